This is an optimization exercise on Yosys and OpenROAD, whose aim is a short achievable clock period and few clock cycles, not a production implementation. In this exercise RTL edits were held to simulation tests only and were not proved equivalent to the original. Runs are listed by start time; runs that overlapped did not see each other's results, and the first one shown may already differ from the original design. The series may have gaps, and a smaller design here may also do less where the tests do not look. No activity file was given, so power comes from the tool's default toggle rates.

### flow/design.v
`timescale 1ns / 1ps
module alu ( input      [4:0]  alu_ctl, 
             input      [31:0] a_in, b_in, 
             output reg [31:0] result, 
             output            zero_flag );
     assign zero_flag = (result == 0);
     always @(alu_ctl, a_in, b_in) begin          
          case (alu_ctl)
               0:  result = a_in & b_in;          
               1:  result = a_in | b_in;          
               2:  result = a_in + b_in;          
               6:  result = a_in - b_in;          
               7:  result = a_in < b_in ? 1 : 0;  
               8:  result = ~(a_in | b_in);       
               9:  result = a_in ^ b_in;          
               default: result = 0;
          endcase
     end
endmodule
`timescale 1ns / 1ps
module alu_ctrl( input      [1:0] alu_op,
                 input      [5:0] func_code,
		       output reg [4:0] alu_ctl );
     always @* begin
          if(alu_op == 0)       
               alu_ctl = 2;              
          else if(alu_op == 1)  
               alu_ctl = 6;      
          else case( func_code )
               32: alu_ctl = 2;	      
               34: alu_ctl = 6;	      
               36: alu_ctl = 0;	      
               37: alu_ctl = 1;	      
               38: alu_ctl = 9;	      
               39: alu_ctl = 8;	      
               42: alu_ctl = 7;	      
               default: alu_ctl = 15;    
          endcase
     end
endmodule
`timescale 1ns / 1ps
module control( input [5:0]      opcode,
                input            branch_eq,        
                output reg [1:0] if_pc_source,
                output           id_rt_is_source,  
                output           ex_imm_command,
                output reg       ex_alu_src_b,
                output reg       ex_dst_reg_sel,
                output reg [1:0] ex_alu_op,
                output reg       mem_read,
                output reg       mem_write,
                output reg       wb_mem_to_reg,
                output reg       wb_reg_write );
     localparam     LW    = 6'b100011, 
                    SW    = 6'b101011, 
                    BEQ   = 6'b000100, 
                    RTYPE = 6'b0, 
                    J     = 6'd2,
                    JAL   = 6'd3,			
                    ADDI  = 6'b001000, 
                    ANDI  = 6'b001100, 
                    ORI   = 6'b001101, 
                    XORI  = 6'b001110, 
                    SLTI  = 6'b001010;  
     reg memory_op;
     reg r_type_op;
     reg immediate_op;
     reg branch_op;
     reg jump_op;
     assign ex_imm_command = immediate_op;
     assign id_rt_is_source = (r_type_op | branch_op | opcode == SW);
     always @* begin
          if_pc_source   = 0;
          ex_alu_src_b   = 0;
          ex_dst_reg_sel = 0;
          ex_alu_op      = 0;
          mem_read       = 0;
          mem_write      = 0;
          wb_mem_to_reg  = 0;
          wb_reg_write   = 0;
          memory_op    = ( (opcode == LW) | (opcode == SW) );
          r_type_op    = ( opcode == RTYPE );
          branch_op    = ( opcode == BEQ );
          immediate_op = ( (opcode == ADDI) | (opcode == ANDI) | (opcode == ORI) | (opcode == XORI) | (opcode == SLTI) );
          jump_op      = ( opcode == J);
          if (memory_op) begin
               ex_alu_src_b   = 1'b1;   
               ex_dst_reg_sel = 1'b0;   
               ex_alu_op      = 2'b00;  
               wb_mem_to_reg  = 1'b1;   
               if ( opcode == LW ) begin
                    mem_read = 1'b1;
                    wb_reg_write = 1'b1;              
               end
               else 
                    mem_write = 1'b1;        
          end
          else if (r_type_op) begin
               ex_alu_src_b = 1'b0;     
               ex_dst_reg_sel = 1'b1;   
               ex_alu_op = 2'b10;       
               wb_mem_to_reg = 1'b0;    
               wb_reg_write  = 1'b1;    
          end
          else if (immediate_op) begin
               ex_alu_src_b = 1'b1;     
               ex_dst_reg_sel = 1'b0;   
               ex_alu_op = 2'b10;       
               wb_mem_to_reg = 1'b0;    
               wb_reg_write = 1'b1;           
          end
          else if (branch_op) begin
               if (branch_eq) 
                    if_pc_source = 2'b01;  
               else 
                    if_pc_source = 2'b00;
          end
          else if (jump_op)
               if_pc_source = 2'b10;   
          else begin
          end
     end
endmodule
`timescale 1ns / 1ps
module regfile(
               input wire         clk,                    
               input wire         rst,                    
               input wire [4:0]   raddr1, raddr2, waddr,  
               input wire [31:0]  wdata,                  
               input wire         w_en,                   
               output wire [31:0] rdata1, rdata2          
               );    
   reg [31:0]                        rf [31:0];           
   assign rdata1 = rf [raddr1];
   assign rdata2 = rf [raddr2];
   always @(posedge clk)
     begin
        if (rst)
          rf[0] <= 0;
        else
          if(w_en && waddr != 0)
            rf [waddr] <= wdata;
     end
endmodule
`timescale 1ns / 1ps
module forwarding_unit (
     input        ex_mem_reg_write, 
     input        mem_wb_reg_write,
     input [4:0]  ex_mem_dst_reg, 
     input [4:0]  mem_wb_dst_reg,
     input [4:0]  id_ex_rs, 
     input [4:0]  id_ex_rt,
     input [4:0]  if_id_rs, 
     input [4:0]  if_id_rt,
     output [1:0] if_rs_forward_control, 
     output [1:0] id_rt_forward_control,
     output [1:0] ex_rs_forward_control, 
     output [1:0] ex_rt_forward_control );
     wire [3:0]   id_fwd_ctrl, ex_fwd_ctrl;
     assign if_rs_forward_control = id_fwd_ctrl[0] ? 2'b01 : id_fwd_ctrl[2] ? 2'b10 : 2'b00;
     assign id_rt_forward_control = id_fwd_ctrl[1] ? 2'b01 : id_fwd_ctrl[3] ? 2'b10 : 2'b00;
     assign ex_rs_forward_control = ex_fwd_ctrl[0] ? 2'b01 : ex_fwd_ctrl[2] ? 2'b10 : 2'b00;
     assign ex_rt_forward_control = ex_fwd_ctrl[1] ? 2'b01 : ex_fwd_ctrl[3] ? 2'b10 : 2'b00;
     base_forwarding_unit ex_forwarding_inst(
          .ex_mem_reg_write(ex_mem_reg_write),
          .mem_wb_reg_write(mem_wb_reg_write),
          .ex_mem_dst_reg(ex_mem_dst_reg), 
          .mem_wb_dst_reg(mem_wb_dst_reg), 
          .rs(id_ex_rs), 
          .rt(id_ex_rt),			     
          .forward_control(ex_fwd_ctrl));
     base_forwarding_unit id_forwarding_inst(
          .ex_mem_reg_write(ex_mem_reg_write),
          .mem_wb_reg_write(mem_wb_reg_write),
          .ex_mem_dst_reg(ex_mem_dst_reg), 
          .mem_wb_dst_reg(mem_wb_dst_reg), 
          .rs(if_id_rs),
          .rt(if_id_rt),			     
          .forward_control(id_fwd_ctrl));
endmodule
module base_forwarding_unit ( input            ex_mem_reg_write, 
                              input            mem_wb_reg_write,
                              input      [4:0] ex_mem_dst_reg, 
                              input      [4:0] mem_wb_dst_reg, 
                              input      [4:0] rs, 
                              input      [4:0] rt,
                              output reg [3:0] forward_control);
     reg ex_mem_dst_reg_is_not_zero;
     reg mem_wb_dst_reg_is_not_zero;
     always @* begin
          ex_mem_dst_reg_is_not_zero = |ex_mem_dst_reg;
          mem_wb_dst_reg_is_not_zero = |mem_wb_dst_reg;
          forward_control = 4'h0;        
          if (ex_mem_reg_write & ex_mem_dst_reg_is_not_zero) begin
               if (ex_mem_dst_reg == rs) 
                    forward_control[0] = 1'b1;
               else 
                    forward_control[0] = 1'b0;
               if (ex_mem_dst_reg == rt) 
                    forward_control[1] = 1'b1;
               else 
                    forward_control[1] = 1'b0;
          end
          else 
               forward_control[1:0] = 2'b00;
          if (mem_wb_reg_write & mem_wb_dst_reg_is_not_zero) begin
               if (mem_wb_dst_reg == rs) 
                    forward_control[2] = 1'b1;
               else 
                    forward_control[2] = 1'b0;
               if (mem_wb_dst_reg == rt)
                    forward_control[3] = 1'b1;
               else 
                    forward_control[3] = 1'b0;
          end
          else
               forward_control[3:2] = 2'b00;
     end
endmodule
`timescale 1ns / 1ps
module hazard_unit( input       clk,        
                    input       rst,        
                    input [4:0] ex_dst_reg,
                    input [4:0] mem_dst_reg,
                    input [4:0] id_rs,
                    input [4:0] id_rt,	
                    input wb_done_i,
                    output pstop_o,
                    input [5:0] mem_opcode, 
                    input [5:0] ex_opcode, 
                    input [5:0] id_opcode,
                    input       id_rt_is_source,
                    input       ex_reg_write,
                    input       mem_reg_write,
                    output      pc_write,
                    output      if_id_write_en,
                    output      hazard_detected_o );
     localparam     LW  = 6'b100011, 
                    SW  = 6'b101011,
                    BEQ = 6'b000100;
     assign pc_write       = ~hazard_detected_o;
     assign if_id_write_en = ~hazard_detected_o;
     reg mem_wait_r;
     reg hazard_detected;
     assign hazard_detected_o = hazard_detected;
     assign pstop_o = mem_wait_r;
     always@(posedge clk) begin
        if(rst)  
            mem_wait_r <= 0;
        else if (wb_done_i)
            mem_wait_r <= 0;
        else if (id_opcode == LW || id_opcode == SW)
            mem_wait_r <= (id_opcode == LW || id_opcode == SW);
     end
     reg [1:0] coincidence;
     always @* begin
          coincidence = 0;
          if (ex_reg_write && ( (id_rs == ex_dst_reg) | ( (id_rt == ex_dst_reg) && id_rt_is_source)))
               coincidence[0] = 1'b1;
          else if (mem_reg_write && ( (id_rs == mem_dst_reg) | ( (id_rt == mem_dst_reg) && id_rt_is_source)))
               coincidence[1] = 1'b1;        
     end
     always @* begin
          hazard_detected = 0;
          if (coincidence [0]) begin
               if ( id_opcode == BEQ && ex_opcode == LW )
                    hazard_detected = 1;
               else if ( id_opcode == BEQ && ex_opcode != LW)
                    hazard_detected = 1;
               else if ( id_opcode != BEQ && ex_opcode == LW)
                    hazard_detected = 1;             
          end
          else if (coincidence [1]) begin
               if (id_opcode == BEQ && mem_opcode == LW)
                    hazard_detected = 1;             
          end
     end
endmodule
`timescale 1ns / 1ps
module if_stage( input             clk, rst,
                 input             if_id_write_en,
                 input             pc_write,
                 input      [1:0]  pc_source,
                 input pstop_i,
                 output            i_read_en,
                 output     [31:0] i_addr,
                 input      [31:0] i_instr_in, 
                 input      [31:0] jump_addr, branch_addr,
                 output reg [31:0] IF_ID_next_i_addr,
                 output reg [31:0] IF_ID_instruction );
     reg  [31:0] pc_reg, pc_next;  
     wire [31:0] next_i_addr;
     localparam     LW  = 6'b100011, 
                    SW  = 6'b101011;
     wire mem_op = (IF_ID_instruction[31:26] == LW) || (IF_ID_instruction[31:26] == SW);
     assign next_i_addr = pc_reg + 4;
     assign i_read_en   = 1;
     assign i_addr      = pc_reg >> 2;
     always @* begin
          pc_next = pc_reg;
          case (pc_source)
               2'b00: pc_next = next_i_addr;
               2'b01: pc_next = branch_addr;
               2'b10: pc_next = jump_addr;                   
          endcase
     end
     always @(posedge clk) begin
          if (rst)
               pc_reg <= 0;        
          else begin
               if (pc_write && !(pstop_i || mem_op))
                    pc_reg <= pc_next;             
          end        
     end
     always @(posedge clk) begin
          if (rst) begin
               IF_ID_next_i_addr <= 0;
               IF_ID_instruction <= 0;           
          end
          else begin
               if ( if_id_write_en) begin
                    IF_ID_next_i_addr <= next_i_addr;
                    IF_ID_instruction <= !(pstop_i || mem_op)? i_instr_in: 0;
               end
          end
     end
endmodule
`timescale 1ns / 1ps
module id_stage( input             clk, rst,
                 input             reg_write,
                 input [4:0]       wreg_addr,                 
                 input [31:0]      wreg_data,                 
                 input [31:0]      instruction, next_i_addr,  
                 input [1:0]       rs_fwd_sel, rt_fwd_sel,    
                 input [31:0]      mem_fwd_val, wb_fwd_val,   
                 input             hazard,
                 input pstop_i,
                 output [4:0] id_rs,
                 output [4:0] id_rt,
                 output [5:0] id_opcode,
                 output reg [31:0] ID_EX_A,
                 output reg [31:0] ID_EX_B,
                 output reg [4:0]  ID_EX_rt,
                 output reg [4:0]  ID_EX_rs,
                 output reg [4:0]  ID_EX_rd,
                 output reg [5:0]  ID_EX_opcode,
                 output reg [31:0] ID_EX_sign_extend_offset,
                 output reg        ID_EX_wb_reg_write,
                 output reg        ID_EX_wb_mem_to_reg,
                 output reg        ID_EX_mem_read,
                 output reg        ID_EX_mem_write,
                 output reg        ID_EX_ex_imm_command,
                 output reg        ID_EX_ex_alu_src_b,
                 output reg        ID_EX_ex_dst_reg_sel,
                 output reg [1:0]  ID_EX_ex_alu_op,
                 output [31:0]     branch_addr, jump_addr,     
                 output            id_rt_is_source,
                 output [1:0]      if_pc_source );
     reg  [31:0] A, B;
     wire [31:0] a_out;
     wire [31:0] b_out;
     wire [31:0] sign_extend_offset;
     wire        ex_imm_command;   
     wire        ex_alu_src_b;   
     wire        ex_dst_reg_sel;   
     wire [1:0]  ex_alu_op;   
     wire        mem_read;   
     wire        mem_write;   
     wire        wb_mem_to_reg;   
     wire        wb_reg_write;
     wire        is_nop;
     wire        branch_eq;
     regfile regfile_inst (
          .clk( clk ),
          .rst( rst ),
          .raddr1( instruction[25:21] ),
          .raddr2( instruction[20:16] ),
          .waddr( wreg_addr ),
          .wdata( wreg_data ),
          .w_en( reg_write ),
          .rdata1( a_out ),
          .rdata2( b_out ));
     always @* begin
          A = 0;     
          case (rs_fwd_sel)
               0: A = a_out;
               1: A = mem_fwd_val;
               2: A = wb_fwd_val;
          endcase
     end
     always @* begin
          B = 0;
          case (rt_fwd_sel)
               0: B = b_out;
               1: B = mem_fwd_val;
               2: B = wb_fwd_val;       
          endcase
     end
     assign sign_extend_offset = { { 16{instruction[15]} }, instruction [15:0]};
     assign branch_addr = next_i_addr + ( sign_extend_offset << 2 );
     assign jump_addr = {next_i_addr[31:28], instruction[25:0], 2'b00 };
     assign branch_eq = ( A == B);
     assign id_rs = instruction[25:21];
     assign id_rt =  instruction[20:16];   
     assign id_opcode = instruction[31:26];
     assign is_nop = ~|instruction;
     control cunit_instance (
          .opcode( instruction [31:26] ),
          .branch_eq( branch_eq ),
          .id_rt_is_source(id_rt_is_source),
          .if_pc_source(if_pc_source),
          .ex_imm_command(ex_imm_command),
          .ex_alu_src_b(ex_alu_src_b),
          .ex_dst_reg_sel(ex_dst_reg_sel),
          .ex_alu_op(ex_alu_op),
          .mem_read(mem_read),
          .mem_write(mem_write),
          .wb_mem_to_reg(wb_mem_to_reg),
          .wb_reg_write(wb_reg_write));
     always @(posedge clk) begin
          if (rst) begin
               ID_EX_A <= 0;
               ID_EX_B <= 0;
               ID_EX_rt <= 0;
               ID_EX_rs <= 0;
               ID_EX_rd <= 0;
               ID_EX_opcode <= 0;
               ID_EX_sign_extend_offset <= 0;
               ID_EX_wb_reg_write <= 0;
               ID_EX_wb_mem_to_reg <= 0;
               ID_EX_mem_read <= 0;
               ID_EX_mem_write <= 0;
               ID_EX_ex_imm_command <= 0;
               ID_EX_ex_alu_src_b <= 0;
               ID_EX_ex_dst_reg_sel <= 0;
               ID_EX_ex_alu_op <= 0;
          end
          else begin
               if(!pstop_i) begin
                   ID_EX_A <= A;
                   ID_EX_B <= B;
                   ID_EX_rt <= id_rt;
                   ID_EX_rs <= id_rs;
                   ID_EX_rd <= instruction[15:11];
                   ID_EX_opcode <= id_opcode;
                   ID_EX_sign_extend_offset <= sign_extend_offset;
               end                
               if(!pstop_i) begin
                   if (is_nop || hazard) begin
                        ID_EX_wb_reg_write   <= 0;
                        ID_EX_wb_mem_to_reg  <= 0;
                        ID_EX_mem_read       <= 0;
                        ID_EX_mem_write      <= 0;
                        ID_EX_ex_imm_command <= 0;
                        ID_EX_ex_alu_src_b   <= 0;
                        ID_EX_ex_dst_reg_sel <= 0;
                        ID_EX_ex_alu_op      <= 0;                        
                    end
                    else begin
                        ID_EX_wb_reg_write <= wb_reg_write;
                        ID_EX_wb_mem_to_reg <= wb_mem_to_reg;
                        ID_EX_mem_read <= mem_read;
                        ID_EX_mem_write <= mem_write;
                        ID_EX_ex_imm_command <= ex_imm_command;
                        ID_EX_ex_alu_src_b <= ex_alu_src_b;
                        ID_EX_ex_dst_reg_sel <= ex_dst_reg_sel;
                        ID_EX_ex_alu_op <= ex_alu_op;   
                    end
                end
          end
     end
endmodule
module ex_stage( input             clk,
                 input             rst,
                 input             wb_reg_write,
                 input             wb_mem_to_reg,               
                 input             mem_read, 
                 input             mem_write,
                 input             ex_imm_command,
                 input             ex_alu_src_b,
                 input             ex_dst_reg_sel,
                 input [1:0]       ex_alu_op,
                 input pstop_i,
                 input [31:0]      A,
                 input [31:0]      B,
                 input [31:0]      sign_extend_offset,
                 input [4:0]       rt,                  
                 input [4:0]       rd,                  
                 input [5:0]       opcode, 
                 input [1:0]       rs_fwd_sel,          
                 input [1:0]       rt_fwd_sel,          
                 input [31:0]      mem_fwd_val,         
                 input [31:0]      wb_fwd_val,          
                 output [4:0]      ex_dst_reg,
                 output [5:0]      ex_opcode,
                 output reg [31:0] EX_MEM_alu_result,
                 output reg [31:0] EX_MEM_B_value,
                 output reg [4:0]  EX_MEM_dst_reg,
                 output reg [5:0]  EX_MEM_opcode,                 
                 output reg        EX_MEM_mem_read,
                 output reg        EX_MEM_mem_write,
                 output reg        EX_MEM_wb_reg_write,
                 output reg        EX_MEM_wb_mem_to_reg );
     wire [5:0]  func_field;      
     wire [5:0]  func_code;       
     wire [4:0]  alu_ctl;         
     reg  [31:0] alu_a_in;
     wire [31:0] alu_b_in;
     reg  [31:0] b_value;
     wire [31:0] alu_result;                    
     wire        zero;
     always @* begin
          case(rs_fwd_sel)
               0: alu_a_in = A;
               1: alu_a_in = mem_fwd_val;
               2: alu_a_in = wb_fwd_val;
               default: alu_a_in = 0;   
          endcase
     end
     always @* begin
          case(rt_fwd_sel)
               0: b_value = B;
               1: b_value = mem_fwd_val;
               2: b_value = wb_fwd_val;
               default: b_value = 0;    
          endcase
     end
     assign alu_b_in   = ex_alu_src_b ? sign_extend_offset : b_value;
     assign func_field = sign_extend_offset [5:0];  
     assign func_code  = ex_imm_command ? {{2'b10},{~opcode[2] & opcode[1] & ~opcode[0]},opcode[2:0]} : func_field;
     assign ex_opcode  = opcode;
     assign ex_dst_reg = ex_dst_reg_sel ? rd : rt;
     alu_ctrl aluctl_inst(
          .alu_op    (ex_alu_op),
          .func_code (func_code),
          .alu_ctl   (alu_ctl));
     alu alu_inst(
          .alu_ctl   (alu_ctl), 
          .a_in      (alu_a_in), 
          .b_in      (alu_b_in), 
          .result    (alu_result), 
          .zero_flag (zero));
     always @(posedge clk) begin
          if (rst) begin
                EX_MEM_alu_result <= 0;
                EX_MEM_B_value <= 0;
                EX_MEM_dst_reg <= 0;
                EX_MEM_mem_read <= 0;
                EX_MEM_mem_write <= 0;
                EX_MEM_wb_reg_write <= 0;
                EX_MEM_wb_mem_to_reg <= 0;
          end
          else begin
                EX_MEM_alu_result <= alu_result;
                EX_MEM_B_value <= b_value;
                EX_MEM_dst_reg <= ex_dst_reg;
                EX_MEM_opcode <= opcode;           
                EX_MEM_mem_read <= mem_read;
                EX_MEM_mem_write <= mem_write;
                EX_MEM_wb_reg_write <= wb_reg_write;
                EX_MEM_wb_mem_to_reg <= wb_mem_to_reg;
          end
     end
endmodule
`timescale 1ns / 1ps
module mem_stage  (
                   input             clk, 
                   input             rst,
                   input             mem_read, 
                   input             mem_write,
                   input [31:0]      alu_result, 
                   input [31:0]      B,
                   input [4:0]       dst_reg,
                   input             wb_reg_write,
                   input             wb_mem_to_reg,
                   input pstop_i,
                   output reg [4:0]  MEM_WB_dst_reg,
                   output reg        MEM_WB_reg_write,
                   output reg        MEM_WB_mem_to_reg,
                   output reg [31:0] MEM_WB_mem_out,
                   output reg [31:0] MEM_WB_alu_out,
                   output            d_read_en,
                   output            d_write_en,
                   output [31:0]     d_addr,
                   output [31:0]     d_write_data,
                   input [31:0]      d_data_in                   
   );
   assign d_read_en    = mem_read;
   assign d_write_en   = mem_write;
   assign d_addr       = alu_result;
   assign d_write_data = B;
   always @(posedge clk) begin
      if (rst)
        begin
           MEM_WB_dst_reg <= 0;
           MEM_WB_reg_write <= 0;
           MEM_WB_mem_to_reg <= 0;
           MEM_WB_mem_out <= 0;
           MEM_WB_alu_out <= 0;
        end
      else
        begin
           MEM_WB_dst_reg <= dst_reg;
           MEM_WB_reg_write <= wb_reg_write;
           MEM_WB_mem_to_reg <= wb_mem_to_reg;
           MEM_WB_mem_out <= d_data_in;
           MEM_WB_alu_out <= alu_result;
        end
   end
endmodule
`timescale 1ns / 1ps
module wb_stage( input         mem_to_reg,
                 input  [31:0] mem_out, alu_out,
                 output [31:0] write_data );
     assign write_data = mem_to_reg ? mem_out : alu_out;
endmodule
`timescale 1ns / 1ps
module pipeline ( input wire         clk,
                  input wire         rst,
                  output             i_read_en,
                  output [31:0]      i_addr,
                  input [31:0]       i_instr_in,
                  input wb_done_i,
                  output wire        d_read_en,
                  output wire        d_write_en,
                  output wire [31:0] d_addr,
                  output wire [31:0] d_write_data,
                  input  wire [31:0] d_data_in );
     wire [1:0]  pc_source;
     wire        pc_write;
     wire [31:0] jump_addr;
     wire [31:0] branch_addr;
     wire [31:0] next_i_addr;
     wire [31:0] i_fetched;              
     wire        if_id_write_en;         
     wire [31:0] wreg_data;              
     wire [4:0]  ex_dst_reg;
     wire [5:0]  ex_opcode;
     wire [4:0]  id_rs;
     wire [4:0]  id_rt;
     wire [5:0]  id_opcode;
     wire        ID_EX_wb_reg_write;
     wire        ID_EX_wb_mem_to_reg;
     wire        ID_EX_mem_read;
     wire        ID_EX_mem_write;
     wire        ID_EX_ex_imm_command;
     wire        ID_EX_ex_alu_src_b;
     wire        ID_EX_ex_dst_reg_sel;
     wire [1:0]  ID_EX_ex_alu_op;
     wire [31:0] ID_EX_A;
     wire [31:0] ID_EX_B;
     wire [31:0] ID_EX_sign_extend_offset;
     wire [4:0]  ID_EX_rt;               
     wire [4:0]  ID_EX_rd;               
     wire [4:0]  ID_EX_rs;               
     wire [5:0]  ID_EX_opcode;
     wire [31:0] EX_MEM_alu_result;
     wire [31:0] EX_MEM_B_value;
     wire [4:0]  EX_MEM_dst_reg;
     wire [5:0]  EX_MEM_opcode;
     wire        EX_MEM_mem_read;
     wire        EX_MEM_mem_write;
     wire        EX_MEM_wb_reg_write;
     wire        EX_MEM_wb_mem_to_reg;
     wire [4:0]  MEM_WB_dst_reg;
     wire        MEM_WB_reg_write;
     wire        MEM_WB_mem_to_reg;
     wire [31:0] MEM_WB_mem_out;
     wire [31:0] MEM_WB_alu_out;
     wire        id_rt_is_source;
     wire        hazard_detected;
     wire        pstop;                  
     wire [1:0]  if_rs_forward_control;
     wire [1:0]  id_rt_forward_control;
     wire [1:0]  ex_rs_forward_control;
     wire [1:0]  ex_rt_forward_control;
     if_stage ifetch_inst(
          .clk               ( clk ),
          .rst               ( rst ),
          .pstop_i(pstop),
          .if_id_write_en    ( if_id_write_en ),
          .pc_write          ( pc_write ),
          .pc_source         ( pc_source ),
          .i_read_en         ( i_read_en ),
          .i_addr            ( i_addr ),
          .i_instr_in        ( i_instr_in),
          .jump_addr         ( jump_addr ),
          .branch_addr       ( branch_addr ),
          .IF_ID_instruction ( i_fetched ),
          .IF_ID_next_i_addr ( next_i_addr ));
     hazard_unit hazard_inst(
          .clk ( clk ),                
          .rst ( rst ),                
          .ex_dst_reg ( ex_dst_reg ),
          .pstop_o(pstop),
          .mem_dst_reg ( EX_MEM_dst_reg ),
          .id_rs ( id_rs ),
          .id_rt ( id_rt ),
          .mem_opcode ( EX_MEM_opcode ),
          .ex_opcode ( ex_opcode ),
          .id_opcode ( id_opcode ),
          .id_rt_is_source ( id_rt_is_source ),
          .ex_reg_write ( ID_EX_wb_reg_write ),
          .mem_reg_write ( EX_MEM_wb_reg_write ),
          .pc_write ( pc_write ),
          .if_id_write_en ( if_id_write_en ),
          .wb_done_i(wb_done_i),
          .hazard_detected_o ( hazard_detected ));
     forwarding_unit forwarding_inst(
          .ex_mem_reg_write (EX_MEM_wb_reg_write),
          .mem_wb_reg_write (MEM_WB_reg_write),
          .ex_mem_dst_reg (EX_MEM_dst_reg),
          .mem_wb_dst_reg (MEM_WB_dst_reg),
          .id_ex_rs (ID_EX_rs),
          .id_ex_rt (ID_EX_rt),
          .if_id_rs (id_rs),
          .if_id_rt (id_rt),
          .if_rs_forward_control ( if_rs_forward_control ),
          .id_rt_forward_control ( id_rt_forward_control ),
          .ex_rs_forward_control ( ex_rs_forward_control ),
          .ex_rt_forward_control ( ex_rt_forward_control ));
     id_stage idecode_inst(      
          .clk ( clk ),
          .rst ( rst ),      
          .reg_write ( MEM_WB_reg_write ),
          .wreg_addr ( MEM_WB_dst_reg ),                
          .wreg_data ( wreg_data ),                     
          .instruction ( i_fetched ),
          .next_i_addr ( next_i_addr ),                 
          .pstop_i(pstop),
          .rs_fwd_sel ( if_rs_forward_control ),        
          .rt_fwd_sel ( id_rt_forward_control ),        
          .mem_fwd_val ( EX_MEM_alu_result ),           
          .wb_fwd_val ( wreg_data ),                    
          .hazard ( hazard_detected ),
          .id_rs( id_rs ),
          .id_rt( id_rt ),
          .id_opcode( id_opcode ),
          .ID_EX_A ( ID_EX_A ),
          .ID_EX_B ( ID_EX_B ),
          .ID_EX_rt ( ID_EX_rt ),
          .ID_EX_rs ( ID_EX_rs ),
          .ID_EX_rd ( ID_EX_rd ),
          .ID_EX_opcode ( ID_EX_opcode ),
          .ID_EX_sign_extend_offset ( ID_EX_sign_extend_offset ),
          .ID_EX_wb_reg_write ( ID_EX_wb_reg_write ),
          .ID_EX_wb_mem_to_reg ( ID_EX_wb_mem_to_reg ),
          .ID_EX_mem_read ( ID_EX_mem_read ),
          .ID_EX_mem_write ( ID_EX_mem_write ),
          .ID_EX_ex_imm_command ( ID_EX_ex_imm_command ),
          .ID_EX_ex_alu_src_b ( ID_EX_ex_alu_src_b ),
          .ID_EX_ex_dst_reg_sel ( ID_EX_ex_dst_reg_sel ),
          .ID_EX_ex_alu_op ( ID_EX_ex_alu_op ),
          .branch_addr ( branch_addr ),
          .jump_addr ( jump_addr ),
          .id_rt_is_source ( id_rt_is_source ),
          .if_pc_source ( pc_source ));
     ex_stage execute_inst(
          .clk ( clk ),
          .rst ( rst ),
          .wb_reg_write ( ID_EX_wb_reg_write ),
          .wb_mem_to_reg ( ID_EX_wb_mem_to_reg ),
          .mem_read ( ID_EX_mem_read ),
          .pstop_i(pstop),
          .mem_write ( ID_EX_mem_write ),
          .ex_imm_command ( ID_EX_ex_imm_command ),
          .ex_alu_src_b ( ID_EX_ex_alu_src_b ),
          .ex_dst_reg_sel ( ID_EX_ex_dst_reg_sel ),
          .ex_alu_op ( ID_EX_ex_alu_op ),
          .A ( ID_EX_A ),
          .B ( ID_EX_B ),
          .sign_extend_offset ( ID_EX_sign_extend_offset ),
          .rt ( ID_EX_rt ),                                  
          .rd ( ID_EX_rd ),                                  
          .opcode ( ID_EX_opcode ),
          .rs_fwd_sel ( ex_rs_forward_control ),             
          .rt_fwd_sel ( ex_rt_forward_control ),             
          .mem_fwd_val ( EX_MEM_alu_result ),                
          .wb_fwd_val ( wreg_data ),                         
          .ex_dst_reg ( ex_dst_reg ),
          .ex_opcode ( ex_opcode ),
          .EX_MEM_alu_result ( EX_MEM_alu_result ),
          .EX_MEM_B_value ( EX_MEM_B_value ),
          .EX_MEM_dst_reg ( EX_MEM_dst_reg ),
          .EX_MEM_opcode ( EX_MEM_opcode ),
          .EX_MEM_mem_read ( EX_MEM_mem_read ),
          .EX_MEM_mem_write ( EX_MEM_mem_write ),
          .EX_MEM_wb_reg_write ( EX_MEM_wb_reg_write ),
          .EX_MEM_wb_mem_to_reg ( EX_MEM_wb_mem_to_reg ));
     mem_stage memstage_inst(
          .clk ( clk ),
          .rst ( rst ),
          .mem_read ( EX_MEM_mem_read ),
          .mem_write ( EX_MEM_mem_write ),
          .alu_result ( EX_MEM_alu_result ),
          .B ( EX_MEM_B_value ),
          .pstop_i(pstop),
          .dst_reg ( EX_MEM_dst_reg ),
          .wb_reg_write ( EX_MEM_wb_reg_write ),
          .wb_mem_to_reg ( EX_MEM_wb_mem_to_reg ),
          .MEM_WB_dst_reg ( MEM_WB_dst_reg ),
          .MEM_WB_reg_write ( MEM_WB_reg_write ),
          .MEM_WB_mem_to_reg ( MEM_WB_mem_to_reg ),
          .MEM_WB_mem_out ( MEM_WB_mem_out ),
          .MEM_WB_alu_out ( MEM_WB_alu_out ),
          .d_read_en ( d_read_en ),
          .d_write_en ( d_write_en ),
          .d_addr ( d_addr ),
          .d_write_data ( d_write_data ),
          .d_data_in ( d_data_in ));
     wb_stage wb_inst(
          .mem_to_reg ( MEM_WB_mem_to_reg ),
          .mem_out ( MEM_WB_mem_out ),
          .alu_out ( MEM_WB_alu_out ),
          .write_data ( wreg_data ));
endmodule
`timescale 1ns / 1ps
module master_wb(
    input clk,
    input rst,
    output reg done_o,
    input  wire         d_read_en,
    input  wire         d_write_en,
    input  wire [31:0]  d_addr,
    input  wire [31:0]  d_write_data,
    output reg  [31:0]  d_data_out,
    input             wbm_done_pls_i,
    input      [31:0] wbm_dat_i,
    input             wbm_ack_i,
    output reg [31:0] wbm_dat_o,
    output reg        wbm_we_o,
    output     [3:0]  wbm_sel_o,
    output reg [31:0] wbm_adr_o,
    output reg        wbm_cyc_o,
    output reg        wbm_stb_o
);
    reg [1:0] state_r;
    assign wbm_sel_o = 4'b1111;
    localparam IDLE      = 0;
    localparam WRITE_ACK = 1;
    localparam READ_ACK  = 2;
    localparam DONE_PLS  = 3;
    reg rd_r, wr_r;
    always@(posedge clk) 
        if(rst) begin
             state_r    <= IDLE;
             done_o     <= 1'b0;
             wbm_adr_o <= 0;
             wbm_dat_o  <= 0;
             wbm_we_o   <= 1'b0;
             wbm_stb_o  <= 1'b0;
             wbm_cyc_o  <= 1'b0;
             d_data_out <= 0;
             rd_r <= 0;
             wr_r <= 0;
        end else begin
            rd_r <= d_read_en;
            wr_r <= d_write_en;
            done_o <= 1'b0;
            case(state_r) 
                IDLE: 
                    if(d_write_en && !wr_r) begin
                         wbm_adr_o <= d_addr;
                         wbm_dat_o  <= d_write_data;
                         wbm_we_o   <= 1'b1;
                         wbm_stb_o  <= 1'b1;
                         wbm_cyc_o  <= 1'b1;
                         state_r    <= WRITE_ACK;
                    end else if (d_read_en && !rd_r) begin
                         wbm_adr_o <= d_addr;
                         wbm_stb_o  <= 1'b1;
                         wbm_cyc_o  <= 1'b1;
                         state_r <= READ_ACK;
                    end else if (wbm_done_pls_i) begin
                         done_o  <= 1'b1;
                         state_r <= DONE_PLS;
                    end
                WRITE_ACK: 
                    if(wbm_ack_i) begin
                        wbm_we_o   <= 1'b0;
                        wbm_stb_o  <= 1'b0;
                        wbm_cyc_o  <= 1'b0;
                        done_o     <= 1'b1;
                        state_r    <= IDLE;
                    end
                READ_ACK:
                    if(wbm_ack_i) begin
                         wbm_stb_o  <= 1'b0;
                         wbm_cyc_o  <= 1'b0;
                         d_data_out <= wbm_dat_i;
                         done_o     <= 1'b1;
                         state_r    <= IDLE;
                    end
                DONE_PLS: 
                    if(!wbm_done_pls_i)
                         state_r <= IDLE;
            endcase
        end
endmodule
`timescale 1ns / 1ps
module mips_core (
     input  wire        clk,
     input  wire        rst,
     output wire [31:0] i_addr,
     input  wire [31:0] i_instr_in,
     input  wire [31:0] wbm_dat_i,
     input  wire        wbm_ack_i,
     output wire [31:0] wbm_dat_o,
     output wire        wbm_we_o,
     output wire [3:0]  wbm_sel_o,
     output wire [31:0] wbm_adr_o,
     output wire        wbm_cyc_o,
     output wire        wbm_stb_o
);
     wire        i_read_en;
     wire        d_read_en;
     wire        d_write_en;
     wire [31:0] d_addr;
     wire [31:0] d_write_data;
     wire [31:0] d_read_data;
     wire        wb_done;
     pipeline pipeline_inst (
          .clk(clk),
          .rst(rst),
          .wb_done_i(wb_done),
          .i_read_en(i_read_en),
          .i_addr(i_addr),
          .i_instr_in(i_instr_in),
          .d_read_en(d_read_en),
          .d_write_en(d_write_en),
          .d_addr(d_addr),
          .d_write_data(d_write_data),
          .d_data_in(d_read_data));
     master_wb mwb_inst (
          .clk(clk),
          .rst(rst),
          .done_o(wb_done),
          .d_read_en(d_read_en),
          .d_write_en(d_write_en),
          .d_addr(d_addr),
          .d_write_data(d_write_data),
          .d_data_out(d_read_data),
          .wbm_done_pls_i(1'b0),
          .wbm_dat_i(wbm_dat_i),
          .wbm_ack_i(wbm_ack_i),
          .wbm_dat_o(wbm_dat_o),
          .wbm_we_o(wbm_we_o),
          .wbm_sel_o(wbm_sel_o),
          .wbm_adr_o(wbm_adr_o),
          .wbm_cyc_o(wbm_cyc_o),
          .wbm_stb_o(wbm_stb_o));
endmodule
### flow/run.sh
#!/bin/bash
# synth_recipe.tcl (not shown) runs the flow's synth.tcl, then flattens the netlist and writes it again
# the make line also repeats each setting of config.mk as NAME=value (left out here)
make -C /OpenROAD-flow-scripts/flow DESIGN_CONFIG=/design/flow/config.mk WORK_HOME=/design/flow/orfs CLKGATE_MAP_FILE= SYNTH_SCRIPT=/design/flow/synth_recipe.tcl finish
### flow/config.mk
export PLATFORM = sky130hd
export DESIGN_NAME = mips_core
export DESIGN_NICKNAME = mips_core
export VERILOG_FILES = /design/flow/design.v
export SDC_FILE = /design/flow/constraint.sdc
export NUM_CORES = 4
export LEC_CHECK = 0
export CAP_MARGIN = 20
export CORE_MARGIN = 2
export CORE_UTILIZATION = 40
export SLEW_MARGIN = 20
### flow/constraint.sdc
create_clock -name core_clock -period 10.0 [get_ports {clk}]
set_input_delay 2.0000 -clock core_clock [delete_from_list [all_inputs] [get_ports {clk}]]
set_output_delay 2.0000 -clock core_clock [all_outputs]
set_load 0.01 [all_outputs]
==> flow_summary_export.csv, run 1 <==
group,metric,value,unit
floorplan,die_area,189000,µm²
global_routing,grt_pass1_vias,50600,
placed_design,numPortBuffers,163,
setup_path,critPathSlowestCell,"dfxtp_4",
synthesis,ys_seq_elements,1484,
clock_tree,cts_sinks,1484,
synthesis,synth_area_per_cell,13.0,µm²
run_status,status,"complete, no violations",
timing,setup_tns,0,ps
setup_path,path_max_fanout,40,
clock_tree,cts_hold_buf,0,
synthesis,yosysSeqAreaShare,53.8,%
route,routed_wl,252000,µm
power_and_ir_drop,pwr_density_cell,176,nW/µm²
route,drt_drc_violations_left,0,
route,ant_nets,0,
clock_tree,path_clk_slew,60,ps
clock_tree,cts_tree,"done",
timing,setup_violations,0,
global_routing,antenna_found_initial,4,
timing,worst_pin_slew,1190,ps
floorplan,io_pins,170,
clock_tree,htreeDepth,4,
final_layout,nets,5992,
clock_tree,post_cts_resize_count,0,
final_layout,top_register,"pipeline_inst.idecode_inst.regfile_inst.rf",
route,drt_first_pass_iters,8,
floorplan,num_rows,158,
global_routing,grt_usage,26.0,%
power_and_ir_drop,p_leak,28.2,nW
timing,setup_ws,2230,ps
timing,max-slew-margin-rel,18.3,%
timing,skew,57.0,ps
setup_path,crit_arrival,8460,ps
setup_path,crit_top_cell,"mux4_2",
synthesis,ys_warn_count,11,
timing,final_min_period_over_clock_period,77.7,%
timing,fmax,129,MHz
floorplan,die_w,435,µm
clock_tree,cts_root_buf,"clkbuf_16",
timing,fin_crit,7770,ps
synthesis,syn_inst,5721,
global_routing,grt_pass1_wl,361000,µm
setup_path,end_kind,"register",
timing,rsz0062_at_grt,"false",
setup_path,critPathRequiredTime,10690,ps
floorplan,start_util,40.2,%
synthesis,synth_edf_count,1030,
flow_run,drv_cap,0,
clock_tree,cts_setup_buffers,0,
final_layout,drive_gt1_share,18.6,%
power_and_ir_drop,peakVddDrop,0.142,mV
placed_design,hpwl,158000,µm
clock_tree,cts.path.max_buffers,3,
final_layout,fin_cells,8408,
route,initialDrtViolationCount,6234,
placed_design,dpl_worst_slack,2400,ps
final_layout,syn2layout_area_growth,13.7,%
global_routing,gr-total-overflow,0,
synthesis,ys.flop_type,"edfxtp_1",
synthesis,syn_area,74300,µm²
timing,drv_slew,0,
setup_path,worst-setup-path-type,"reg -> reg",
clock_tree,cts_inserted_buffers,158,
route,wl_per_cell,29.9,µm
global_routing,grt_max_degree,168,
clock_tree,insertion_delay,840,ps
route,vias,52100,
power_and_ir_drop,p_total,14.8,mW
hold_path,hold_class,"reg -> reg",
route,vias_per_cell,6.20,
placed_design,dp_cells,8108,
setup_path,critPathMaxStageDelay,930,ps
floorplan,die_y,435,µm
final_layout,largest_reg_flops,1024,
setup_path,rrSetupSlack,2230,ps
timing,final_hold_viol_count,0,
setup_path,cp-start-kind,"register",
floorplan,core,185000,µm²
synthesis,synth_cell_type_count,90,
setup_path,worstPathCellList,"buf_12 > buf_4 > mux4_2 > mux4_2 > a2111o_1 > xor2_1 > nand4_1 > nor4_1 > nand3_1 > nor4_2 > ha_1 > clkinv_1 > nand2_1 > a21oi_1 > a2111oi_0",
synthesis,async_flop_share,0,%
placed_design,globalplace.congestion,0.943,
## routing by layer
layer | GRT usage, % | routed length [µm] | vias to the layer above
met5 | 0 | 0 | -
met4 | 11.6 | 12200 | 0
met3 | 5.04 | 23400 | 543
met2 | 41.2 | 117000 | 2858
met1 | 34.6 | 99000 | 26500
li1 | - | - | 22200
## power breakdown
part	internal [mW]	switching, mW	total [mW]
combinational	0.721	1.08	1.80
sequential	6.60	0.197	6.80
clock	3.64	2.59	6.23
## per-stage QoR
stage	cell area, µm²	utilization [%]	hold slack [ps]
2_1_floorplan	74300	-	373
3_3_place_gp	78900	42.7	385
3_5_place_dp	79000	42.7	393
4_1_cts	84500	45.7	407
5_1_grt	84500	45.7	420
6_report	84500	45.7	400
## Yosys cell counts (102+ instances only)
| master | instances | area (µm²) |
|---|---|---|
| nor2_1 | 390 | 1460 |
| ha_1 | 134 | 1680 |
| a21oi_1 | 357 | 1790 |
| nand3_1 | 102 | 510 |
| mux4_2 | 532 | 12000 |
| inv_1 | 115 | 432 |
| clkbuf_1 | 255 | 957 |
| edfxtp_1 | 1030 | 30900 |
| nor2b_1 | 108 | 676 |
| nand2_1 | 542 | 2030 |
| dfxtp_1 | 454 | 9090 |
| mux2i_1 | 266 | 2660 |
| o21ai_0 | 225 | 1130 |
## placed cells by master, fill, tap and decap left out, types with 16 or more instances in the layout
| master | count |
|---|---|
| edfxtp_1 | 1030 |
| nand2_1 | 540 |
| mux4_2 | 532 |
| dfxtp_1 | 443 |
| a21oi_1 | 357 |
| nor2_1 | 351 |
| mux2i_1 | 263 |
| o21ai_0 | 225 |
| buf_4 | 166 |
| clkbuf_16 | 165 |
| clkdlybuf4s50_1 | 162 |
| ha_1 | 134 |
| inv_1 | 115 |
| nor2b_1 | 107 |
| nand3_1 | 101 |
| xnor2_1 | 87 |
| a22oi_1 | 73 |
| a211oi_1 | 69 |
| xor2_1 | 58 |
| nand4_1 | 49 |
| o21a_1 | 47 |
| and2_1 | 47 |
| nor3_1 | 47 |
| a221oi_1 | 43 |
| a21o_1 | 42 |
| nor4_1 | 36 |
| nor2_4 | 35 |
| a31oi_1 | 30 |
| clkinv_2 | 30 |
| mux2_2 | 28 |
| o22ai_1 | 28 |
| nand2b_1 | 27 |
| o211ai_1 | 27 |
| clkbuf_1 | 26 |
| o21bai_1 | 23 |
| bufinv_16 | 20 |
| or3_1 | 17 |
| clkinv_1 | 16 |
## path summary, 6_finish.rpt
check	start	to	depth (start not counted)
min reg2reg	mwb_inst.done_o$_SDFF_PP0_	pipeline_inst.hazard_inst.mem_wait_r$_SDFFE_PP0P_	1
max	register	pipeline_inst.ifetch_inst.pc_reg[24]$_SDFFE_PP0P_	15
max reg2reg	register	pipeline_inst.ifetch_inst.pc_reg[24]$_SDFFE_PP0P_	15
min	mwb_inst.done_o$_SDFF_PP0_	pipeline_inst.hazard_inst.mem_wait_r$_SDFFE_PP0P_	1
## critical path, delay by kind of cell (launching register included)
| family | cells | cell delay, ps |
|---|---|---|
| simple gates | 5 | 2130 |
| flops | 1 | 930 |
| xor+xnor | 1 | 170 |
| buf+inv | 3 | 1580 |
| fa+ha+maj | 1 | 620 |
| compound gates | 3 | 930 |
| mux | 2 | 1120 |
## cells by family (layout without fill, tap and decap cells)
family,Yosys count,count (layout),share of synthesized area (%)
flops,1484,1484,53.8
simple gates,1440,1440,8.85
compound gates,1129,1129,9.80
mux,826,826,20.1
buf+inv,558,757,3.33
xor+xnor,145,145,1.71
fa+ha+maj,137,137,2.34
other cells,2,10,0.0101
## final cells by class
type | instances | area, µm²
diodes | 4 | 10.0
clock buffers | 202 | 4380
clock inverters | 94 | 1130
fillers | 16500 | 101000
inverters | 119 | 447
multi-input cells | 3683 | 32200
flip-flops and latches | 1484 | 40100
well taps | 2480 | 3100
repair buffers | 342 | 3140
Testbench counts, summed over its fixed seeds: cycles 37,053.
==> inputs of run 2 (changes only) <==
==> flow/design.v (replaced) <==
`timescale 1ns / 1ps
module ks_add #(parameter W = 32) (
     input  wire [W-1:0] a,
     input  wire [W-1:0] b,
     input  wire         cin,
     output reg  [W-1:0] sum,
     output reg          cout
);
     reg [W-1:0] p, g, gg, pp, ng, np;
     integer d, i;
     always @* begin
          p = a ^ b;
          g = a & b;
          g[0] = g[0] | (p[0] & cin);
          gg = g;
          pp = p;
          for (d = 1; d < W; d = d * 2) begin
               ng = gg;
               np = pp;
               for (i = d; i < W; i = i + 1) begin
                    ng[i] = gg[i] | (pp[i] & gg[i-d]);
                    np[i] = pp[i] & pp[i-d];
               end
               gg = ng;
               pp = np;
          end
          sum  = p ^ {gg[W-2:0], cin};
          cout = gg[W-1];
     end
endmodule
`timescale 1ns / 1ps
module mips_core (
     input  wire        clk,
     input  wire        rst,
     output wire [31:0] i_addr,
     input  wire [31:0] i_instr_in,
     input  wire [31:0] wbm_dat_i,
     input  wire        wbm_ack_i,
     output wire [31:0] wbm_dat_o,
     output wire        wbm_we_o,
     output wire [3:0]  wbm_sel_o,
     output wire [31:0] wbm_adr_o,
     output wire        wbm_cyc_o,
     output wire        wbm_stb_o
);
     localparam OP_R    = 6'd0,
                OP_J    = 6'd2,
                OP_BEQ  = 6'd4,
                OP_ADDI = 6'd8,
                OP_SLTI = 6'd10,
                OP_ANDI = 6'd12,
                OP_ORI  = 6'd13,
                OP_XORI = 6'd14,
                OP_LW   = 6'd35,
                OP_SW   = 6'd43;
     integer i;
     reg  [29:0] pc;                  
     reg  [31:0] fd_ins;
     reg  [29:0] fd_npc;              
     reg  [31:0] fd_rs_oh, fd_rt_oh, fd_rd_oh;  
     reg         fd_r, fd_imm, fd_lw, fd_sw, fd_beq, fd_j;
     reg  [31:0] e_a, e_op2, e_sd;    
     reg  [31:0] e_op2n;              
     reg         e_fa, e_fb, e_fs;    
     reg  [4:0]  e_dest;
     reg         e_wr;                
     reg         e_mem, e_ld, e_ldbusy, e_beq;
     reg  [29:0] e_target;            
     reg         e_and, e_or, e_xor, e_nor;
     reg         s_add_ab, s_add_mb, s_add_am, s_add_mm;
     reg         s_sub_ab, s_sub_mb, s_sub_am;
     reg         s_slt_ab, s_slt_mb, s_slt_am;
     reg  [31:0] m_res, m_resn;       
     reg  [31:0] m_wd;                
     reg  [4:0]  m_dest;
     reg         m_wr;
     reg         o_valid, o_we, o_ld;
     reg  [31:0] o_adr, o_dat;
     reg  [4:0]  o_dest;
     reg  [31:0] o_ldoh;              
     localparam QN = 4, QB = 2;
     reg  [QN-1:0] q_we;
     reg  [31:0]   q_adr  [0:QN-1];
     reg  [31:0]   q_dat  [0:QN-1];
     reg  [4:0]    q_dest [0:QN-1];
     reg  [31:0]   q_ldoh [0:QN-1];
     reg  [QN-1:0] q_th;              
     reg  [QB-1:0] q_rd, q_wr;
     reg  [31:0]   busy;
     reg         w_valid;
     reg  [31:0] w_data;
     reg  [4:0]  w_dest;
     reg  [31:0] rf [1:31];
     assign i_addr = {2'b00, pc};
     wire [5:0] f_op = i_instr_in[31:26];
     wire [4:0]  d_rs  = fd_ins[25:21];
     wire [4:0]  d_rt  = fd_ins[20:16];
     wire [4:0]  d_rd  = fd_ins[15:11];
     wire [5:0]  d_fn  = fd_ins[5:0];
     wire [31:0] d_se  = {{16{fd_ins[15]}}, fd_ins[15:0]};
     reg  [31:0] a_rf, b_rf;
     always @* begin
          a_rf = 32'd0;
          b_rf = 32'd0;
          for (i = 1; i < 32; i = i + 1) begin
               a_rf = a_rf | ({32{fd_rs_oh[i]}} & rf[i]);
               b_rf = b_rf | ({32{fd_rt_oh[i]}} & rf[i]);
          end
     end
     wire        byp_a  = m_wr && (m_dest == d_rs);
     wire        byp_b  = m_wr && (m_dest == d_rt);
     wire        wbyp_a = w_valid && (w_dest == d_rs);
     wire        wbyp_b = w_valid && (w_dest == d_rt);
     wire [31:0] d_a    = byp_a ? m_wd : wbyp_a ? w_data : a_rf;
     wire [31:0] d_b    = byp_b ? m_wd : wbyp_b ? w_data : b_rf;
     wire [4:0]  d_dest    = fd_r ? d_rd : d_rt;
     wire        d_writes  = fd_r | fd_imm | fd_lw;
     wire        d_wr      = (fd_r | fd_imm) && (d_dest != 5'd0);
     wire        d_use_rs  = fd_r | fd_imm | fd_lw | fd_sw | fd_beq;
     wire        d_use_rt  = fd_r | fd_sw | fd_beq;
     wire        d_op2_imm = fd_imm | fd_lw | fd_sw;
     wire r_add = fd_r && (d_fn == 6'd32);
     wire r_sub = fd_r && (d_fn == 6'd34);
     wire r_and = fd_r && (d_fn == 6'd36);
     wire r_or  = fd_r && (d_fn == 6'd37);
     wire r_xor = fd_r && (d_fn == 6'd38);
     wire r_nor = fd_r && (d_fn == 6'd39);
     wire r_slt = fd_r && (d_fn == 6'd42);
     wire [5:0] d_op = fd_ins[31:26];
     wire d_add = r_add | (d_op == OP_ADDI) | fd_lw | fd_sw;
     wire d_and = r_and | (d_op == OP_ANDI);
     wire d_or  = r_or  | (d_op == OP_ORI);
     wire d_xor = r_xor | (d_op == OP_XORI);
     wire d_slt = r_slt | (d_op == OP_SLTI);
     wire [31:0] d_dest_oh = fd_r ? fd_rd_oh : fd_rt_oh;
     wire haz_ld  = (d_use_rs && |(fd_rs_oh & busy)) || (d_use_rt && |(fd_rt_oh & busy)) ||
                    (d_writes && |(d_dest_oh & busy));
     wire q_empty = !q_th[0];
     wire q_full  = q_th[QN-1];
     wire stall_e = e_mem && q_full;
     wire haz_d   = haz_ld;
     wire stall_d = stall_e | haz_d;
     wire [31:0] x_a   = e_fa ? m_res : e_a;
     wire [31:0] x_b   = e_fb ? m_res : e_op2;
     wire [31:0] x_sd  = e_fs ? m_res : e_sd;
     wire [31:0] sum_ab, sum_mb, sum_am, diff_ab, diff_mb, diff_am;
     wire        c_ab, c_mb, c_am, nlt_ab, nlt_mb, nlt_am;
     wire [31:0] sum_mm  = {m_res[30:0], 1'b0};
     ks_add add_ab (.a(e_a),   .b(e_op2),  .cin(1'b0), .sum(sum_ab),  .cout(c_ab));
     ks_add add_mb (.a(m_res), .b(e_op2),  .cin(1'b0), .sum(sum_mb),  .cout(c_mb));
     ks_add add_am (.a(e_a),   .b(m_res),  .cin(1'b0), .sum(sum_am),  .cout(c_am));
     ks_add sub_ab (.a(e_a),   .b(e_op2n), .cin(1'b1), .sum(diff_ab), .cout(nlt_ab));
     ks_add sub_mb (.a(m_res), .b(e_op2n), .cin(1'b1), .sum(diff_mb), .cout(nlt_mb));
     ks_add sub_am (.a(e_a),   .b(m_resn), .cin(1'b1), .sum(diff_am), .cout(nlt_am));
     wire        lt_ab   = !nlt_ab;
     wire        lt_mb   = !nlt_mb;
     wire        lt_am   = !nlt_am;
     wire [31:0] x_addr = e_fa ? sum_mb : sum_ab;
     wire [31:0] x_res = ({32{s_add_ab}} & sum_ab) |
                         ({32{s_add_mb}} & sum_mb) |
                         ({32{s_add_am}} & sum_am) |
                         ({32{s_add_mm}} & sum_mm) |
                         ({32{s_sub_ab}} & diff_ab) |
                         ({32{s_sub_mb}} & diff_mb) |
                         ({32{s_sub_am}} & diff_am) |
                         ({32{e_and}} & (x_a & x_b)) |
                         ({32{e_or }} & (x_a | x_b)) |
                         ({32{e_xor}} & (x_a ^ x_b)) |
                         ({32{e_nor}} & ~(x_a | x_b)) |
                         {31'd0, (s_slt_ab & lt_ab) | (s_slt_mb & lt_mb) | (s_slt_am & lt_am)};
     wire eq_rr  = (e_a == e_op2);
     wire eq_mr  = (m_res == e_op2);
     wire eq_rm  = (e_a == m_res);
     wire x_eq   = e_fa ? (e_fb ? 1'b1 : eq_mr) : (e_fb ? eq_rm : eq_rr);
     wire taken  = e_beq && x_eq;
     wire e_send = e_mem && !q_full;
     wire n_fa = e_wr && (e_dest == d_rs);
     wire n_fb = e_wr && (e_dest == d_rt) && !d_op2_imm;
     wire o_free = !o_valid || wbm_ack_i;
     assign wbm_cyc_o = o_valid;
     assign wbm_stb_o = o_valid;
     assign wbm_we_o  = o_we;
     assign wbm_adr_o = o_adr;
     assign wbm_dat_o = o_dat;
     assign wbm_sel_o = 4'b1111;
     always @(posedge clk) begin
          if (rst)
               pc <= 30'd0;
          else if (taken)
               pc <= e_target;
          else if (!stall_d) begin
               if (fd_j)
                    pc <= {pc[29:26], fd_ins[25:0]};
               else
                    pc <= pc + 30'd1;
          end
     end
     always @(posedge clk) begin
          if (rst) begin
               fd_r     <= 1'b0;
               fd_imm   <= 1'b0;
               fd_lw    <= 1'b0;
               fd_sw    <= 1'b0;
               fd_beq   <= 1'b0;
               fd_j     <= 1'b0;
          end else if (!stall_d) begin
               fd_r     <= !taken && (f_op == OP_R);
               fd_imm   <= !taken && ((f_op == OP_ADDI) | (f_op == OP_SLTI) | (f_op == OP_ANDI) |
                                      (f_op == OP_ORI) | (f_op == OP_XORI));
               fd_lw    <= !taken && (f_op == OP_LW);
               fd_sw    <= !taken && (f_op == OP_SW);
               fd_beq   <= !taken && (f_op == OP_BEQ);
               fd_j     <= !taken && (f_op == OP_J);
          end
     end
     always @(posedge clk) begin
          if (!stall_d) begin
               fd_ins   <= i_instr_in;
               fd_npc   <= pc + 30'd1;
               fd_rs_oh <= 32'd1 << i_instr_in[25:21];
               fd_rt_oh <= 32'd1 << i_instr_in[20:16];
               fd_rd_oh <= 32'd1 << i_instr_in[15:11];
          end
     end
     always @(posedge clk) begin
          if (rst) begin
               e_wr     <= 1'b0;
               e_mem    <= 1'b0;
               e_ldbusy <= 1'b0;
               e_beq    <= 1'b0;
               e_fa     <= 1'b0;
               e_fb     <= 1'b0;
               e_fs     <= 1'b0;
          end else if (stall_e) begin
               e_fa     <= 1'b0;
               e_fb     <= 1'b0;
               e_fs     <= 1'b0;
          end else begin
               e_fa     <= n_fa;
               e_fb     <= n_fb;
               e_fs     <= e_wr && (e_dest == d_rt);
               e_wr     <= !haz_d && d_wr;
               e_mem    <= !haz_d && (fd_lw | fd_sw);
               e_ldbusy <= !haz_d && fd_lw && (d_rt != 5'd0);
               e_beq    <= !haz_d && fd_beq;
          end
     end
     always @(posedge clk) begin
          if (stall_e) begin
               e_a      <= x_a;
               e_op2    <= x_b;
               e_op2n   <= ~x_b;
               e_sd     <= x_sd;
          end else begin
               e_a      <= d_a;
               e_op2    <= d_op2_imm ? d_se : d_b;
               e_op2n   <= ~(d_op2_imm ? d_se : d_b);
               e_sd     <= d_b;
               e_dest   <= d_dest;
               e_ld     <= fd_lw;
               e_target <= fd_npc + d_se[29:0];
               s_add_ab <= d_add & !n_fa & !n_fb;
               s_add_mb <= d_add &  n_fa & !n_fb;
               s_add_am <= d_add & !n_fa &  n_fb;
               s_add_mm <= d_add &  n_fa &  n_fb;
               s_sub_ab <= r_sub & !n_fa & !n_fb;
               s_sub_mb <= r_sub &  n_fa & !n_fb;
               s_sub_am <= r_sub & !n_fa &  n_fb;
               s_slt_ab <= d_slt & !n_fa & !n_fb;
               s_slt_mb <= d_slt &  n_fa & !n_fb;
               s_slt_am <= d_slt & !n_fa &  n_fb;
               e_and    <= d_and;
               e_or     <= d_or;
               e_xor    <= d_xor;
               e_nor    <= r_nor;
          end
     end
     always @(posedge clk) begin
          if (rst)
               m_wr <= 1'b0;
          else
               m_wr <= e_wr;
          m_res  <= x_res;
          m_resn <= ~x_res;
          if (e_wr)
               m_wd <= x_res;
          m_dest <= e_dest;
     end
     wire q_pop  = o_free && !q_empty;
     wire q_push = e_send && !(o_free && q_empty);
     wire [31:0] e_ldoh = e_ldbusy ? (32'd1 << e_dest) : 32'd0;
     always @(posedge clk) begin
          if (rst) begin
               o_valid <= 1'b0;
               q_th    <= 0;
               q_rd    <= 0;
               q_wr    <= 0;
          end else begin
               if (o_free)
                    o_valid <= !q_empty | e_send;
               if (q_pop)
                    q_rd <= q_rd + 1'b1;
               if (q_push)
                    q_wr <= q_wr + 1'b1;
               if (q_push && !q_pop)
                    q_th <= {q_th[QN-2:0], 1'b1};
               else if (q_pop && !q_push)
                    q_th <= {1'b0, q_th[QN-1:1]};
          end
     end
     wire d_go = !stall_e && !haz_d;
     always @(posedge clk) begin
          if (rst)
               busy <= 32'd0;
          else
               busy <= (busy & ~({32{o_valid && wbm_ack_i}} & o_ldoh)) |
                       ((d_go && fd_lw) ? (fd_rt_oh & 32'hFFFF_FFFE) : 32'd0);
     end
     always @(posedge clk) begin
          if (o_free) begin
               if (!q_empty) begin
                    o_we    <= q_we[q_rd];
                    o_ld    <= |q_ldoh[q_rd];
                    o_ldoh  <= q_ldoh[q_rd];
                    o_adr   <= q_adr[q_rd];
                    o_dat   <= q_dat[q_rd];
                    o_dest  <= q_dest[q_rd];
               end else begin
                    o_we    <= !e_ld;
                    o_ld    <= e_ldbusy;
                    o_ldoh  <= e_ldoh;
                    o_adr   <= x_addr;
                    o_dat   <= x_sd;
                    o_dest  <= e_dest;
               end
          end
          if (e_send) begin
               q_we[q_wr]   <= !e_ld;
               q_ldoh[q_wr] <= e_ldoh;
               q_adr[q_wr]  <= x_addr;
               q_dat[q_wr]  <= x_sd;
               q_dest[q_wr] <= e_dest;
          end
     end
     always @(posedge clk) begin
          if (rst)
               w_valid <= 1'b0;
          else
               w_valid <= o_valid && o_ld && wbm_ack_i;
          w_data <= wbm_dat_i;
          w_dest <= o_dest;
     end
     always @(posedge clk) begin
          for (i = 1; i < 32; i = i + 1) begin
               if (w_valid && w_dest == i)
                    rf[i] <= w_data;
               else if (m_wr && m_dest == i)
                    rf[i] <= m_wd;
          end
     end
endmodule
==> flow/flow/run.sh (new file) <==
#!/bin/bash
# The standard ORFS layout (standard.sh) of the standard synthesis,
# with timing repair aiming further below the unchanged clock period.
# Each tool's output goes to a log file of its own in the work folder.
set -euo pipefail
bash standard.sh synth > synth_tool.log 2>&1
bash standard.sh finish SETUP_SLACK_MARGIN=6.8 > layout_tool.log 2>&1
==> flow/standard.sh (new file) <==
#!/bin/bash
# synth_recipe.tcl (not shown) runs the flow's synth.tcl, then flattens the netlist and writes it again
# the make line also repeats each setting of config.mk as NAME=value (left out here)
make -C /OpenROAD-flow-scripts/flow DESIGN_CONFIG=/design/flow/config.mk WORK_HOME=/design/flow/orfs CLKGATE_MAP_FILE= SYNTH_SCRIPT=/design/flow/synth_recipe.tcl "${@:-finish}"
--- a/flow/config.mk
+++ b/flow/config.mk
@@ -8,4 +8,7 @@
 export CAP_MARGIN = 20
+export CELL_PAD_IN_SITES_DETAIL_PLACEMENT = 1
 export CORE_MARGIN = 2
-export CORE_UTILIZATION = 40
+export CORE_UTILIZATION = 30
+export PLACE_DENSITY = 0.45
 export SLEW_MARGIN = 20
+export TNS_END_PERCENT = 100
removed: flow/run.sh
==> run 2 against run 1 <==
Non-clock buffer count rose by 495. Final cell count rose by 67%. Critical path depth fell by 3. Maximum frequency rose by 110%. Clock skew fell by 0.94 ps. Power rose by 60%. Hold slack got worse by 4.2 ps. Global-route usage rose by 4.6 points. Die area rose by 94%. Synthesized cell count rose by 52%. Critical path type unchanged. Largest cell class unchanged. Highest routed layer is now met5.
==> flow_summary_export.csv, run 2 <==
group,metric,value,unit
run_status,status,"complete, no violations",
clock_tree,cts_sinks,2065,
synthesis,synth_largest_area_cell,"edfxtp_1",
timing,skew,56.1,ps
floorplan,die_area,368000,µm²
synthesis,syn_area,109000,µm²
hold_path,worstHoldStart,"o_dest[1]$_DFFE_PN_",
global_routing,grt_usage,30.6,%
timing,fin_crit,3670,ps
placed_design,hpwl,342000,µm
synthesis,synth_top_cell_area_share,48.1,%
final_layout,syn2layout_area_growth,22.0,%
timing,fmax,273,MHz
global_routing,antenna_found_initial,44,
power_and_ir_drop,peakVddDrop,0.159,mV
synthesis,synthAdderAreaFrac,3.47,%
clock_tree,cts.path.max_buffers,4,
route,wl_per_cell,41.7,µm
synthesis,yosysSeqAreaShare,54.0,%
final_layout,nets,9376,
synthesis,yosys.area_share.simple,6.98,%
setup_path,rrSetupSlack,6330,ps
timing,hold_ws,396,ps
synthesis,synth_edf_count,1743,
clock_tree,cts_tree,"done",
timing,worst_pin_slew,1300,ps
setup_path,critPathMaxStageDelay,520,ps
setup_path,crit_family,"compound AO/OA/AOI/OAI gates",
setup_path,reg2reg_depth,12,
synthesis,synth_compound_area_share,14.9,%
floorplan,num_rows,221,
synthesis,synth_top_family_by_area,"multiplexers",
timing,setup_violations,0,
power_and_ir_drop,pwr_density_cell,179,nW/µm²
clock_tree,htreeDepth,4,
synthesis,synthMuxAreaShare,15.1,%
setup_path,crit_arrival,4350,ps
placed_design,placed_area,117000,µm²
route,drt_first_pass_iters,11,
synthesis,ys.flop_type,"edfxtp_1",
setup_path,cp-start-kind,"register",
clock_tree,insertion_delay,980,ps
timing,drv_slew,0,
final_layout,layout_commonest_cell,"edfxtp_1",
setup_path,rr_startpoint,"e_a[0]$_DFF_P_",
clock_tree,cts_hold_buf,0,
global_routing,grt_pass1_vias,88800,
global_routing,gr-total-overflow,0,
final_layout,final_area,133000,µm²
synthesis,ys_warn_count,3,
synthesis,synth_commonest_cells,"edfxtp_1, mux2_2, clkbuf_1",
timing,setup_tns,0,ps
setup_path,critPathSlowestCell,"or4b_4",
timing,rsz0062_at_grt,"true",
setup_path,r2r-end,"m_wd[0]$_DFFE_PP_",
synthesis,async_flop_share,0,%
floorplan,io_pins,170,
timing,max-slew-margin-rel,13.5,%
route,vias_per_cell,6.44,
global_routing,grt_max_degree,109,
setup_path,crit_buf_inv,1,
synthesis,ys_seq_elements,2065,
setup_path,worst-setup-path-type,"reg -> reg",
flow_run,drv_cap,0,
power_and_ir_drop,p_leak,46.3,nW
final_layout,largest_reg_flops,992,
setup_path,critPathRequiredTime,10680,ps
synthesis,yosysMostFrequentCell,"edfxtp_1",
timing,final_hold_viol_count,0,
floorplan,core,362000,µm²
final_layout,mostFrequentLayoutCells,"edfxtp_1, mux2_2, buf_4, nor2_1, nand2_1",
synthesis,synth_area_per_cell,12.5,µm²
synthesis,synthXorXnorAreaFrac,2.20,%
route,ant_nets,0,
route,routed_wl,585000,µm
clock_tree,cts_inserted_buffers,240,
hold_path,hold-path-cell-count,0,
setup_path,path_max_fanout,4,
clock_tree,cts_root_buf,"clkbuf_16",
floorplan,die_y,606,µm
final_layout,drive_gt1_share,33.9,%
global_routing,grt_pass1_wl,778000,µm
final_layout,top_register,"rf",
timing,final_min_period_over_clock_period,36.7,%
synthesis,synth.area.top_cells,"edfxtp_1, mux2_2, dfxtp_1",
floorplan,start_util,30.1,%
clock_tree,path_clk_slew,70,ps
hold_path,hold_class,"reg -> reg",
setup_path,worstPathCellList,"inv_4 > ha_2 > fa_2 > nand2b_4 > a21oi_4 > o21ba_4 > a21oi_4 > o21ba_4 > o221ai_4 > a21oi_2 > o311a_1 > or4b_4",
setup_path,end_kind,"register",
placed_design,globalplace.congestion,0.925,
synthesis,synth_cell_type_count,105,
synthesis,syn_inst,8682,
placed_design,numPortBuffers,163,
route,vias,90300,
route,initialDrtViolationCount,14500,
floorplan,die_w,606,µm
route,drt_drc_violations_left,0,
hold_path,whs_endpoint,"w_dest[1]$_DFF_P_",
==> run 2: metal layers <==
metal / GRT usage [%] / vias up / wire (µm)
met5: 0.222 / - / 237
met4: 18.4 / 22 / 44200
met3: 8.04 / 2000 / 61300
met2: 45.9 / 6432 / 250000
met1: 39.4 / 46900 / 229000
li1: - / 35000 / -
==> run 2: logic make-up (layout without fill, tap and decap cells) <==
group | Yosys count | count (layout)
other | 2 | 29
flip-flops | 2065 | 2065
XOR/XNOR | 273 | 273
multiplexers | 1367 | 1367
buffers and inverters | 933 | 1450
adder cells (fa/ha/maj) | 298 | 298
AO/OA/AOI/OAI | 2161 | 2161
AND/OR/NAND/NOR | 1583 | 1591
==> run 2: repair_timing <==
| item | CTS | global route |
|---|---|---|
| resized for setup | 1164 | 441 |
| setup buffers | 209 | 155 |
| cloned | 13 | 8 |
| pin swaps | 178 | 164 |
| endpoints found under the setup margin | 1478 | 771 |
==> run 2: area by class of cell <==
cell class,count,area [µm²]
Tap cell,4794,6000
Multi-Input combinational cell,5696,51500
Clock inverter,118,1150
Timing Repair inverter,3,33.8
Clock buffer,324,6530
Fill cell,37700,229000
Inverter,168,671
Sequential cell,2065,59100
Timing Repair Buffer,837,7840
Antenna cell,23,57.6
==> run 2: how the worst max path moves through the flow <==
stage | start | to | slack, ps | depth (start not counted)
after floorplan | wbm_ack_i | q_th[0]$_SDFFE_PP0P_ | 5440 | 7
after global placement | m_res[2]$_DFF_P_ | m_wd[31]$_DFFE_PP_ | 5290 | 11
after detailed placement | e_a[0]$_DFF_P_ | m_wd[30]$_DFFE_PP_ | 5330 | 12
after CTS | o_adr[1]$_DFFE_PN_ | wbm_adr_o[1] | 6330 | 1
after global routing | e_a[9]$_DFF_P_ | m_wd[28]$_DFFE_PP_ | 6330 | 13
final | e_a[0]$_DFF_P_ | m_wd[0]$_DFFE_PP_ | 6330 | 12
==> run 2: power breakdown <==
part	leakage [nW]	internal (mW)	switching [mW]	total, mW
Sequential	19.3	9.69	0.300	9.99
Combinational	23.3	1.93	2.90	4.83
Clock	3.73	5.02	3.91	8.93
Total	46.3	16.6	7.11	23.7
==> run 2: stage by stage <==
step,utilization (%),cells,setup WS [ps],power (mW)
2_1_floorplan,-,8686,5440,12.2
3_3_place_gp,32.2,13200,5290,13.9
3_5_place_dp,32.2,13200,5330,13.9
4_1_cts,35.7,13800,6330,23.3
5_1_grt,36.7,14000,6330,24.4
6_report,36.7,14000,6330,23.7
Testbench counts for the RTL of run 2, summed over its fixed seeds: cycles 12,949.
==> inputs of run 3 (changes only) <==
--- a/flow/design.v
+++ b/flow/design.v
@@ -62,3 +62,3 @@
      reg  [31:0] e_a, e_op2, e_sd;    
-     reg  [31:0] e_op2n;              
+     reg  [31:0] e_an;                
      reg         e_fa, e_fb, e_fs;    
@@ -146,3 +146,3 @@
      wire [31:0] sum_ab, sum_mb, sum_am, diff_ab, diff_mb, diff_am;
-     wire        c_ab, c_mb, c_am, nlt_ab, nlt_mb, nlt_am;
+     wire        c_ab, c_mb, c_am;
      wire [31:0] sum_mm  = {m_res[30:0], 1'b0};
@@ -151,8 +151,10 @@
      ks_add add_am (.a(e_a),   .b(m_res),  .cin(1'b0), .sum(sum_am),  .cout(c_am));
-     ks_add sub_ab (.a(e_a),   .b(e_op2n), .cin(1'b1), .sum(diff_ab), .cout(nlt_ab));
-     ks_add sub_mb (.a(m_res), .b(e_op2n), .cin(1'b1), .sum(diff_mb), .cout(nlt_mb));
-     ks_add sub_am (.a(e_a),   .b(m_resn), .cin(1'b1), .sum(diff_am), .cout(nlt_am));
-     wire        lt_ab   = !nlt_ab;
-     wire        lt_mb   = !nlt_mb;
-     wire        lt_am   = !nlt_am;
+     wire [31:0] ndiff_ab, ndiff_mb, ndiff_am;
+     wire        lt_ab, lt_mb, lt_am;
+     ks_add sub_ab (.a(e_an),   .b(e_op2), .cin(1'b0), .sum(ndiff_ab), .cout(lt_ab));
+     ks_add sub_mb (.a(m_resn), .b(e_op2), .cin(1'b0), .sum(ndiff_mb), .cout(lt_mb));
+     ks_add sub_am (.a(e_an),   .b(m_res), .cin(1'b0), .sum(ndiff_am), .cout(lt_am));
+     assign diff_ab = ~ndiff_ab;
+     assign diff_mb = ~ndiff_mb;
+     assign diff_am = ~ndiff_am;
      wire [31:0] x_addr = e_fa ? sum_mb : sum_ab;
@@ -251,3 +253,3 @@
                e_op2    <= x_b;
-               e_op2n   <= ~x_b;
+               e_an     <= ~x_a;
                e_sd     <= x_sd;
@@ -256,3 +258,3 @@
                e_op2    <= d_op2_imm ? d_se : d_b;
-               e_op2n   <= ~(d_op2_imm ? d_se : d_b);
+               e_an     <= ~d_a;
                e_sd     <= d_b;
@@ -284,4 +286,3 @@
           m_resn <= ~x_res;
-          if (e_wr)
-               m_wd <= x_res;
+          m_wd   <= {32{e_wr}} & x_res;
           m_dest <= e_dest;
==> run 3 against run 2 <==
Hold slack gained 18 ps. Final cell count grew 1.2%. Routed wire length grew 1.7%. First-iteration DRC count grew 5.8%. Die area grew 0.31%. Non-clock buffer count shrank 45. Clock skew grew 20 ps. Clock-buffer cell count shrank 24. Critical path type unchanged. Highest routed layer unchanged.
==> flow_summary_export.csv, run 3 <==
group,metric,value,unit
clock_tree,insertion_delay,940,ps
route,drt_drc_violations_left,0,
power_and_ir_drop,p_total,23.7,mW
synthesis,synth_commonest_cells,"edfxtp_1, mux2_2, nor2_1",
setup_path,rr_startpoint,"m_res[21]$_DFF_P_",
final_layout,fin_cells,14200,
hold_path,hold-path-cell-count,0,
synthesis,ys.flop_type,"edfxtp_1",
route,vias,92100,
timing,max-slew-margin-rel,16.5,%
setup_path,cp-start-kind,"register",
route,vias_per_cell,6.49,
placed_design,numPortBuffers,163,
setup_path,crit_arrival,4600,ps
setup_path,reg2reg_depth,11,
setup_path,path_max_fanout,7,
placed_design,dp_cells,13400,
setup_path,crit_buf_inv,2,
timing,hold_ws,414,ps
final_layout,fillCellCount,38000,
floorplan,die_y,607,µm
global_routing,gr-total-overflow,0,
final_layout,largest_reg_flops,992,
floorplan,core,362000,µm²
floorplan,die_area,369000,µm²
timing,rsz0062_at_grt,"true",
setup_path,crit_family,"simple AND/OR/NAND/NOR gates",
synthesis,yosysMostFrequentCell,"edfxtp_1",
timing,fin_crit,3770,ps
synthesis,ys_seq_elements,2065,
final_layout,drive_gt1_share,33.0,%
route,wl_per_cell,41.9,µm
clock_tree,cts_sinks,2065,
synthesis,synth_edf_count,1711,
synthesis,synth_area_per_cell,12.2,µm²
synthesis,synth.area.top_cells,"edfxtp_1, mux2_2, dfxtp_1",
clock_tree,cts.path.max_buffers,4,
final_layout,post-route-util,36.6,%
final_layout,mostFrequentLayoutCells,"edfxtp_1, mux2_2, nor2_1, a22oi_1, buf_4",
synthesis,syn_inst,8930,
clock_tree,cts_tree,"done",
global_routing,grt_usage,30.8,%
clock_tree,cts_root_buf,"clkbuf_16",
clock_tree,cts_inserted_buffers,232,
global_routing,grt_pass1_vias,89800,
power_and_ir_drop,peakVddDrop,0.162,mV
floorplan,num_rows,221,
timing,setup_violations,0,
setup_path,crit_top_cell,"nand4_1",
clock_tree,path_clk_slew,70,ps
synthesis,syn_area,109000,µm²
setup_path,rrSetupSlack,6230,ps
setup_path,critPathSlowestCell,"nor3_1",
route,routed_wl,595000,µm
placed_design,hpwl,356000,µm
route,ant_nets,0,
route,drt_first_pass_iters,8,
clock_tree,htreeDepth,4,
synthesis,synth_largest_area_cell,"edfxtp_1",
floorplan,start_util,30.1,%
floorplan,die_w,607,µm
hold_path,whs_endpoint,"w_dest[4]$_DFF_P_",
timing,setup_tns,0,ps
power_and_ir_drop,pwr_density_cell,179,nW/µm²
hold_path,worstHoldStart,"o_dest[4]$_DFFE_PN_",
run_status,status,"complete, no violations",
final_layout,layout_commonest_cell,"edfxtp_1",
synthesis,ys_warn_count,3,
timing,worst_pin_slew,1250,ps
final_layout,syn2layout_area_growth,21.5,%
global_routing,grt_max_degree,92,
flow_run,drv_cap,0,
power_and_ir_drop,p_leak,48.9,nW
synthesis,yosysSeqAreaShare,53.6,%
global_routing,grt_pass1_wl,791000,µm
placed_design,globalplace.congestion,0.972,
hold_path,hold_class,"reg -> reg",
global_routing,antenna_found_initial,35,
setup_path,worst-setup-path-type,"reg -> reg",
synthesis,async_flop_share,0,%
synthesis,synth_cell_type_count,108,
timing,skew,75.8,ps
final_layout,nets,9550,
floorplan,io_pins,170,
setup_path,critPathMaxStageDelay,870,ps
timing,drv_slew,0,
final_layout,top_register,"rf",
route,initialDrtViolationCount,15300,
timing,final_min_period_over_clock_period,37.7,%
synthesis,synth_top_cell_area_share,47.1,%
setup_path,end_kind,"register",
setup_path,critPathRequiredTime,10830,ps
timing,fmax,265,MHz
setup_path,r2r-end,"m_wd[30]$_DFF_P_",
setup_path,worstPathCellList,"ha_1 > nand4_1 > nor3_1 > a2111oi_4 > buf_4 > buf_6 > o31ai_4 > xnor2_2 > a21oi_1 > nand4_1 > and2_1",
timing,final_hold_viol_count,0,
run 3: cell families (layout without fill, tap and decap cells):
kind of cell / after synthesis / count (layout) / synth area share, %
other cells: 2 / 26 / 0.00688
simple gates: 1788 / 1798 / 7.75
fa+ha+maj: 298 / 298 / 3.46
flops: 2065 / 2065 / 53.6
buf+inv: 993 / 1430 / 3.46
compound gates: 2190 / 2190 / 15.0
mux: 1323 / 1323 / 14.6
xor+xnor: 271 / 271 / 2.17
run 3: worst max-delay path by stage:
stage | from | endpoint | slack [ps] | cells after the start
finish | m_res[21]$_DFF_P_ | m_wd[30]$_DFF_P_ | 6230 | 11
global route | m_res[21]$_DFF_P_ | m_wd[30]$_DFF_P_ | 6200 | 11
CTS | o_dat[7]$_DFFE_PN_ | wbm_dat_o[7] | 6320 | 1
detailed placement | wbm_ack_i | register | 5210 | 7
global placement | fd_rs_oh[4]$_SDFFCE_PP0N_ | busy[22]$_SDFF_PP0_ | 5150 | 12
floorplan | wbm_ack_i | q_th[1]$_SDFFE_PP0P_ | 5430 | 8
run 3: power by group:
| part | internal (mW) | total [mW] | switching, mW |
|---|---|---|---|
| Sequential | 9.66 | 9.95 | 0.298 |
| Combinational | 1.78 | 4.77 | 3.00 |
| Clock | 5.08 | 8.99 | 3.91 |
| Total | 16.5 | 23.7 | 7.20 |
run 3: per-layer routing:
metal | track usage (%) | part of all wire [%] | vias to the layer above
met5 | 0.522 | 0.056 | -
met4 | 17.9 | 7.4 | 16
met3 | 9.01 | 12 | 2190
met2 | 46.5 | 43 | 7108
met1 | 39.0 | 38 | 47200
li1 | - | - | 35500
run 3: final cells by class:
type / count / area, µm² / share of cell area, %
repair inverters: 6 / 72.6 / 0.0547
flip-flops and latches: 2065 / 58700 / 44.3
clock inverters: 130 / 1360 / 1.03
clock buffers: 300 / 6300 / 4.75
multi-input cells: 5886 / 51700 / 39.0
diodes: 20 / 50.0 / 0.0377
well taps: 4794 / 6000 / 4.52
repair buffers: 792 / 7630 / 5.75
inverters: 202 / 796 / 0.600
run 3: per-stage QoR:
step                instance area [µm²]  worst slack [ps]
finish                           133000              6230
global route                     133000              6200
detailed placement               117000              5210
CTS                              130000              6320
global placement                 117000              5150
floorplan                        109000              5430
run 3: timing repair:
action                     4_1_cts  5_1_grt
pin swaps                      193      154
cloned                          20       12
resized for setup             1177      403
setup endpoints to repair     1639      988
hold buffers                     0        0
buffers inserted               205      106
Testbench counts for the RTL of run 3, summed over its fixed seeds: cycles 12,949.
==> inputs of run 4 (changes only) <==
--- a/flow/flow/run.sh
+++ b/flow/flow/run.sh
@@ -6,2 +6,2 @@
 bash standard.sh synth > synth_tool.log 2>&1
-bash standard.sh finish SETUP_SLACK_MARGIN=6.8 > layout_tool.log 2>&1
+bash standard.sh finish SETUP_SLACK_MARGIN=7.5 > layout_tool.log 2>&1
--- a/flow/config.mk
+++ b/flow/config.mk
@@ -11,3 +11,3 @@
 export CORE_UTILIZATION = 30
-export PLACE_DENSITY = 0.45
+export PLACE_DENSITY = 0.4
 export SLEW_MARGIN = 20
==> run 4 against run 3 <==
Final area is 10% higher. Routed wire length up 14%. Critical endpoint is now wbm_dat_o[6]. First-iteration DRC count fell by 3.4%. Still clean. Die area is the same. Clock skew grew 3.9 ps.
==> flow_summary_export.csv, run 4 <==
group,metric,value,unit
setup_path,cp-start-kind,"register",
setup_path,cp_num_cells,1,
clock_tree,cts_root_buf,"clkbuf_16",
synthesis,ys.flop_type,"edfxtp_1",
setup_path,worst-setup-path-type,"reg -> out",
power_and_ir_drop,p_leak,54.6,nW
synthesis,synth.area.top_cells,"edfxtp_1, mux2_2, dfxtp_1",
synthesis,synth_edf_count,1711,
timing,skew,79.7,ps
clock_tree,path_clk_slew,60,ps
timing,worst_pin_slew,1220,ps
clock_tree,insertion_delay,960,ps
route,vias_per_cell,6.54,
timing,final_hold_viol_count,0,
setup_path,reg2reg_depth,14,
power_and_ir_drop,pwr_density_cell,173,nW/µm²
timing,final_min_period_over_clock_period,36.2,%
clock_tree,htreeDepth,5,
timing,hold_ws,491,ps
synthesis,synth_commonest_cells,"edfxtp_1, mux2_2, nor2_1",
clock_tree,cts.path.max_buffers,4,
power_and_ir_drop,peakVddDrop,0.114,mV
floorplan,start_util,30.1,%
setup_path,crit_arrival,1620,ps
setup_path,worstPathCellList,"buf_6",
clock_tree,cts_tree,"done",
final_layout,syn2layout_area_growth,34.1,%
clock_tree,cts_inserted_buffers,264,
synthesis,synth_top_cell_area_share,47.1,%
timing,setup_ws,6380,ps
timing,drv_slew,0,
synthesis,yosysMostFrequentCell,"edfxtp_1",
floorplan,num_rows,221,
timing,setup_violations,0,
floorplan,core,362000,µm²
global_routing,grt_pass1_wl,879000,µm
setup_path,critPathSlowestCell,"edfxtp_1",
final_layout,top_register,"rf",
placed_design,numPortBuffers,163,
route,ant_nets,0,
synthesis,synth_area_per_cell,12.2,µm²
global_routing,grt_usage,35.0,%
synthesis,synth_cell_type_count,108,
final_layout,mostFrequentLayoutCells,"edfxtp_1, mux2_2, nor2_1, buf_4, a22oi_1",
hold_path,hold_class,"reg -> reg",
setup_path,crit_family,"flip-flops",
final_layout,post-route-util,40.4,%
clock_tree,cts_sinks,2065,
floorplan,die_w,607,µm
run_status,status,"complete, no violations",
route,routed_wl,676000,µm
floorplan,io_pins,170,
synthesis,syn_area,109000,µm²
timing,max-slew-margin-rel,18.4,%
setup_path,path_max_fanout,1,
synthesis,yosysSeqAreaShare,53.6,%
setup_path,crit_buf_inv,1,
route,vias,96700,
global_routing,gr-total-overflow,0,
synthesis,syn_inst,8930,
synthesis,ys_seq_elements,2065,
route,initialDrtViolationCount,14800,
flow_run,drv_cap,0,
route,wl_per_cell,45.7,µm
placed_design,dpl_worst_slack,5050,ps
timing,rsz0062_at_grt,"true",
final_layout,drive_gt1_share,42.2,%
setup_path,end_kind,"output port",
floorplan,die_area,369000,µm²
timing,fmax,276,MHz
placed_design,globalplace.congestion,0.950,
final_layout,nets,10100,
timing,fin_crit,3620,ps
global_routing,grt_pass1_vias,93300,
final_layout,largest_reg_flops,992,
synthesis,synth_largest_area_cell,"edfxtp_1",
hold_path,hold-path-cell-count,1,
global_routing,grt_max_degree,77,
route,drt_drc_violations_left,0,
synthesis,ys_warn_count,3,
setup_path,critPathRequiredTime,8000,ps
floorplan,die_y,607,µm
global_routing,antenna_found_initial,70,
setup_path,critPathMaxStageDelay,500,ps
timing,setup_tns,0,ps
placed_design,hpwl,375000,µm
synthesis,async_flop_share,0,%
route,drt_first_pass_iters,10,
final_layout,layout_commonest_cell,"edfxtp_1",
[run 4: cell counts after synthesis]
Identical to the previous run, type by type.
[run 4: final cells by class]
| cell class | count | area (µm²) |
|---|---|---|
| clock inverters | 113 | 1060 |
| inverters | 202 | 816 |
| multi-input cells | 5889 | 55600 |
| repair inverters | 15 | 263 |
| flip-flops and latches | 2065 | 58800 |
| clock buffers | 359 | 7410 |
| fillers | 37000 | 216000 |
| repair buffers | 1314 | 16400 |
| diodes | 44 | 110 |
| well taps | 4794 | 6000 |
[run 4: timing repair]
item / CTS / global route
setup buffers: 592 / 150
gates cloned: 102 / 11
hold buffers: 0 / 0
pin swaps: 489 / 391
resized for setup: 2283 / 568
endpoints found under the hold margin: 0 / 0
endpoints found under the setup margin: 2983 / 1236
[run 4: cell families (layout without fill, tap and decap cells)]
| logic type | Yosys count | in the layout | share of synthesized area (%) |
|---|---|---|---|
| adders and majority gates | 298 | 298 | 3.46 |
| muxes | 1323 | 1323 | 14.6 |
| xor gates and xnor gates | 271 | 271 | 2.17 |
| AOI/OAI and AO/OA | 2190 | 2190 | 15.0 |
| other | 2 | 50 | 0.00688 |
| and+or+nand+nor | 1788 | 1801 | 7.75 |
| DFF | 2065 | 2065 | 53.6 |
| buffers and inverters | 993 | 2003 | 3.46 |
[run 4: power by group]
part / total (mW) / internal, mW / switching [mW]
sequential: 9.99 / 9.66 / 0.327
combinational: 5.53 / 2.19 / 3.34
clock: 9.77 / 5.66 / 4.11
[run 4: worst paths after layout]
path	from	endpoint	slack, ps
max	o_dat[6]$_DFFE_PN_	wbm_dat_o[6]	6380
min	e_target[13]$_DFFE_PN_	pc[13]$_SDFFE_PP0P_	490
max reg2reg	m_res[1]$_DFF_P_	m_wd[29]$_DFF_P_	6390
min reg2reg	e_target[13]$_DFFE_PN_	pc[13]$_SDFFE_PP0P_	490
[run 4: through the flow]
| step | power (mW) | instances | cell area (µm²) |
|---|---|---|---|
| 5_1_grt | 25.9 | 14800 | 146000 |
| 2_1_floorplan | 12.4 | 8934 | 111000 |
| 3_3_place_gp | 14.3 | 13400 | 118000 |
| 6_report | 25.3 | 14800 | 146000 |
| 3_5_place_dp | 14.4 | 13400 | 118000 |
| 4_1_cts | 25.0 | 14600 | 142000 |
[run 4: metal layers]
layer | GRT usage (%) | up-vias | share of wire (%)
li1 | - | 36800 | -
met1 | 43.2 | 49800 | 38
met2 | 51.6 | 7526 | 42
met3 | 11.3 | 2522 | 11
met4 | 24.5 | 28 | 8.7
met5 | 0 | - | 0.030
==> inputs of run 5 (changes only) <==
--- a/flow/design.v
+++ b/flow/design.v
@@ -63,3 +63,2 @@
      reg  [31:0] e_an;                
-     reg         e_fa, e_fb, e_fs;    
      reg  [4:0]  e_dest;
@@ -68,7 +67,3 @@
      reg  [29:0] e_target;            
-     reg         e_and, e_or, e_xor, e_nor;
-     reg         s_add_ab, s_add_mb, s_add_am, s_add_mm;
-     reg         s_sub_ab, s_sub_mb, s_sub_am;
-     reg         s_slt_ab, s_slt_mb, s_slt_am;
-     reg  [31:0] m_res, m_resn;       
+     reg         e_add, e_sub, e_slt, e_and, e_or, e_xor, e_nor;
      reg  [31:0] m_wd;                
@@ -140,42 +135,20 @@
      wire stall_e = e_mem && q_full;
-     wire haz_d   = haz_ld;
+     wire haz_e   = e_wr && ((d_use_rs && d_rs == e_dest) || (d_use_rt && d_rt == e_dest));
+     wire haz_d   = haz_ld | haz_e;
      wire stall_d = stall_e | haz_d;
-     wire [31:0] x_a   = e_fa ? m_res : e_a;
-     wire [31:0] x_b   = e_fb ? m_res : e_op2;
-     wire [31:0] x_sd  = e_fs ? m_res : e_sd;
-     wire [31:0] sum_ab, sum_mb, sum_am, diff_ab, diff_mb, diff_am;
-     wire        c_ab, c_mb, c_am;
-     wire [31:0] sum_mm  = {m_res[30:0], 1'b0};
-     ks_add add_ab (.a(e_a),   .b(e_op2),  .cin(1'b0), .sum(sum_ab),  .cout(c_ab));
-     ks_add add_mb (.a(m_res), .b(e_op2),  .cin(1'b0), .sum(sum_mb),  .cout(c_mb));
-     ks_add add_am (.a(e_a),   .b(m_res),  .cin(1'b0), .sum(sum_am),  .cout(c_am));
-     wire [31:0] ndiff_ab, ndiff_mb, ndiff_am;
-     wire        lt_ab, lt_mb, lt_am;
-     ks_add sub_ab (.a(e_an),   .b(e_op2), .cin(1'b0), .sum(ndiff_ab), .cout(lt_ab));
-     ks_add sub_mb (.a(m_resn), .b(e_op2), .cin(1'b0), .sum(ndiff_mb), .cout(lt_mb));
-     ks_add sub_am (.a(e_an),   .b(m_res), .cin(1'b0), .sum(ndiff_am), .cout(lt_am));
-     assign diff_ab = ~ndiff_ab;
-     assign diff_mb = ~ndiff_mb;
-     assign diff_am = ~ndiff_am;
-     wire [31:0] x_addr = e_fa ? sum_mb : sum_ab;
-     wire [31:0] x_res = ({32{s_add_ab}} & sum_ab) |
-                         ({32{s_add_mb}} & sum_mb) |
-                         ({32{s_add_am}} & sum_am) |
-                         ({32{s_add_mm}} & sum_mm) |
-                         ({32{s_sub_ab}} & diff_ab) |
-                         ({32{s_sub_mb}} & diff_mb) |
-                         ({32{s_sub_am}} & diff_am) |
-                         ({32{e_and}} & (x_a & x_b)) |
-                         ({32{e_or }} & (x_a | x_b)) |
-                         ({32{e_xor}} & (x_a ^ x_b)) |
-                         ({32{e_nor}} & ~(x_a | x_b)) |
-                         {31'd0, (s_slt_ab & lt_ab) | (s_slt_mb & lt_mb) | (s_slt_am & lt_am)};
-     wire eq_rr  = (e_a == e_op2);
-     wire eq_mr  = (m_res == e_op2);
-     wire eq_rm  = (e_a == m_res);
-     wire x_eq   = e_fa ? (e_fb ? 1'b1 : eq_mr) : (e_fb ? eq_rm : eq_rr);
-     wire taken  = e_beq && x_eq;
-     wire e_send = e_mem && !q_full;
-     wire n_fa = e_wr && (e_dest == d_rs);
-     wire n_fb = e_wr && (e_dest == d_rt) && !d_op2_imm;
+     wire [31:0] x_sum, nx_diff;
+     wire        x_c, x_lt;
+     ks_add add_i (.a(e_a),  .b(e_op2), .cin(1'b0), .sum(x_sum),   .cout(x_c));
+     ks_add sub_i (.a(e_an), .b(e_op2), .cin(1'b0), .sum(nx_diff), .cout(x_lt));
+     wire [31:0] x_res = ({32{e_add}} & x_sum) |
+                         ({32{e_sub}} & ~nx_diff) |
+                         ({32{e_and}} & (e_a & e_op2)) |
+                         ({32{e_or }} & (e_a | e_op2)) |
+                         ({32{e_xor}} & (e_a ^ e_op2)) |
+                         ({32{e_nor}} & ~(e_a | e_op2)) |
+                         {31'd0, e_slt & x_lt};
+     wire [31:0] x_addr = x_sum;
+     wire [31:0] x_sd   = e_sd;
+     wire        taken  = e_beq && (e_a == e_op2);
+     wire        e_send = e_mem && !q_full;
      wire o_free = !o_valid || wbm_ack_i;
@@ -232,13 +205,3 @@
                e_beq    <= 1'b0;
-               e_fa     <= 1'b0;
-               e_fb     <= 1'b0;
-               e_fs     <= 1'b0;
-          end else if (stall_e) begin
-               e_fa     <= 1'b0;
-               e_fb     <= 1'b0;
-               e_fs     <= 1'b0;
-          end else begin
-               e_fa     <= n_fa;
-               e_fb     <= n_fb;
-               e_fs     <= e_wr && (e_dest == d_rt);
+          end else if (!stall_e) begin
                e_wr     <= !haz_d && d_wr;
@@ -250,8 +213,3 @@
      always @(posedge clk) begin
-          if (stall_e) begin
-               e_a      <= x_a;
-               e_op2    <= x_b;
-               e_an     <= ~x_a;
-               e_sd     <= x_sd;
-          end else begin
+          if (!stall_e) begin
                e_a      <= d_a;
@@ -263,12 +221,5 @@
                e_target <= fd_npc + d_se[29:0];
-               s_add_ab <= d_add & !n_fa & !n_fb;
-               s_add_mb <= d_add &  n_fa & !n_fb;
-               s_add_am <= d_add & !n_fa &  n_fb;
-               s_add_mm <= d_add &  n_fa &  n_fb;
-               s_sub_ab <= r_sub & !n_fa & !n_fb;
-               s_sub_mb <= r_sub &  n_fa & !n_fb;
-               s_sub_am <= r_sub & !n_fa &  n_fb;
-               s_slt_ab <= d_slt & !n_fa & !n_fb;
-               s_slt_mb <= d_slt &  n_fa & !n_fb;
-               s_slt_am <= d_slt & !n_fa &  n_fb;
+               e_add    <= d_add;
+               e_sub    <= r_sub;
+               e_slt    <= d_slt;
                e_and    <= d_and;
@@ -284,5 +235,3 @@
                m_wr <= e_wr;
-          m_res  <= x_res;
-          m_resn <= ~x_res;
-          m_wd   <= {32{e_wr}} & x_res;
+          m_wd   <= x_res;
           m_dest <= e_dest;
==> run 5 against run 4 <==
Still clean. Routed wire length shrank 16%. Maximum frequency up 3.1%. Critical path depth stayed put. Core utilization grew 0.19 points. Non-clock buffer count fell by 18. Clock power down 5.1%. Global-route usage shrank 1.9 points. Register-to-register slack better by 290 ps. Die area shrank 10%. Final cell count down 16%. Final area fell by 9.9%. First-iteration DRC count shrank 20%. Largest cell class unchanged. Largest power group unchanged.
==> flow_summary_export.csv, run 5 <==
group,metric,value,unit
synthesis,syn_inst,7085,
setup_path,crit_buf_inv,1,
timing,final_min_period_over_clock_period,35.1,%
route,wl_per_cell,45.7,µm
power_and_ir_drop,p_total,23.2,mW
synthesis,synth_cell_type_count,82,
synthesis,ys_seq_elements,1991,
final_layout,mostFrequentLayoutCells,"edfxtp_1, mux2_2, buf_4, a22oi_1, buf_6",
global_routing,grt_pass1_wl,744000,µm
synthesis,yosysMostFrequentCell,"edfxtp_1",
synthesis,async_flop_share,0,%
route,vias_per_cell,6.41,
power_and_ir_drop,p_leak,48.4,nW
setup_path,critPathMaxStageDelay,440,ps
setup_path,critPathRequiredTime,8000,ps
placed_design,dp_cells,11200,
route,routed_wl,571000,µm
final_layout,post-route-util,40.6,%
setup_path,worst-setup-path-type,"reg -> out",
global_routing,grt_max_degree,72,
timing,fin_crit,3510,ps
route,drt_drc_violations_left,0,
setup_path,critPathSlowestCell,"edfxtp_1",
clock_tree,cts_inserted_buffers,239,
clock_tree,cts_sinks,1991,
placed_design,globalplace.congestion,0.918,
route,ant_nets,0,
setup_path,crit_family,"flip-flops",
timing,rsz0062_at_grt,"true",
synthesis,synth_edf_count,1832,
setup_path,reg2reg_depth,11,
final_layout,final_area,132000,µm²
synthesis,ys_warn_count,3,
clock_tree,cts_root_buf,"clkbuf_16",
floorplan,die_area,331000,µm²
placed_design,hpwl,310000,µm
synthesis,synth_largest_area_cell,"edfxtp_1",
setup_path,end_kind,"output port",
power_and_ir_drop,peakVddDrop,0.153,mV
synthesis,synth_area_per_cell,13.8,µm²
setup_path,path_max_fanout,1,
route,initialDrtViolationCount,11900,
floorplan,num_rows,209,
timing,final_hold_viol_count,0,
hold_path,hold_class,"reg -> reg",
clock_tree,insertion_delay,970,ps
timing,worst_pin_slew,1220,ps
clock_tree,cts_tree,"done",
route,drt_first_pass_iters,9,
timing,drv_slew,0,
synthesis,ys.flop_type,"edfxtp_1",
floorplan,start_util,30.2,%
clock_tree,cts.path.max_buffers,4,
route,vias,80100,
timing,fmax,285,MHz
floorplan,io_pins,170,
final_layout,syn2layout_area_growth,34.5,%
final_layout,top_register,"rf",
setup_path,worstPathCellList,"buf_6",
hold_path,hold-path-cell-count,0,
setup_path,r2r-end,"o_adr[30]$_DFFE_PN_",
timing,max-slew-margin-rel,18.3,%
timing,setup_tns,0,ps
floorplan,die_y,576,µm
final_layout,largest_reg_flops,992,
final_layout,fillCellCount,32500,
global_routing,grt_pass1_vias,77600,
floorplan,die_w,576,µm
global_routing,antenna_found_initial,40,
floorplan,core,325000,µm²
run_status,status,"complete, no violations",
clock_tree,path_clk_slew,60,ps
final_layout,layout_commonest_cell,"edfxtp_1",
global_routing,grt_usage,33.1,%
final_layout,drive_gt1_share,45.0,%
synthesis,syn_area,98100,µm²
final_layout,fin_cells,12500,
synthesis,yosysSeqAreaShare,59.4,%
timing,skew,81.6,ps
setup_path,rrSetupSlack,6680,ps
placed_design,numPortBuffers,163,
timing,setup_violations,0,
hold_path,worstHoldStart,"o_dest[4]$_DFFE_PN_",
setup_path,crit_arrival,1510,ps
setup_path,rr_startpoint,"e_op2[0]$_DFFE_PN_",
final_layout,nets,8144,
setup_path,cp-start-kind,"register",
hold_path,whs_endpoint,"w_dest[4]$_DFF_P_",
placed_design,placed_area,106000,µm²
global_routing,gr-total-overflow,0,
power_and_ir_drop,pwr_density_cell,176,nW/µm²
synthesis,synth.area.top_cells,"edfxtp_1, mux2_2, a22oi_1",
synthesis,synth_top_cell_area_share,56.1,%
flow_run,drv_cap,0,
synthesis,synth_commonest_cells,"edfxtp_1, mux2_2, clkbuf_1",
clock_tree,htreeDepth,4,
-- run 5: layout make-up --
cell class	instances	area [µm²]	share of cell area, %
Sequential cell	1991	58400	44.2
Multi-Input combinational cell	4265	42800	32.4
Timing Repair Buffer	1296	16700	12.6
Clock buffer	309	6510	4.93
Tap cell	4325	5410	4.10
Clock inverter	137	1560	1.18
Inverter	147	571	0.432
Antenna cell	24	60.1	0.0455
-- run 5: per-layer routing --
| metal | routed length (µm) | share of wire [%] | GRT usage (%) |
|---|---|---|---|
| met5 | 212 | 0.037 | 0 |
| met1 | 219000 | 38 | 41.6 |
| met2 | 240000 | 42 | 48.8 |
| met3 | 63400 | 11 | 10.2 |
| met4 | 48200 | 8.4 | 22.4 |
-- run 5: what timing repair did --
action                                  4_1_cts  5_1_grt
resized for setup                          1981      400
buffers inserted                            591      165
hold buffers                                  0        0
cloned                                       87       16
endpoints found under the setup margin     3049     1035
pin swaps                                   360      281
-- run 5: stage by stage --
step           worst slack, ps  hold slack (ps)
2_1_floorplan             5460              323
3_3_place_gp              5480              496
3_5_place_dp              5440              485
4_1_cts                   6400              506
5_1_grt                   6430              518
6_report                  6490              495
-- run 5: kinds of logic after synthesis --
| kind of cell | count (synthesis) | synth area share (%) |
|---|---|---|
| buffers and inverters | 849 | 3.42 |
| DFF | 1991 | 59.4 |
| muxes | 1318 | 16.2 |
| xor gates and xnor gates | 136 | 1.21 |
| AOI/OAI and AO/OA | 1585 | 12.7 |
| other | 2 | 0.00766 |
| adders and majority gates | 137 | 1.77 |
| and+or+nand+nor | 1067 | 5.36 |
-- run 5: worst max path at each step --
stage,startpoint,end,slack (ps),depth (start not counted)
2_1_floorplan,wbm_ack_i,q_th[1]$_SDFFE_PP0P_,5460,8
3_3_place_gp,wbm_ack_i,o_dat[25]$_DFFE_PN_,5480,5
3_5_place_dp,wbm_ack_i,o_dat[24]$_DFFE_PN_,5440,5
4_1_cts,o_we$_DFFE_PN_,wbm_we_o,6400,1
5_1_grt,o_we$_DFFE_PN_,wbm_we_o,6430,1
6_report,o_dat[25]$_DFFE_PN_,wbm_dat_o[25],6490,1
-- run 5: power breakdown --
| group | internal, mW | switching (mW) | total (mW) |
|---|---|---|---|
| Combinational | 1.89 | 2.29 | 4.18 |
| Clock | 5.41 | 3.85 | 9.27 |
| Sequential | 9.54 | 0.250 | 9.79 |
| Total | 16.8 | 6.40 | 23.2 |
Testbench counts for the RTL of run 5, summed over its fixed seeds: cycles 13,150.
==> inputs of run 6 (changes only) <==
--- a/flow/design.v
+++ b/flow/design.v
@@ -73,2 +73,4 @@
      reg  [31:0] o_adr, o_dat;
+     reg         b_valid, b_we;
+     reg  [31:0] b_adr, b_dat;
      reg  [4:0]  o_dest;
@@ -154,7 +156,7 @@
      wire o_free = !o_valid || wbm_ack_i;
-     assign wbm_cyc_o = o_valid;
-     assign wbm_stb_o = o_valid;
-     assign wbm_we_o  = o_we;
-     assign wbm_adr_o = o_adr;
-     assign wbm_dat_o = o_dat;
+     assign wbm_cyc_o = b_valid;
+     assign wbm_stb_o = b_valid;
+     assign wbm_we_o  = b_we;
+     assign wbm_adr_o = b_adr;
+     assign wbm_dat_o = b_dat;
      assign wbm_sel_o = 4'b1111;
@@ -268,2 +270,15 @@
      end
+     wire        n_valid = !q_empty | e_send;
+     wire        n_we    = !q_empty ? q_we[q_rd]  : !e_ld;
+     wire [31:0] n_adr   = !q_empty ? q_adr[q_rd] : x_addr;
+     wire [31:0] n_dat   = !q_empty ? q_dat[q_rd] : x_sd;
+     always @(posedge clk) begin
+          if (rst)
+               b_valid <= 1'b0;
+          else
+               b_valid <= o_free ? n_valid : o_valid;
+          b_we  <= o_free ? (n_valid & n_we) : o_we;
+          b_adr <= o_free ? ({32{n_valid}} & n_adr) : o_adr;
+          b_dat <= o_free ? ({32{n_valid}} & n_dat) : o_dat;
+     end
      always @(posedge clk) begin
==> run 6 against run 5 <==
First-iteration DRC count is 9.3% higher. Register-to-register slack hardly changed. Highest routed layer unchanged. Worst setup slack better by 65 ps. Final area is 2.6% higher. Hold slack worse by 80 ps. Sequential power hardly changed. Clock skew is 26 ps lower. Maximum frequency is 1.9% higher. Synthesized area is 1.8% higher. Sequential share of layout area is 0.13 points lower. Non-clock buffer count is 69 higher. Power is 4.1% higher. Still clean on timing, DRC and antenna.
==> flow_summary_export.csv, run 6 <==
group,metric,value,unit
floorplan,core,331000,µm²
floorplan,start_util,30.2,%
clock_tree,cts_tree,"done",
timing,final_min_period_over_clock_period,34.5,%
placed_design,numPortBuffers,163,
timing,rsz0062_at_grt,"true",
synthesis,async_flop_share,0,%
setup_path,worstPathCellList,"buf_6",
synthesis,syn_inst,7310,
setup_path,crit_buf_inv,1,
global_routing,grt_max_degree,71,
setup_path,crit_arrival,1450,ps
route,ant_nets,0,
final_layout,largest_reg_flops,992,
route,wl_per_cell,44.4,µm
timing,fin_crit,3450,ps
synthesis,synth.area.top_cells,"edfxtp_1, mux2_2, dfxtp_1",
timing,setup_violations,0,
setup_path,end_kind,"output port",
timing,hold_ws,416,ps
floorplan,die_w,581,µm
setup_path,worst-setup-path-type,"reg -> out",
clock_tree,cts.path.max_buffers,4,
synthesis,synth_cell_type_count,73,
timing,skew,55.5,ps
synthesis,yosysSeqAreaShare,59.6,%
timing,worst_pin_slew,1140,ps
setup_path,crit_family,"flip-flops",
global_routing,antenna_found_initial,42,
timing,final_hold_viol_count,0,
setup_path,critPathMaxStageDelay,380,ps
placed_design,hpwl,304000,µm
timing,drv_slew,0,
synthesis,yosysMostFrequentCell,"edfxtp_1",
global_routing,grt_usage,32.4,%
hold_path,hold_class,"reg -> reg",
global_routing,grt_pass1_vias,78800,
setup_path,cp-start-kind,"register",
route,initialDrtViolationCount,13000,
placed_design,globalplace.congestion,0.931,
power_and_ir_drop,p_leak,49.8,nW
final_layout,post-route-util,40.9,%
flow_run,drv_cap,0,
final_layout,nets,8423,
synthesis,ys.flop_type,"edfxtp_1",
setup_path,critPathRequiredTime,8000,ps
power_and_ir_drop,peakVddDrop,0.146,mV
floorplan,die_area,337000,µm²
synthesis,ys_seq_elements,2056,
clock_tree,path_clk_slew,70,ps
synthesis,ys_warn_count,3,
final_layout,layout_commonest_cell,"edfxtp_1",
global_routing,grt_pass1_wl,744000,µm
final_layout,syn2layout_area_growth,35.6,%
final_layout,drive_gt1_share,46.1,%
synthesis,synth_area_per_cell,13.7,µm²
setup_path,critPathSlowestCell,"dfxtp_4",
clock_tree,cts_inserted_buffers,242,
floorplan,num_rows,211,
synthesis,synth_commonest_cells,"edfxtp_1, mux2_2, clkbuf_1",
clock_tree,cts_root_buf,"clkbuf_16",
clock_tree,cts_hold_buf,0,
route,routed_wl,569000,µm
clock_tree,insertion_delay,970,ps
synthesis,syn_area,99800,µm²
clock_tree,htreeDepth,4,
timing,setup_tns,0,ps
route,drt_first_pass_iters,9,
route,vias_per_cell,6.35,
global_routing,gr-total-overflow,0,
timing,fmax,290,MHz
synthesis,synth_largest_area_cell,"edfxtp_1",
route,vias,81400,
final_layout,fin_cells,12800,
synthesis,synth_edf_count,1832,
placed_design,dpl_worst_slack,5100,ps
final_layout,mostFrequentLayoutCells,"edfxtp_1, mux2_2, buf_4, a22oi_1, nor2_1",
setup_path,path_max_fanout,2,
synthesis,synth_top_cell_area_share,55.1,%
placed_design,dp_cells,11400,
floorplan,io_pins,170,
final_layout,top_register,"rf",
route,drt_drc_violations_left,0,
run_status,status,"complete, no violations",
clock_tree,cts_sinks,2056,
timing,setup_ws,6550,ps
floorplan,die_y,581,µm
timing,max-slew-margin-rel,24.1,%
power_and_ir_drop,pwr_density_cell,179,nW/µm²
## run 6: report_power, final
group / internal (mW) / total (mW) / switching [mW]
Sequential: 9.87 / 10.1 / 0.275
Combinational: 2.15 / 4.74 / 2.59
Clock: 5.35 / 9.31 / 3.96
## run 6: through the flow
stage | power (mW) | area (µm²)
2_1_floorplan | 12.0 | 101000
3_3_place_gp | 13.2 | 108000
3_5_place_dp | 13.3 | 108000
4_1_cts | 23.8 | 131000
5_1_grt | 24.9 | 135000
6_report | 24.2 | 135000
## run 6: kinds of logic after synthesis
logic type	synth area share [%]
AND/OR/NAND/NOR	5.91
XOR/XNOR	1.23
flip-flops	59.6
adder cells (fa/ha/maj)	1.74
multiplexers	15.5
other	0.00752
AO/OA/AOI/OAI	12.7
buffers and inverters	3.28
## run 6: routing by layer
| metal | wire length [µm] | up-vias | track usage, % | part of all wire, % |
|---|---|---|---|---|
| met5 | 261 | - | 0 | 0.046 |
| met4 | 44800 | 26 | 20.8 | 7.9 |
| met3 | 63200 | 2004 | 9.89 | 11 |
| met2 | 241000 | 6062 | 47.7 | 42 |
| met1 | 219000 | 42200 | 41.1 | 38 |
| li1 | - | 31100 | - | - |
## run 6: final timing paths
check | start | end | slack [ps] | cells past startpoint
worst max-delay path | pc[0]$_SDFFE_PP0P_ | i_addr[0] | 6550 | 1
worst min-delay path | o_dest[4]$_DFFE_PN_ | w_dest[4]$_DFF_P_ | 420 | 0
worst max register to register | fd_rs_oh[20]$_SDFFCE_PN0N_ | fd_rt_oh[23]$_SDFFCE_PN0N_ | 6690 | 13
worst min register to register | o_dest[4]$_DFFE_PN_ | w_dest[4]$_DFF_P_ | 420 | 0
## run 6: final cells by class
type	count	area (µm²)
Fill cell	32900	195000
Sequential cell	2056	59700
Inverter	141	558
Multi-Input combinational cell	4409	44000
Timing Repair inverter	4	33.8
Antenna cell	24	60.1
Clock inverter	121	1240
Clock buffer	332	6890
Tap cell	4366	5460
Timing Repair Buffer	1365	17400
## run 6: timing repair
| action | 4_1_cts | 5_1_grt |
|---|---|---|
| endpoints found under the setup margin | 3167 | 1306 |
| setup buffers | 592 | 228 |
| gates resized for setup | 2111 | 465 |
| gates cloned | 86 | 11 |
| pin swaps | 434 | 333 |
Testbench counts for the RTL of run 6, summed over its fixed seeds: cycles 13,150.
==> inputs of run 7 (changes only) <==
--- a/flow/design.v
+++ b/flow/design.v
@@ -82,3 +82,3 @@
      reg  [4:0]    q_dest [0:QN-1];
-     reg  [31:0]   q_ldoh [0:QN-1];
+     reg  [QN-1:0] q_ld;              
      reg  [QN-1:0] q_th;              
@@ -287,4 +287,4 @@
                     o_we    <= q_we[q_rd];
-                    o_ld    <= |q_ldoh[q_rd];
-                    o_ldoh  <= q_ldoh[q_rd];
+                    o_ld    <= q_ld[q_rd];
+                    o_ldoh  <= q_ld[q_rd] ? (32'd1 << q_dest[q_rd]) : 32'd0;
                     o_adr   <= q_adr[q_rd];
@@ -303,3 +303,3 @@
                q_we[q_wr]   <= !e_ld;
-               q_ldoh[q_wr] <= e_ldoh;
+               q_ld[q_wr]   <= e_ldbusy;
                q_adr[q_wr]  <= x_addr;
--- a/flow/config.mk
+++ b/flow/config.mk
@@ -10,4 +10,4 @@
 export CORE_MARGIN = 2
-export CORE_UTILIZATION = 30
-export PLACE_DENSITY = 0.4
+export CORE_UTILIZATION = 45
+export PLACE_DENSITY = 0.5
 export SLEW_MARGIN = 20
==> run 7 against run 6 <==
Still clean. Sequential share of layout area decreased by 0.12 points. Synthesized area decreased by 4.5%. Clock-buffer cell count decreased by 24. Via count increased by 3.9%. First-iteration DRC count increased by 26%. Clock skew increased by 6.4 ps.
==> flow_summary_export.csv, run 7 <==
group,metric,value,unit
clock_tree,cts.path.max_buffers,3,
setup_path,path_max_fanout,2,
synthesis,synth_cell_type_count,86,
synthesis,synth_area_per_cell,13.4,µm²
setup_path,critPathMaxStageDelay,370,ps
synthesis,yosysMostFrequentCell,"edfxtp_1",
floorplan,core,210000,µm²
global_routing,gr-total-overflow,0,
placed_design,globalplace.congestion,0.955,
floorplan,die_y,464,µm
timing,hold_ws,466,ps
hold_path,hold_class,"reg -> reg",
synthesis,ys_warn_count,3,
synthesis,syn_inst,7122,
setup_path,cp-start-kind,"register",
route,drt_drc_violations_left,0,
synthesis,synth.area.top_cells,"edfxtp_1, mux2_2, dfxtp_1",
final_layout,largest_reg_flops,992,
floorplan,io_pins,170,
global_routing,antenna_found_initial,49,
setup_path,crit_family,"flip-flops",
clock_tree,insertion_delay,960,ps
synthesis,synth_commonest_cells,"edfxtp_1, mux2_2, clkbuf_1",
route,initialDrtViolationCount,16300,
timing,final_hold_viol_count,0,
final_layout,syn2layout_area_growth,33.5,%
final_layout,drive_gt1_share,46.3,%
placed_design,numPortBuffers,163,
power_and_ir_drop,pwr_density_cell,178,nW/µm²
run_status,status,"complete, no violations",
setup_path,crit_arrival,1430,ps
global_routing,grt_pass1_wl,690000,µm
final_layout,fillCellCount,19100,
floorplan,die_area,215000,µm²
clock_tree,cts_root_buf,"clkbuf_16",
synthesis,async_flop_share,0,%
final_layout,top_regs,"rf x992, q_adr x128, q_dat x128",
timing,fin_crit,3430,ps
route,routed_wl,551000,µm
synthesis,synth_largest_area_cell,"edfxtp_1",
final_layout,seq_area,56000,µm²
global_routing,grt_max_degree,68,
setup_path,critPathSlowestCell,"dfxtp_4",
final_layout,top_register,"rf",
timing,max-slew-margin-rel,17.4,%
flow_run,drv_cap,0,
route,vias_per_cell,7.68,
setup_path,worst-setup-path-type,"reg -> out",
route,drt_first_pass_iters,13,
floorplan,num_rows,168,
final_layout,multi_input_area,43300,µm²
timing,setup_violations,0,
timing,final_min_period_over_clock_period,34.3,%
final_layout,nets,8174,
timing,setup_tns,0,ps
route,vias,84500,
final_layout,layout_commonest_cell,"edfxtp_1",
clock_tree,cts_sinks,1932,
synthesis,syn_area,95300,µm²
route,ant_nets,0,
timing,drv_slew,0,
setup_path,worstPathCellList,"buf_6",
timing,rsz0062_at_grt,"true",
final_layout,mostFrequentLayoutCells,"edfxtp_1, mux2_2, buf_4, a22oi_1, buf_6",
timing,fmax,292,MHz
synthesis,yosysSeqAreaShare,58.5,%
timing,skew,62.0,ps
clock_tree,cts_tree,"done",
route,wl_per_cell,50.0,µm
setup_path,end_kind,"output port",
placed_design,hpwl,266000,µm
global_routing,grt_pass1_vias,77100,
floorplan,start_util,45.4,%
clock_tree,cts_hold_buf,0,
synthesis,synth_top_cell_area_share,53.8,%
clock_tree,path_clk_slew,60,ps
timing,worst_pin_slew,1240,ps
power_and_ir_drop,peakVddDrop,0.231,mV
floorplan,die_w,464,µm
global_routing,grt_usage,47.0,%
clock_tree,htreeDepth,4,
synthesis,synth_edf_count,1708,
setup_path,crit_buf_inv,1,
setup_path,critPathRequiredTime,8000,ps
clock_tree,cts_inserted_buffers,210,
synthesis,ys.flop_type,"edfxtp_1",
power_and_ir_drop,p_leak,47.1,nW
synthesis,ys_seq_elements,1932,
## run 7: final cells by class
| type | count | share of cell area (%) |
|---|---|---|
| Timing Repair inverter | 32 | 0.423 |
| Tap cell | 2805 | 2.76 |
| Timing Repair Buffer | 1291 | 12.6 |
| Antenna cell | 42 | 0.0826 |
| Clock buffer | 308 | 4.70 |
| Sequential cell | 1932 | 44.0 |
| Multi-Input combinational cell | 4346 | 34.0 |
| Inverter | 157 | 0.525 |
| Clock inverter | 91 | 0.903 |
## run 7: worst register-to-register path, stage by stage, from the launching register on
cell and delay, ps:
edfxtp_1 460, ha_4 210, fa_2 410, a211oi_2 230, nor2_2 70, o311a_4 380
buf_6 150, o21ai_4 210, a21boi_2 100, o21ai_2 210, a21boi_4 100, o41ai_4 280
buf_4 170, buf_4 100, o211ai_1 100
## run 7: timing repair
action                      CTS  global route
setup buffers               511           280
gates cloned                 92            35
hold endpoints to repair      0             0
resized for setup          1864           864
setup endpoints to repair  2968          1953
pin swaps                   267           360
## run 7: kinds of logic (layout without fill, tap and decap cells)
group	count (synthesis)	after routing	share of synthesized area (%)
mux	1246	1246	15.5
buf+inv	853	1879	3.41
simple gates	1110	1115	5.71
compound gates	1709	1709	13.8
fa+ha+maj	137	137	1.82
flops	1932	1932	58.5
xor+xnor	133	133	1.22
other cells	2	48	0.00788
## run 7: where the power goes
part	switching, mW	leakage (nW)	internal, mW
sequential	0.288	18.5	9.31
combinational	2.68	25.2	2.16
clock	3.59	3.46	4.68
## run 7: path summary, 6_finish.rpt
path	start	to	slack (ps)	depth (start not counted)
setup / recovery	pc[16]$_SDFFE_PP0P_	i_addr[16]	6570	1
hold / removal	o_adr[29]$_DFFE_PN_	b_adr[29]$_DFF_P_	470	2
setup reg to reg	e_op2[0]$_DFFE_PN_	m_wd[14]$_DFF_P_	6680	14
hold reg to reg	o_adr[29]$_DFFE_PN_	b_adr[29]$_DFF_P_	470	2
## run 7: metrics by stage
stage / worst slack (ps) / instance area (µm²) / util, % / std cells / power [mW]
after global placement: 5530 / 101000 / 47.9 / 9645 / 12.5
after floorplan: 5590 / 96100 / - / 7126 / 11.5
after global routing: 6560 / 127000 / 60.6 / 11000 / 23.1
after CTS: 6570 / 120000 / 57.1 / 10600 / 21.6
final: 6570 / 127000 / 60.6 / 11000 / 22.7
after detailed placement: 5600 / 101000 / 47.9 / 9645 / 12.6
## run 7: layer usage
| layer | vias up | track usage [%] | part of all wire [%] |
|---|---|---|---|
| met4 | 50 | 33.1 | 10 |
| met3 | 3047 | 20.6 | 16 |
| met1 | 42700 | 57.8 | 34 |
| li1 | 30200 | - | - |
| met5 | - | 1.36 | 0.26 |
| met2 | 8529 | 65.6 | 40 |
Testbench counts for the RTL of run 7, summed over its fixed seeds: cycles 13,150.
==> inputs of run 8 (changes only) <==
--- a/flow/design.v
+++ b/flow/design.v
@@ -59,6 +59,9 @@
      reg  [29:0] fd_npc;              
+     reg  [13:0] fd_npc_hp, fd_npc_hm;  
      reg  [31:0] fd_rs_oh, fd_rt_oh, fd_rd_oh;  
      reg         fd_r, fd_imm, fd_lw, fd_sw, fd_beq, fd_j;
+     reg         fd_b;                
      reg  [31:0] e_a, e_op2, e_sd;    
      reg  [31:0] e_an;                
+     reg  [31:0] h_a, h_op2, h_an;
      reg  [4:0]  e_dest;
@@ -92,2 +95,3 @@
      wire [5:0] f_op = i_instr_in[31:26];
+     wire [29:0] pc_1 = pc + 30'd1;
      wire [4:0]  d_rs  = fd_ins[25:21];
@@ -131,2 +135,6 @@
      wire d_slt = r_slt | (d_op == OP_SLTI);
+     wire [16:0] bt_lo = {1'b0, fd_npc[15:0]} + {1'b0, fd_ins[15:0]};
+     wire [13:0] bt_hi = fd_ins[15] ? (bt_lo[16] ? fd_npc[29:16] : fd_npc_hm)
+                                    : (bt_lo[16] ? fd_npc_hp : fd_npc[29:16]);
+     wire [29:0] d_target = {bt_hi, bt_lo[15:0]};
      wire [31:0] d_dest_oh = fd_r ? fd_rd_oh : fd_rt_oh;
@@ -170,2 +178,4 @@
                     pc <= {pc[29:26], fd_ins[25:0]};
+               else if (fd_b)
+                    pc <= d_target;
                else
@@ -182,2 +192,3 @@
                fd_j     <= 1'b0;
+               fd_b     <= 1'b0;
           end else if (!stall_d) begin
@@ -188,3 +199,4 @@
                fd_sw    <= !taken && (f_op == OP_SW);
-               fd_beq   <= !taken && (f_op == OP_BEQ);
+               fd_beq   <= !taken && (f_op == OP_BEQ) && (i_instr_in[25:21] != i_instr_in[20:16]);
+               fd_b     <= !taken && (f_op == OP_BEQ) && (i_instr_in[25:21] == i_instr_in[20:16]);
                fd_j     <= !taken && (f_op == OP_J);
@@ -195,3 +207,5 @@
                fd_ins   <= i_instr_in;
-               fd_npc   <= pc + 30'd1;
+               fd_npc    <= pc_1;
+               fd_npc_hp <= pc_1[29:16] + 14'd1;
+               fd_npc_hm <= pc_1[29:16] - 14'd1;
                fd_rs_oh <= 32'd1 << i_instr_in[25:21];
@@ -216,5 +230,5 @@
           if (!stall_e) begin
-               e_a      <= d_a;
-               e_op2    <= d_op2_imm ? d_se : d_b;
-               e_an     <= ~d_a;
+               h_a      <= d_a;
+               h_op2    <= d_op2_imm ? d_se : d_b;
+               h_an     <= ~d_a;
                e_sd     <= d_b;
@@ -222,3 +236,3 @@
                e_ld     <= fd_lw;
-               e_target <= fd_npc + d_se[29:0];
+               e_target <= d_target;
                e_add    <= d_add;
@@ -231,2 +245,17 @@
           end
+     end
+     always @(posedge clk) begin
+          if (rst) begin
+               e_a   <= 32'd0;
+               e_op2 <= 32'd0;
+               e_an  <= 32'd0;
+          end else if (stall_e) begin
+               e_a   <= h_a;
+               e_op2 <= h_op2;
+               e_an  <= h_an;
+          end else begin
+               e_a   <= d_a;
+               e_op2 <= d_op2_imm ? d_se : d_b;
+               e_an  <= ~d_a;
+          end
      end
==> run 8 against run 7 <==
Highest routed layer unchanged. Critical endpoint is now i_addr[4]. First-iteration DRC count fell by 8.9%. Core utilization fell by 1.5 points. Global-route usage fell by 0.76 points.
==> flow_summary_export.csv, run 8 <==
group,metric,value,unit
synthesis,ys_warn_count,3,
route,wl_per_cell,47.6,µm
global_routing,grt_max_degree,73,
setup_path,crit_arrival,1430,ps
hold_path,hold_class,"reg -> reg",
timing,worst_pin_slew,1170,ps
hold_path,worstHoldStart,"h_an[8]$_DFF_P_",
floorplan,core,220000,µm²
synthesis,yosysMostFrequentCell,"edfxtp_1",
synthesis,synth_edf_count,1639,
setup_path,crit_family,"flip-flops",
floorplan,die_w,474,µm
placed_design,globalplace.congestion,0.978,
synthesis,synth.area.top_cells,"edfxtp_1, mux2_2, dfxtp_1",
setup_path,rrSetupSlack,6620,ps
run_status,status,"complete, no violations",
final_layout,largest_reg_flops,992,
final_layout,drive_gt1_share,43.0,%
clock_tree,cts_sinks,2056,
setup_path,reg2reg_depth,16,
global_routing,grt_usage,46.2,%
synthesis,synthXorXnorAreaFrac,1.32,%
placed_design,numPortBuffers,163,
setup_path,end_kind,"output port",
setup_path,rr_startpoint,"fd_rt_oh[1]$_SDFFCE_PP0N_",
floorplan,start_util,45.2,%
synthesis,synthAdderAreaFrac,1.61,%
clock_tree,cts.path.max_buffers,3,
synthesis,synth_cell_type_count,99,
final_layout,fillCellCount,20400,
power_and_ir_drop,pwr_density_cell,163,nW/µm²
synthesis,yosysSeqAreaShare,57.9,%
setup_path,path_max_fanout,5,
placed_design,hpwl,287000,µm
timing,setup_violations,0,
final_layout,seq_area,57900,µm²
route,routed_wl,548000,µm
final_layout,top_register,"rf",
setup_path,worstPathCellList,"buf_6",
global_routing,grt_pass1_wl,711000,µm
synthesis,syn_inst,7668,
global_routing,grt_pass1_vias,81000,
setup_path,cp-endpoint,"i_addr[4]",
synthesis,synthMuxAreaShare,14.3,%
final_layout,top_regs,"rf x992, q_adr x128, q_dat x128",
setup_path,cp_num_cells,1,
setup_path,critPathRequiredTime,8000,ps
clock_tree,cts_root_buf,"clkbuf_16",
final_layout,mostFrequentLayoutCells,"edfxtp_1, mux2_2, buf_4, a22o_1, nor2_1",
timing,drv_slew,0,
setup_path,critPathSlowestCell,"dfxtp_4",
setup_path,worst-setup-path-type,"reg -> out",
synthesis,synth_top_family_by_area,"compound AO/OA/AOI/OAI gates",
route,vias,85700,
setup_path,r2r-end,"fd_ins[23]$_DFFE_PN_",
synthesis,ys.flop_type,"edfxtp_1",
floorplan,die_y,474,µm
final_layout,layout_commonest_cell,"edfxtp_1",
synthesis,synth_top_cell_area_share,49.5,%
synthesis,ys_seq_elements,2056,
final_layout,multi_input_area,45000,µm²
clock_tree,cts_tree,"done",
route,drt_drc_violations_left,0,
setup_path,critPathMaxStageDelay,400,ps
final_layout,nets,8519,
clock_tree,path_clk_slew,60,ps
global_routing,antenna_found_initial,32,
timing,rsz0062_at_grt,"true",
clock_tree,cts_hold_buf,0,
synthesis,yosys.area_share.simple,7.04,%
synthesis,synth_largest_area_cell,"edfxtp_1",
route,initialDrtViolationCount,14900,
route,drt_first_pass_iters,9,
setup_path,crit_buf_inv,1,
power_and_ir_drop,p_leak,48.5,nW
synthesis,async_flop_share,0,%
timing,fin_crit,3430,ps
synthesis,synth_compound_area_share,14.4,%
power_and_ir_drop,peakVddDrop,0.203,mV
synthesis,syn_area,99400,µm²
timing,final_min_period_over_clock_period,34.3,%
floorplan,io_pins,170,
clock_tree,cts_inserted_buffers,224,
synthesis,synth_area_per_cell,13.0,µm²
timing,skew,39.2,ps
final_layout,syn2layout_area_growth,30.7,%
timing,fmax,291,MHz
timing,setup_tns,0,ps
clock_tree,htreeDepth,4,
timing,hold_ws,448,ps
floorplan,die_area,225000,µm²
global_routing,gr-total-overflow,0,
clock_tree,insertion_delay,940,ps
setup_path,cp-start-kind,"register",
timing,final_hold_viol_count,0,
synthesis,synth_commonest_cells,"edfxtp_1, mux2_2, clkbuf_1",
route,vias_per_cell,7.44,
route,ant_nets,0,
timing,max-slew-margin-rel,21.9,%
setup_path,worstSetupStartpoint,"pc[4]$_SDFFE_PP0P_",
floorplan,num_rows,172,
flow_run,drv_cap,0,
run 8: kinds of logic (layout without fill, tap and decap cells):
logic type               Yosys count  after routing
adder cells (fa/ha/maj)          126            126
AO/OA/AOI/OAI                   1826           1827
other                              2             36
buffers and inverters            903           1744
multiplexers                    1196           1196
AND/OR/NAND/NOR                 1409           1421
flip-flops                      2056           2056
XOR/XNOR                         150            150
run 8: how the worst min path moves through the flow:
stage,end,cells after the start
3_3_place_gp,h_an[19]$_DFF_P_,1
4_1_cts,h_an[25]$_DFF_P_,1
3_5_place_dp,h_an[6]$_DFF_P_,1
6_report,h_an[8]$_DFF_P_,1
5_1_grt,h_an[18]$_DFF_P_,1
2_1_floorplan,w_dest[0]$_DFF_P_,0
run 8: routing by layer:
layer  wire (µm)  vias to the layer above  track usage (%)  part of all wire [%]
met3       73800                     2754             16.8                    13
met1      194000                    43700             56.7                    35
met5         893                        -             1.99                  0.16
met2      226000                     7601             67.1                    41
met4       53200                       28             32.7                   9.7
li1            -                    31700                -                     -
run 8: timing repair:
item / 4_1_cts / 5_1_grt
pin swaps: 336 / 370
setup buffers: 445 / 224
cloned: 91 / 20
gates resized for setup: 1916 / 573
endpoints found under the setup margin: 2957 / 1658
run 8: report_power, final:
part           switching, mW  internal, mW  leakage [nW]
Clock                   3.70          4.92          3.64
Sequential             0.261          9.59          19.5
Combinational           1.58          1.18          25.3
Total                   5.54          15.7          48.5
run 8: cell type report:
cell class | count | area share (%)
tap | 2958 | 2.85
clock buffer | 337 | 5.00
clock inverter | 89 | 0.759
sequential | 2056 | 44.5
multi-input combinational | 4726 | 34.6
antenna | 30 | 0.0578
inverter | 122 | 0.401
timing repair inverter | 16 | 0.221
timing repair buffer | 1180 | 11.5
run 8: through the flow:
step / setup slack [ps] / cell area (µm²) / std cells / util [%] / total power [mW]
after floorplan: 6910 / 101000 / 7672 / - / 11.1
after CTS: 6560 / 125000 / 11200 / 56.9 / 20.8
final: 6570 / 130000 / 11500 / 59.1 / 21.2
after global routing: 6550 / 130000 / 11500 / 59.1 / 21.7
after global placement: 4620 / 105000 / 10300 / 47.9 / 11.8
after detailed placement: 4560 / 105000 / 10300 / 47.9 / 11.9
Testbench counts for the RTL of run 8, summed over its fixed seeds: cycles 13,020.
==> inputs of run 9 (changes only) <==
--- a/flow/config.mk
+++ b/flow/config.mk
@@ -10,4 +10,4 @@
 export CORE_MARGIN = 2
-export CORE_UTILIZATION = 45
-export PLACE_DENSITY = 0.5
+export CORE_UTILIZATION = 30
+export PLACE_DENSITY = 0.4
 export SLEW_MARGIN = 20
==> run 9 against run 8 <==
Still clean. Combinational power increased by 1%. Maximum frequency fell by 3.1%. Synthesized cell count stayed put. First-iteration DRC count fell by 17%. Core utilization is 18 points lower. Largest power group unchanged. Non-clock buffer count is 188 higher. Largest cell class unchanged. Clock skew is 54 ps higher. Routed wire length rose by 6.3%.
==> flow_summary_export.csv, run 9 <==
group,metric,value,unit
run_status,status,"complete, no violations",
synthesis,synth_edf_count,1639,
final_layout,drive_gt1_share,44.5,%
hold_path,hold_class,"reg -> reg",
final_layout,nets,8725,
clock_tree,cts_root_buf,"clkbuf_16",
power_and_ir_drop,peakVddDrop,0.163,mV
clock_tree,insertion_delay,990,ps
final_layout,layout_commonest_cell,"edfxtp_1",
final_layout,top_regs,"rf x992, q_adr x128, q_dat x128",
route,initialDrtViolationCount,12400,
setup_path,crit_arrival,1540,ps
global_routing,grtUsageMet2,50.3,%
synthesis,synth_area_per_cell,13.0,µm²
final_layout,fin_cells,13100,
synthesis,synth_cell_type_count,99,
placed_design,placed_area,107000,µm²
setup_path,worst-setup-path-type,"reg -> out",
setup_path,critPathSlowestCell,"dfxtp_2",
synthesis,yosysMostFrequentCell,"edfxtp_1",
synthesis,syn_inst,7668,
timing,final_hold_viol_count,0,
final_layout,final_area,135000,µm²
floorplan,io_pins,170,
timing,fin_crit,3540,ps
placed_design,globalplace.congestion,0.927,
route,vias,83000,
route,wl_per_cell,44.4,µm
hold_path,hold-path-cell-count,1,
clock_tree,path_clk_slew,60,ps
synthesis,synth.area.top_cells,"edfxtp_1, mux2_2, dfxtp_1",
placed_design,hpwl,320000,µm
setup_path,crit_buf_inv,2,
floorplan,num_rows,211,
final_layout,top_register,"rf",
setup_path,r2r-end,"b_adr[26]$_DFF_P_",
power_and_ir_drop,p_leak,50.2,nW
route,vias_per_cell,6.33,
clock_tree,cts_tree,"done",
clock_tree,cts_sinks,2056,
global_routing,use_met3,8.67,%
placed_design,dp_cells,11700,
synthesis,syn_area,99400,µm²
setup_path,path_max_fanout,2,
synthesis,synth_largest_area_cell,"edfxtp_1",
synthesis,synth_top_cell_area_share,49.5,%
timing,rsz0062_at_grt,"true",
setup_path,cp-start-kind,"register",
floorplan,die_area,336000,µm²
final_layout,largest_reg_flops,992,
global_routing,grt_pass1_wl,760000,µm
clock_tree,htreeDepth,4,
final_layout,syn2layout_area_growth,35.7,%
timing,final_min_period_over_clock_period,35.4,%
flow_run,drv_cap,0,
route,ant_nets,0,
placed_design,numPortBuffers,163,
setup_path,crit_family,"flip-flops",
setup_path,end_kind,"output port",
power_and_ir_drop,p_total,21.9,mW
setup_path,reg2reg_depth,11,
setup_path,critPathRequiredTime,8000,ps
synthesis,synth_commonest_cells,"edfxtp_1, mux2_2, clkbuf_1",
synthesis,yosysSeqAreaShare,57.9,%
global_routing,antenna_found_initial,37,
final_layout,fillCellCount,33300,
setup_path,crit_top_cell,"buf_6",
timing,setup_tns,0,ps
final_layout,post-route-util,40.9,%
synthesis,ys_seq_elements,2056,
timing,skew,93.1,ps
synthesis,ys.flop_type,"edfxtp_1",
clock_tree,cts_inserted_buffers,243,
setup_path,rrSetupSlack,6700,ps
timing,worst_pin_slew,1150,ps
global_routing,gr-total-overflow,0,
global_routing,gr-usage-met1,41.6,%
timing,fmax,282,MHz
floorplan,die_w,580,µm
global_routing,grt_usage,33.0,%
synthesis,async_flop_share,0,%
setup_path,critPathMaxStageDelay,320,ps
synthesis,ys_warn_count,3,
hold_path,whs_endpoint,"b_adr[3]$_DFF_P_",
setup_path,rr_startpoint,"e_a[0]$_SDFF_PP0_",
hold_path,worstHoldStart,"o_adr[3]$_DFFE_PN_",
timing,setup_violations,0,
route,drt_drc_violations_left,0,
global_routing,grt_max_degree,68,
clock_tree,cts.path.max_buffers,4,
timing,drv_slew,0,
route,drt_first_pass_iters,10,
floorplan,die_y,580,µm
route,routed_wl,583000,µm
floorplan,start_util,30.1,%
global_routing,grt_pass1_vias,80500,
final_layout,mostFrequentLayoutCells,"edfxtp_1, mux2_2, buf_4, a22o_1, buf_6",
setup_path,worstPathCellList,"buf_6 > buf_6",
global_routing,grt-busiest-layer,"met2",
floorplan,core,330000,µm²
timing,max-slew-margin-rel,23.3,%
power_and_ir_drop,pwr_density_cell,162,nW/µm²
-- run 9: worst max path at each step --
stage                               start              endpoint  slack, ps  cells past startpoint
4_1_cts               pc[20]$_SDFFE_PP0P_            i_addr[20]       6400                      2
5_1_grt               pc[20]$_SDFFE_PP0P_            i_addr[20]       6420                      2
3_5_place_dp   fd_rt_oh[13]$_SDFFCE_PP0N_   pc[21]$_SDFFE_PP0P_       4640                     12
2_1_floorplan                   wbm_ack_i  q_th[0]$_SDFFE_PP0P_       6910                      8
3_3_place_gp   fd_rt_oh[13]$_SDFFCE_PP0N_   pc[23]$_SDFFE_PP0P_       4570                     12
6_report              pc[20]$_SDFFE_PP0P_            i_addr[20]       6460                      2
-- run 9: cells by family after synthesis --
kind of cell | Yosys count | synth area share [%]
mux | 1196 | 14.3
buf+inv | 903 | 3.48
other cells | 2 | 0.00755
flops | 2056 | 57.9
xor+xnor | 150 | 1.32
fa+ha+maj | 126 | 1.61
simple gates | 1409 | 7.04
compound gates | 1826 | 14.4
-- run 9: final cells by class --
| cell class | instances | area, µm² | area share [%] |
|---|---|---|---|
| Multi-Input combinational cell | 4726 | 45200 | 33.5 |
| Timing Repair Buffer | 1368 | 17500 | 12.9 |
| Sequential cell | 2056 | 57900 | 42.9 |
| Clock inverter | 139 | 1410 | 1.04 |
| Timing Repair inverter | 15 | 267 | 0.198 |
| Inverter | 122 | 524 | 0.389 |
| Clock buffer | 319 | 6660 | 4.94 |
| Tap cell | 4366 | 5460 | 4.05 |
| Antenna cell | 13 | 32.5 | 0.0241 |
-- run 9: worst register-to-register path, delay by kind of cell, from the launching register on --
family | cells | cell delay (ps)
compound gates | 7 | 2030
simple gates | 1 | 100
fa+ha+maj | 2 | 510
xor+xnor | 1 | 210
flops | 1 | 350
-- run 9: metal layers --
metal	part of all wire [%]	vias to the layer above	wire, µm
met1	39	43400	226000
met5	0.018	-	105
li1	-	32100	-
met4	8.1	14	47400
met3	9.9	1921	57600
met2	43	5578	251000
-- run 9: what timing repair did --
item | CTS | global route
pin swaps | 380 | 400
buffers inserted | 581 | 259
gates resized for setup | 2045 | 639
hold buffers | 0 | 0
gates cloned | 85 | 16
endpoints found under the setup margin | 3074 | 1300
-- run 9: metrics by stage --
stage	hold slack, ps	worst slack [ps]
CTS	429	6400
floorplan	323	6910
detailed placement	433	4640
global placement	424	4570
global route	437	6420
finish	418	6460
-- run 9: power breakdown --
group | leakage [nW] | total, mW | switching (mW) | internal (mW)
Clock | 3.93 | 9.25 | 3.97 | 5.28
Sequential | 19.5 | 9.81 | 0.225 | 9.59
Combinational | 26.7 | 2.80 | 1.58 | 1.21
Total | 50.2 | 21.9 | 5.78 | 16.1

==> static timing again, ports no longer ideal <==
In the flow no input, the clock included, has a driving cell. The finished layouts below were timed again as built, in two steps. Step 1 assumes that a clkbuf_16 drives the clock port and a buf_2 every other input. Step 2, shift: input delay + t, output delay - t, t = (earliest + latest rising clock arrival at the registers) / 2. This alone moves slack from input paths to output paths. a / b / c = ideal / step 1 / step 2; a / b = the first two.
| run | t (ns) | slack for setup (ns) | worst data-port slew with drivers (ns) |
|---|---|---|---|
| run 1 | 0.903 | 2.228 / 2.228 / 2.228 | 0.05 |
| run 2 | 1.056 | 6.331 / 6.273 / 5.900 | 0.17 |
| run 3 | 1.018 | 6.229 / 6.229 / 6.090 | 0.10 |
| run 4 | 1.052 | 6.382 / 6.255 / 6.389 | 0.16 |
| run 5 | 1.044 | 6.490 / 6.377 / 6.385 | 0.08 |
| run 6 | 1.051 | 6.554 / 6.447 / 6.197 | 0.18 |
| run 7 | 1.035 | 6.572 / 6.461 / 6.070 | 0.16 |
| run 8 | 1.000 | 6.568 / 6.483 / 6.220 | 0.17 |
| run 9 | 1.052 | 6.459 / 6.353 / 6.144 | 0.06 |
After both steps every run listed still meets setup and hold. For run 7, which loses most, drivers alone change the setup slack by -0.111 ns; drivers and shift together by -0.502 ns.
